From an optimization exercise on the open Yosys and OpenROAD flow, aimed at small area; shortcuts taken in it are not production practice. At most, simulation tests tie the RTL to the original design; equivalence was not proved. The runs stand in the order in which they began. Some may have run side by side, so a run need not build on the results above it, and the first need not be the original design. The series may have gaps, and a smaller design here may also do less where the tests do not look. Only the layout flow was run in runs 2 to 6 and 9; the RTL was not checked for function there.

File: design/flow/run.sh
#!/bin/bash
# synth_recipe.tcl (not shown) runs the flow's synth.tcl, then flattens the netlist and writes it again
# the make line also repeats each setting of config.mk as NAME=value (left out here)
make -C /OpenROAD-flow-scripts/flow DESIGN_CONFIG=/design/flow/config.mk WORK_HOME=/design/flow/orfs CLKGATE_MAP_FILE= SYNTH_SCRIPT=/design/flow/synth_recipe.tcl finish
File: design/flow/config.mk
export PLATFORM = sky130hd
export DESIGN_NAME = router_top
export DESIGN_NICKNAME = router_top
export VERILOG_FILES = /design/flow/design.v
export SDC_FILE = /design/flow/constraint.sdc
export NUM_CORES = 4
export LEC_CHECK = 0
export CAP_MARGIN = 20
export CORE_MARGIN = 2
export CORE_UTILIZATION = 40
export SLEW_MARGIN = 20
File: design/flow/constraint.sdc
create_clock -name core_clock -period 5.0 [get_ports {clock}]
set_input_delay 1.0000 -clock core_clock [delete_from_list [all_inputs] [get_ports {clock}]]
set_output_delay 1.0000 -clock core_clock [all_outputs]
set_load 0.01 [all_outputs]
File: design/flow/design.v
module router_top (
    input clock,
    input resetn,
    input packet_valid,
    input [7:0] data_in,
    input read_enb_0, read_enb_1, read_enb_2,
    output [7:0] data_out_0, data_out_1, data_out_2,
    output vld_out_0, vld_out_1, vld_out_2,
    output err,
    output busy
);
    wire [7:0] dout;
    wire [2:0] write_enb;
    wire [2:0] soft_reset;
    wire write_enb_reg;
    wire [2:0] read_enb;
    wire [2:0] empty;
    wire [2:0] full;
    wire lfd_state;
    wire detect_add;
    wire ld_state;
    wire laf_state;
    wire full_state;
    wire fifo_full;
    wire rst_int_reg;
    wire parity_done;
    wire low_packet_valid;
    assign read_enb = {read_enb_2, read_enb_1, read_enb_0};
    router_fsm FSM (.clock(clock), .resetn(resetn), .packet_valid(packet_valid), .data_in(data_in), .parity_done(parity_done), .soft_reset_0(soft_reset[0]), .soft_reset_1(soft_reset[1]), .soft_reset_2(soft_reset[2]), .fifo_full(fifo_full), .low_packet_valid(low_packet_valid), .fifo_empty_0(empty[0]), .fifo_empty_1(empty[1]), .fifo_empty_2(empty[2]), .detect_add(detect_add), .ld_state(ld_state), .laf_state(laf_state), .lfd_state(lfd_state), .full_state(full_state), .write_enb_reg(write_enb_reg), .rst_int_reg(rst_int_reg), .busy(busy));
    router_register REG (.clock(clock), .resetn(resetn), .packet_valid(packet_valid), .data_in(data_in), .fifo_full(fifo_full), .detect_add(detect_add), .ld_state(ld_state), .laf_state(laf_state), .full_state(full_state), .lfd_state(lfd_state), .rst_int_reg(rst_int_reg), .err(err), .parity_done(parity_done), .low_packet_valid(low_packet_valid), .dout(dout));
    router_sync SYNC (.clock(clock), .resetn(resetn), .data_in(data_in), .detect_add(detect_add), .write_enb_reg(write_enb_reg), .read_enb_0(read_enb_0), .read_enb_1(read_enb_1), .read_enb_2(read_enb_2), .write_enb(write_enb), .fifo_full(fifo_full), .full_0(full[0]), .full_1(full[1]), .full_2(full[2]), .empty_0(empty[0]), .empty_1(empty[1]), .empty_2(empty[2]), .soft_reset_0(soft_reset[0]), .soft_reset_1(soft_reset[1]), .soft_reset_2(soft_reset[2]), .vld_out_0(vld_out_0), .vld_out_1(vld_out_1), .vld_out_2(vld_out_2));
    router_fifo FIFO0 (.clock(clock), .resetn(resetn), .soft_reset(soft_reset[0]), .write_enb(write_enb[0]), .read_enb(read_enb[0]), .data_in({lfd_state, dout}), .lfd_state(lfd_state), .full(full[0]), .empty(empty[0]), .data_out(data_out_0));
    router_fifo FIFO1 (.clock(clock), .resetn(resetn), .soft_reset(soft_reset[1]), .write_enb(write_enb[1]), .read_enb(read_enb[1]), .data_in({lfd_state, dout}), .lfd_state(lfd_state), .full(full[1]), .empty(empty[1]), .data_out(data_out_1));
    router_fifo FIFO2 (.clock(clock), .resetn(resetn), .soft_reset(soft_reset[2]), .write_enb(write_enb[2]), .read_enb(read_enb[2]), .data_in({lfd_state, dout}), .lfd_state(lfd_state), .full(full[2]), .empty(empty[2]), .data_out(data_out_2));
endmodule
module router_fsm (
    input clock, resetn,
    input packet_valid,
    input [7:0] data_in,
    input fifo_full, fifo_empty_0, fifo_empty_1, fifo_empty_2,
    input soft_reset_0, soft_reset_1, soft_reset_2,
    input parity_done, low_packet_valid,
    output reg detect_add, ld_state, laf_state, lfd_state, full_state,
    output reg write_enb_reg, rst_int_reg, busy
);
    parameter DECODE_ADDRESS = 3'b000,
              LOAD_FIRST_DATA = 3'b001,
              LOAD_DATA = 3'b010,
              LOAD_PARITY = 3'b011,
              FIFO_FULL_STATE = 3'b100,
              LOAD_AFTER_FULL = 3'b101,
              DECODE_ADDRESS_WAIT = 3'b110,
              CHECK_PARITY_ERROR = 3'b111;
    reg [2:0] state, next_state;
    reg [1:0] addr;
    always @(posedge clock) begin
        if (~resetn)
            state <= DECODE_ADDRESS;
        else if ((soft_reset_0 && addr == 2'b00) ||
                 (soft_reset_1 && addr == 2'b01) ||
                 (soft_reset_2 && addr == 2'b10))
            state <= DECODE_ADDRESS;
        else
            state <= next_state;
    end
    always @(posedge clock) begin
        if (~resetn)
            addr <= 2'b00;
        else if (detect_add)
            addr <= data_in[1:0];
    end
    always @(*) begin
        next_state = state;
        case (state)
            DECODE_ADDRESS: begin
                if ((packet_valid && (data_in[1:0] == 2'b00) && fifo_empty_0) ||
                    (packet_valid && (data_in[1:0] == 2'b01) && fifo_empty_1) ||
                    (packet_valid && (data_in[1:0] == 2'b10) && fifo_empty_2))
                    next_state = LOAD_FIRST_DATA;
                else if ((packet_valid && (data_in[1:0] == 2'b00) && ~fifo_empty_0) ||
                         (packet_valid && (data_in[1:0] == 2'b01) && ~fifo_empty_1) ||
                         (packet_valid && (data_in[1:0] == 2'b10) && ~fifo_empty_2))
                    next_state = DECODE_ADDRESS_WAIT;
            end
            DECODE_ADDRESS_WAIT: begin
                if ((addr == 2'b00 && fifo_empty_0) ||
                    (addr == 2'b01 && fifo_empty_1) ||
                    (addr == 2'b10 && fifo_empty_2))
                    next_state = LOAD_FIRST_DATA;
            end
            LOAD_FIRST_DATA: begin
                if (fifo_full)
                    next_state = FIFO_FULL_STATE;
                else
                    next_state = LOAD_DATA;
            end
            LOAD_DATA: begin
                if (fifo_full)
                    next_state = FIFO_FULL_STATE;
                else if (~packet_valid)
                    next_state = LOAD_PARITY;
            end
            LOAD_PARITY: begin
                next_state = CHECK_PARITY_ERROR;
            end
            FIFO_FULL_STATE: begin
                if (~fifo_full)
                    next_state = LOAD_AFTER_FULL;
            end
            LOAD_AFTER_FULL: begin
                if (~parity_done && low_packet_valid)
                    next_state = LOAD_PARITY;
                else if (~parity_done && ~low_packet_valid)
                    next_state = LOAD_DATA;
                else if (parity_done)
                    next_state = DECODE_ADDRESS;
            end
            CHECK_PARITY_ERROR: begin
                if (~fifo_full)
                    next_state = DECODE_ADDRESS;
                else
                    next_state = FIFO_FULL_STATE;
            end
        endcase
    end
    always @(*) begin
        detect_add = 0;
        ld_state = 0;
        laf_state = 0;
        lfd_state = 0;
        full_state = 0;
        write_enb_reg = 0;
        rst_int_reg = 0;
        busy = 0;
        case (state)
            DECODE_ADDRESS: begin
                detect_add = 1;
            end
            DECODE_ADDRESS_WAIT: begin
                detect_add = 1;
            end
            LOAD_FIRST_DATA: begin
                lfd_state = 1;
                busy = 1;
            end
            LOAD_DATA: begin
                ld_state = 1;
                write_enb_reg = 1;
                busy = 1;
            end
            LOAD_PARITY: begin
                busy = 1;
            end
            FIFO_FULL_STATE: begin
                full_state = 1;
                busy = 1;
            end
            LOAD_AFTER_FULL: begin
                laf_state = 1;
                busy = 1;
            end
            CHECK_PARITY_ERROR: begin
                rst_int_reg = 1;
                busy = 1;
            end
        endcase
    end
endmodule
module router_register (
    input clock, resetn, packet_valid,
    input [7:0] data_in,
    input fifo_full, detect_add, ld_state, laf_state, full_state, lfd_state, rst_int_reg,
    output reg err, parity_done, low_packet_valid,
    output reg [7:0] dout
);
    reg [7:0] hold_header_byte, fifo_full_header_byte, internal_parity, packet_parity_byte;
    reg [7:0] fifo_full_data_reg;  
    reg [5:0] count;  
    always @(posedge clock) begin
        if (~resetn)
            hold_header_byte <= 8'b0;
        else if (detect_add && packet_valid)
            hold_header_byte <= data_in;
    end
    always @(posedge clock) begin
        if (~resetn)
            fifo_full_header_byte <= 8'b0;
        else if (detect_add && packet_valid)
            fifo_full_header_byte <= data_in;
    end
    always @(posedge clock) begin
        if (~resetn)
            fifo_full_data_reg <= 8'b0;
        else if (ld_state && fifo_full)
            fifo_full_data_reg <= data_in;
    end
    always @(*) begin
        if (lfd_state)
            dout = hold_header_byte;
        else if (ld_state && ~fifo_full)
            dout = data_in;
        else if (ld_state && fifo_full)
            dout = fifo_full_data_reg;
        else if (laf_state)
            dout = fifo_full_header_byte;
        else
            dout = 8'b0;
    end
    always @(posedge clock) begin
        if (~resetn)
            internal_parity <= 8'b0;
        else if (detect_add)
            internal_parity <= 8'b0;
        else if (lfd_state && packet_valid)
            internal_parity <= internal_parity ^ hold_header_byte;
        else if (ld_state && packet_valid && ~full_state)
            internal_parity <= internal_parity ^ data_in;
    end
    always @(posedge clock) begin
        if (~resetn)
            packet_parity_byte <= 8'b0;
        else if (detect_add && packet_valid)
            packet_parity_byte <= 8'b0;
        else if ((ld_state && ~packet_valid) || (laf_state && ~packet_valid && ~parity_done))
            packet_parity_byte <= data_in;
    end
    always @(posedge clock) begin
        if (~resetn)
            count <= 6'b0;
        else if (detect_add)
            count <= data_in[7:2];  
        else if (ld_state && packet_valid)
            count <= count - 1;
    end
    always @(posedge clock) begin
        if (~resetn)
            low_packet_valid <= 0;
        else
            low_packet_valid <= ~packet_valid;
    end
    always @(posedge clock) begin
        if (~resetn)
            parity_done <= 0;
        else if (detect_add)
            parity_done <= 0;
        else if ((count == 0) && (ld_state || laf_state) && (~packet_valid))
            parity_done <= 1;
    end
    always @(posedge clock) begin
        if (~resetn)
            err <= 0;
        else if (rst_int_reg)
            err <= 0;
        else if (parity_done)
            err <= (internal_parity != packet_parity_byte);
    end
endmodule
module router_sync (
    input clock, resetn,
    input [7:0] data_in,
    input detect_add, write_enb_reg,
    input read_enb_0, read_enb_1, read_enb_2,
    input empty_0, empty_1, empty_2,
    input full_0, full_1, full_2,
    output reg [2:0] write_enb,
    output reg fifo_full,
    output reg vld_out_0, vld_out_1, vld_out_2,
    output reg soft_reset_0, soft_reset_1, soft_reset_2
);
    reg [1:0] internal_addr;
    reg [4:0] timer_0, timer_1, timer_2;  
    always @(posedge clock) begin
        if (~resetn)
            internal_addr <= 2'b0;
        else if (detect_add)
            internal_addr <= data_in[1:0];
    end
    always @(*) begin
        case (internal_addr)
            2'b00: write_enb = {2'b0, write_enb_reg};
            2'b01: write_enb = {1'b0, write_enb_reg, 1'b0};
            2'b10: write_enb = {write_enb_reg, 2'b0};
            default: write_enb = 3'b0;
        endcase
    end
    always @(*) begin
        case (internal_addr)
            2'b00: fifo_full = full_0;
            2'b01: fifo_full = full_1;
            2'b10: fifo_full = full_2;
            default: fifo_full = 0;
        endcase
    end
    always @(posedge clock) begin
        if (~resetn) begin
            vld_out_0 <= 0;
            timer_0 <= 0;
            soft_reset_0 <= 0;
        end else begin
            if (~empty_0)
                vld_out_0 <= 1;
            else
                vld_out_0 <= 0;
            if (vld_out_0 && ~read_enb_0)
                timer_0 <= timer_0 + 1;
            else
                timer_0 <= 0;
            if (timer_0 == 29) begin
                soft_reset_0 <= 1;
                vld_out_0 <= 0;
                timer_0 <= 0;
            end else
                soft_reset_0 <= 0;
        end
    end
    always @(posedge clock) begin
        if (~resetn) begin
            vld_out_1 <= 0;
            timer_1 <= 0;
            soft_reset_1 <= 0;
        end else begin
            if (~empty_1)
                vld_out_1 <= 1;
            else
                vld_out_1 <= 0;
            if (vld_out_1 && ~read_enb_1)
                timer_1 <= timer_1 + 1;
            else
                timer_1 <= 0;
            if (timer_1 == 29) begin
                soft_reset_1 <= 1;
                vld_out_1 <= 0;
                timer_1 <= 0;
            end else
                soft_reset_1 <= 0;
        end
    end
    always @(posedge clock) begin
        if (~resetn) begin
            vld_out_2 <= 0;
            timer_2 <= 0;
            soft_reset_2 <= 0;
        end else begin
            if (~empty_2)
                vld_out_2 <= 1;
            else
                vld_out_2 <= 0;
            if (vld_out_2 && ~read_enb_2)
                timer_2 <= timer_2 + 1;
            else
                timer_2 <= 0;
            if (timer_2 == 29) begin
                soft_reset_2 <= 1;
                vld_out_2 <= 0;
                timer_2 <= 0;
            end else
                soft_reset_2 <= 0;
        end
    end
endmodule
module router_fifo (
    input clock, resetn, soft_reset,
    input write_enb, read_enb, lfd_state,
    input [8:0] data_in,  
    output reg [7:0] data_out,  
    output reg full, empty
);
    reg [8:0] mem [15:0];  
    reg [3:0] wr_ptr, rd_ptr;  
    reg [4:0] count;  
    always @(posedge clock) begin
        if (~resetn || soft_reset)
            wr_ptr <= 0;
        else if (write_enb && ~full)
            wr_ptr <= wr_ptr + 1;
    end
    always @(posedge clock) begin
        if (~resetn || soft_reset)
            rd_ptr <= 0;
        else if (read_enb && ~empty)
            rd_ptr <= rd_ptr + 1;
    end
    always @(posedge clock) begin
        if (~resetn || soft_reset)
            count <= 0;
        else begin
            case ({write_enb & ~full, read_enb & ~empty})
                2'b10: count <= count + 1;
                2'b01: count <= count - 1;
                default: count <= count;
            endcase
        end
    end
    always @(*) begin
        full = (count == 16);
        empty = (count == 0);
    end
    always @(posedge clock) begin
        if (write_enb && ~full)
            mem[wr_ptr] <= data_in;
    end
    always @(posedge clock) begin
        if (~resetn)
            data_out <= 8'b0;
        else if (soft_reset)
            data_out <= 8'b0;
        else if (read_enb && ~empty)
            data_out <= mem[rd_ptr][7:0];
        else if (empty)
            data_out <= 8'b0;
    end
endmodule
==> results of run 1 <==
==> worst paths after layout <==
path / start / endpoint / slack, ps / depth (start not counted)
setup / recovery: FIFO1.count[0]$_SDFFE_PP0P_ / FIFO1.mem[0][7]$_DFFE_PP_ / 1520 / 6
setup reg to reg: FIFO1.count[0]$_SDFFE_PP0P_ / FIFO1.mem[0][7]$_DFFE_PP_ / 1520 / 6
hold reg to reg: FSM.rst_int_reg$_SDFF_PN0_ / REG.err$_SDFFE_PP0P_ / 440 / 1
hold / removal: FSM.rst_int_reg$_SDFF_PN0_ / REG.err$_SDFFE_PP0P_ / 440 / 1
==> cell families (layout without fill, tap and decap cells) <==
kind of cell,count (synthesis),in the layout,share of synthesized area (%)
DFF,533,533,68.2
AOI/OAI and AO/OA,91,91,2.77
buffers and inverters,95,206,1.82
muxes,169,169,15.0
and+or+nand+nor,337,337,7.52
adders and majority gates,37,37,2.28
xor gates and xnor gates,60,60,2.47
==> synth_stat cells, drive strengths merged (2+ instances only) <==
cell type / instances / area [um^2]
edfxtp: 384 / 11500
and3: 2 / 12.5
nand3b: 3 / 22.5
a31oi: 3 / 33.8
dfxtp: 149 / 2980
nor3: 16 / 80.1
xor2: 37 / 324
xnor2: 23 / 201
or3: 4 / 25.0
nand3: 27 / 135
nor2b: 6 / 37.5
a22oi: 8 / 60.1
clkbuf: 46 / 174
ha: 34 / 425
o311ai: 2 / 17.5
inv: 28 / 105
buf: 21 / 109
nand2b: 16 / 108
nor4: 9 / 90.1
or4: 3 / 26.3
and2: 2 / 12.5
a21oi: 47 / 235
nand4b: 3 / 26.3
nor2: 172 / 646
nand4: 11 / 68.8
fa: 3 / 60.1
a32oi: 2 / 17.5
mux4: 120 / 2700
or2: 2 / 12.5
mux2i: 49 / 490
a21o: 9 / 68.8
o21ai: 14 / 70.1
nand2: 54 / 203
and4: 2 / 20.0
nor4b: 2 / 47.6
==> through the flow <==
step | utilization (%) | hold WS [ps] | area (um^2) | instances | setup slack, ps
2_1_floorplan | - | 375 | 21300 | 1322 | 1000
3_3_place_gp | 43.1 | 437 | 22700 | 2020 | 1130
3_5_place_dp | 43.1 | 434 | 22700 | 2020 | 1090
4_1_cts | 46.4 | 439 | 24400 | 2121 | 1470
5_1_grt | 46.4 | 441 | 24400 | 2121 | 1210
6_report | 46.4 | 437 | 24400 | 2121 | 1520
==> layout make-up <==
| type | count | area (um^2) |
|---|---|---|
| sequential | 533 | 14500 |
| timing repair buffer | 77 | 683 |
| clock buffer | 78 | 1550 |
| fill | 4515 | 28200 |
| tap | 688 | 861 |
| clock inverter | 23 | 194 |
| inverter | 28 | 105 |
| multi-input combinational | 694 | 6480 |
==> routing by layer <==
metal | GRT usage [%] | share of wire (%) | vias up
li1 | - | - | 5158
met1 | 22.4 | 45 | 5695
met2 | 26.6 | 48 | 281
met3 | 3.22 | 5.1 | 74
met4 | 4.43 | 2.1 | 2
met5 | 0 | 0.029 | -
==> summary.txt, run 1 <==
Worst setup path
  – Family with the most delay on the worst path: simple AND/OR/NAND/NOR gates
  – Crit end category: flip-flop
  – CP bufs+invs: 1
  – Startpoint Class: flip-flop
  – Worst path required time: 5410 ps
  – CP arrival: ~3900 ps
  – CP max FO: 29
  – CP Cell Sequence: nor4_2 -> a32oi_1 -> nand2_1 -> mux2i_1 -> o21ai_4 -> buf_4
  – CP max stage delay: about 780 ps
  – Slowest stage cell, crit path: o21ai_4
  – Critical path class: reg -> reg

Die
  – Die footprint: around 55000 um^2
  – Io pins: 43
  – Starting Density: between 40 and 50%
  – Core Area: between 50000 and 60000 um^2
  – # rows: 84
  – Die X-Extent: between 200 and 250 um
  – Die H: about 230 um

Yosys
  – Number of synthesized flops with an enable pin: 384
  – Synth cell types: between 50 and 60
  – Share of the yosys chip area belonging to registers: between 60% and 70%
  – Syn Inst Count: around 1300
  – Async S/R FF share, synth: 0%
  – Synth Register Bits: between 500 and 600
  – Mapped Nets: around 1400
  – Top FF cell, synth: edfxtp_1
  – Synthesized cell area: 21300 um^2
  – Syn_area_per_cell: ~16 um^2
  – Yosys Warn Count: 4

Final layout
  – Most common cell after layout, fill and taps aside: edfxtp_1
  – Most frequent cells in the layout: edfxtp_1, nor2_1, dfxtp_1
  – Nets@finish: approximately 1400
  – Antenna cells: 0
  – Layout cells sized above 1: a little under a fifth
  – Area Growth Syn to Fin: 14.6%

Global route
  – Antenna violations before repair: 2
  – Largest net degree at the start of global routing: 34
  – Total GRT Usage: between 10% and 20%
  – GR Overflow Total: 0
  – Vias in the first global route: about 11000
  – First-pass GRT wire length: between 60000 and 70000 um

Clock tree
  – CTS hold repair buffers: 0
  – Clk pin slew, worst setup/hold paths: ~60 ps
  – CTS Buffer Depth: 3
  – TritonCTS buffer count: between 50 and 60
  – Root buffer cell: clkbuf_16
  – Post-CTS setup buffer count: 0
  – Skew-Pair Late Insertion Delay: just over 600 ps
  – CTS sink count: about 530
  – CTS tree: yes
  – Clock H-tree levels: 2
  – Post-cts resize count: 0

Drt
  – Post-DRT Antenna Nets: 0
  – Via count: between 10000 and 15000
  – DRC: 0
  – Vias per cell: between 5 and 6
  – Drt total wl: 44800 um
  – First DRT Iteration DRCs: around 930
  – Routed WL per cell: between 20 and 25 um
  – First-pass DRT Iterations: 5

STA
  – Max Clock Freq: ~290 MHz
  – Final Critical Period: approximately 3500 ps
  – RSZ-0062 raised after global routing: no
  – Period utilization: about 70%
  – Clock skew: 26.2 ps
  – Max-slew headroom: roughly 30%
  – Final setup viols: 0
  – Final hold violations: 0
  – Final TNS setup: 0 ps
  – Worst-margin pin slew: between 1000 and 1500 ps
  – Slew Viols, Final: 0

Run status
  – Status: timing/DRC/antenna clean

Worst hold path
  – Worst Hold Class: reg -> reg

Placed design
  – Post-DP HPWL: around 28000 um
  – Placer Congestion: about 0.79
  – IO buf count: between 40 and 50

Job
  – Max-cap violations: 0
Power of run 1 is not shown: the default activity estimate is doubtful for this run.
==> inputs of run 2 (changes only) <==
==> design/flow/design.v (replaced) <==
module router_top (
    input clock,
    input resetn,
    input packet_valid,
    input [7:0] data_in,
    input read_enb_0, read_enb_1, read_enb_2,
    output [7:0] data_out_0, data_out_1, data_out_2,
    output vld_out_0, vld_out_1, vld_out_2,
    output err,
    output busy
);
    localparam [2:0] DA  = 3'b000,    
                     DAW = 3'b001,    
                     LFD = 3'b100,    
                     LD  = 3'b101,    
                     LP  = 3'b110,    
                     FFS = 3'b011,    
                     LAF = 3'b111,    
                     CPE = 3'b010;    
    reg [2:0] state, next_state;
    reg [1:0] addr;
    wire [2:0] empty, full, soft_reset;
    wire st_da  = (state == DA);
    wire st_daw = (state == DAW);
    wire st_lfd = (state == LFD);
    wire st_ld  = (state == LD);
    wire st_laf = (state == LAF);
    wire st_cpe = (state == CPE);
    wire detect = st_da | st_daw;
    assign busy = ~detect;
    wire fifo_full = (addr == 2'd0) ? full[0] :
                     (addr == 2'd1) ? full[1] :
                     (addr == 2'd2) ? full[2] : 1'b0;
    wire din_empty  = (data_in[1:0] == 2'd0) ? empty[0] :
                      (data_in[1:0] == 2'd1) ? empty[1] :
                      (data_in[1:0] == 2'd2) ? empty[2] : 1'b0;
    wire addr_empty = (addr == 2'd0) ? empty[0] :
                      (addr == 2'd1) ? empty[1] :
                      (addr == 2'd2) ? empty[2] : 1'b0;
    wire soft_match = (addr == 2'd0) ? soft_reset[0] :
                      (addr == 2'd1) ? soft_reset[1] :
                      (addr == 2'd2) ? soft_reset[2] : 1'b0;
    reg parity_done, low_packet_valid;
    always @(*) begin
        next_state = state;
        case (state)
            DA:  if (packet_valid && data_in[1:0] != 2'd3)
                     next_state = din_empty ? LFD : DAW;
            DAW: if (addr_empty) next_state = LFD;
            LFD: next_state = fifo_full ? FFS : LD;
            LD:  if (fifo_full) next_state = FFS;
                 else if (~packet_valid) next_state = LP;
            LP:  next_state = CPE;
            FFS: if (~fifo_full) next_state = LAF;
            LAF: if (parity_done) next_state = DA;
                 else next_state = low_packet_valid ? LP : LD;
            CPE: next_state = fifo_full ? FFS : DA;
        endcase
    end
    always @(posedge clock) begin
        if (~resetn || soft_match)
            state <= DA;
        else
            state <= next_state;
    end
    always @(posedge clock)
        if (detect) addr <= data_in[1:0];
    reg [7:0] parity;
    reg [7:0] packet_parity;
    reg [5:0] count;
    reg       err_r;
    always @(posedge clock) begin
        if (detect) begin
            if (packet_valid) parity <= data_in;
        end else if (st_lfd) begin
            if (~packet_valid) parity <= 8'd0;
        end else if (st_ld && packet_valid)
            parity <= parity ^ data_in;
    end
    always @(posedge clock)
        if (~packet_valid && (st_ld || (st_laf && ~parity_done)))
            packet_parity <= data_in;
    always @(posedge clock) begin
        if (detect)
            count <= data_in[7:2];
        else if (st_ld && packet_valid)
            count <= count - 6'd1;
    end
    always @(posedge clock)
        low_packet_valid <= ~packet_valid;
    always @(posedge clock) begin
        if (~resetn || detect)
            parity_done <= 1'b0;
        else if (count == 6'd0 && (st_ld || st_laf) && ~packet_valid)
            parity_done <= 1'b1;
    end
    always @(posedge clock) begin
        if (~resetn || st_cpe)
            err_r <= 1'b0;
        else if (parity_done)
            err_r <= (parity != packet_parity);
    end
    assign err = err_r;
    wire [2:0] rd = {read_enb_2, read_enb_1, read_enb_0};
    wire [23:0] dout;
    wire [2:0] vld;
    genvar i;
    generate
        for (i = 0; i < 3; i = i + 1) begin : q
            router_queue Q (
                .clock(clock), .resetn(resetn),
                .write(st_ld && addr == i), .read(rd[i]),
                .data_in(data_in),
                .data_out(dout[8*i +: 8]), .vld_out(vld[i]),
                .full(full[i]), .empty(empty[i]), .soft_reset(soft_reset[i]));
        end
    endgenerate
    assign data_out_0 = dout[7:0];
    assign data_out_1 = dout[15:8];
    assign data_out_2 = dout[23:16];
    assign vld_out_0 = vld[0];
    assign vld_out_1 = vld[1];
    assign vld_out_2 = vld[2];
endmodule
module router_queue (
    input clock, resetn,
    input write, read,
    input [7:0] data_in,
    output reg [7:0] data_out,
    output reg vld_out,
    output full, empty, soft_reset
);
    reg [7:0] mem [0:15];
    reg [4:0] wr_ptr, rd_ptr;
    reg [4:0] timer;
    assign empty = (wr_ptr == rd_ptr);
    assign full = (wr_ptr[3:0] == rd_ptr[3:0]) && (wr_ptr[4] != rd_ptr[4]);
    assign soft_reset = (timer[4:1] == 4'b1111);
    wire timeout = (timer == 5'd29);
    wire do_write = write && ~full;
    wire do_read = read && ~empty;
    always @(posedge clock) begin
        if (~resetn || soft_reset)
            wr_ptr <= 5'd0;
        else if (do_write)
            wr_ptr <= wr_ptr + 5'd1;
    end
    always @(posedge clock) begin
        if (~resetn || soft_reset)
            rd_ptr <= 5'd0;
        else if (do_read)
            rd_ptr <= rd_ptr + 5'd1;
    end
    always @(posedge clock)
        if (do_write)
            mem[wr_ptr[3:0]] <= data_in;
    always @(posedge clock) begin
        if (~resetn || soft_reset || empty)
            data_out <= 8'd0;
        else if (read)
            data_out <= mem[rd_ptr[3:0]];
    end
    always @(posedge clock) begin
        if (~resetn)
            timer <= 5'd0;
        else if (timeout || (vld_out && ~read))
            timer <= timer + 5'd1;
        else
            timer <= 5'd0;
    end
    always @(posedge clock) begin
        if (~resetn || timeout)
            vld_out <= 1'b0;
        else
            vld_out <= ~empty;
    end
endmodule
==> summary.txt, run 2 <==
Yosys
  – Syn_area_per_cell: around 18 um^2
  – Synth top area cells: edfxtp_1, mux4_2, dfxtp_1
  – Syn Inst Count: ~1100
  – Top FF cell, synth: edfxtp_1
  – Synthesized cell area: 19600 um^2
  – Synth cell types: 57
  – Top-area cell type share of the netlist area: 62.6%
  – Yosys top cell by area: edfxtp_1
  – Most common cell in the synthesized netlist: edfxtp_1
  – Synth Register Bits: 486
  – Mapped Nets: 1130
  – Top cells by count, synth: edfxtp_1, mux4_2, nor2_1
  – Share of the yosys chip area belonging to registers: between 70% and 80%
  – Async S/R FF share, synth: 0%
  – Number of synthesized flops with an enable pin: ~410
  – Yosys Warn Count: 2

Clock tree
  – CTS sink count: between 400 and 500
  – Skew-Pair Late Insertion Delay: roughly 600 ps
  – CTS tree: yes
  – Post-CTS setup buffer count: 0
  – Clk pin slew, worst setup/hold paths: 60 ps
  – CTS hold repair buffers: 0
  – Clock H-tree levels: 2
  – Post-cts resize count: 0
  – TritonCTS buffer count: between 50 and 60
  – Root buffer cell: clkbuf_16
  – CTS Buffer Depth: 3

Die
  – Core Area: about 49000 um^2
  – # rows: around 80
  – Die H: about 230 um
  – Die footprint: 50700 um^2
  – Starting Density: 40.2%
  – Die X-Extent: ~230 um
  – Io pins: 43

Global route
  – GR Overflow Total: 0
  – Largest net degree at the start of global routing: 58
  – Total GRT Usage: 16.5%
  – First-pass GRT wire length: between 60000 and 70000 um
  – Antenna violations before repair: 1
  – Vias in the first global route: ~10000

Worst setup path
  – Worst path required time: 4000 ps
  – Crit end category: primary output
  – FF-to-FF path depth: 5
  – CP arrival: 2790 ps
  – Startpoint Class: flip-flop
  – Reg2reg end: q[1].Q.mem[8][7]$_DFFE_PP_
  – CP max FO: 20
  – Worst r2r src: state[2]$_SDFFE_PP0P_
  – R2R setup slack: 1840 ps
  – Critical path class: reg -> out

STA
  – Max-slew headroom: 37.6%
  – Final hold violations: 0
  – Period utilization: between 70% and 80%
  – Final TNS setup: 0 ps
  – Final Critical Period: 3790 ps
  – Final setup viols: 0
  – Clock skew: 30.0 ps
  – Worst-margin pin slew: between 900 and 1000 ps
  – Max Clock Freq: about 260 MHz
  – RSZ-0062 raised after global routing: no
  – Slew Viols, Final: 0

Drt
  – Via count: just under 10000
  – First-pass DRT Iterations: 5
  – Drt total wl: just over 40000 um
  – First DRT Iteration DRCs: 731
  – Routed WL per cell: 22.1 um
  – Post-DRT Antenna Nets: 0
  – DRC: 0
  – Vias per cell: approximately 5.4

Worst hold path
  – WHS Endpoint: q[0].Q.timer[0]$_SDFF_PN0_
  – Min-Delay Path Depth: 1
  – Worst Hold Class: reg -> reg
  – Hold Crit Start: q[0].Q.timer[0]$_SDFF_PN0_

Run status
  – Status: timing/DRC/antenna clean

Final layout
  – Area Growth Syn to Fin: 15.0%
  – Most frequent cells in the layout: edfxtp_1, mux4_2, nor2_1
  – Final Core Density: between 40% and 50%
  – Layout cells sized above 1: between 20% and 30%
  – Final Non-Filler Cells: around 1800
  – Antenna cells: 0
  – Nets@finish: 1200
  – Max reg flops: roughly 380
  – Most common cell after layout, fill and taps aside: edfxtp_1

Placed design
  – DP Cell Count: between 1500 and 2000
  – Post-DP HPWL: about 25000 um
  – IO buf count: 42
  – Placer Congestion: between 0.7 and 0.8

Job
  – Max-cap violations: 0
## run 2: changes by cell type in the layout (fill, tap and decap cells not counted), moves of 11 or more
cell | before | now
a21oi_1 | 47 | 17
edfxtp_1 | 384 | 408
ha_1 | 34 | 22
nor2_1 | 172 | 117
mux2i_1 | 49 | 26
dfxtp_1 | 146 | 75
inv_1 | 28 | 17
buf_4 | 35 | 21
nand3_1 | 27 | 14
## run 2: logic make-up (layout without fill, tap and decap cells)
group | after synthesis | count (layout) | synth area share, %
AOI/OAI and AO/OA | 68 | 68 | 2.53
muxes | 146 | 146 | 15.1
xor gates and xnor gates | 62 | 62 | 2.85
and+or+nand+nor | 246 | 246 | 5.96
buffers and inverters | 64 | 177 | 1.47
DFF | 486 | 486 | 70.6
adders and majority gates | 22 | 22 | 1.41
## run 2: layout make-up
cell class                 count  area [um^2]
fill                        4131        26200
sequential                   486        13800
multi-input combinational    544         5490
clock buffer                  70         1450
tap                          622          778
timing repair buffer          63          561
clock inverter                26          328
inverter                      18         67.6
## run 2: critical path, stage by stage, from the launching register on
cell,delay (ps)
dfxtp_1,550
nor2_1,760
clkinv_1,150
buf_4,240
clkdlybuf4s50_1,490
## run 2: stage by stage
| stage | worst slack [ps] | cell area, um^2 | hold WS [ps] |
|---|---|---|---|
| floorplan | 2510 | 19600 | 433 |
| global placement | 1780 | 20600 | 449 |
| detailed placement | 1630 | 20600 | 462 |
| CTS | 1140 | 22400 | 478 |
| global route | 1000 | 22500 | 483 |
| finish | 1210 | 22500 | 472 |
## run 2: how the worst max path moves through the flow
stage / end / startpoint / slack [ps] / depth (start not counted)
6_report: busy / state[1]$_SDFFE_PP0P_ / 1210 / 4
5_1_grt: busy / state[1]$_SDFFE_PP0P_ / 1000 / 4
4_1_cts: busy / state[1]$_SDFFE_PP0P_ / 1140 / 4
3_5_place_dp: q[1].Q.mem[0][5]$_DFFE_PP_ / state[2]$_SDFFE_PP0P_ / 1630 / 5
3_3_place_gp: q[2].Q.mem[1][2]$_DFFE_PP_ / q[2].Q.rd_ptr[1]$_SDFFE_PP0P_ / 1780 / 6
2_1_floorplan: q[1].Q.mem[3][0]$_DFFE_PP_ / state[0]$_SDFFE_PP0P_ / 2510 / 5
## run 2: per-layer routing
layer  share of wire, %  vias to the layer above  routed length [um]  GRT usage, %
li1                   -                     4448                   -             -
met1                 44                     5064               17900          22.6
met2                 49                      233               19900          27.2
met3                4.4                       56                1770          2.54
met4                2.1                        2                 839          5.15
met5              0.030                        -                  12             0
Power of run 2 is not shown: the default activity estimate is doubtful for this run.
==> inputs of run 3 (changes only) <==
--- a/design/flow/config.mk
+++ b/design/flow/config.mk
@@ -10,2 +10,3 @@
 export CORE_UTILIZATION = 40
+export CTS_BUF_LIST = sky130_fd_sc_hd__clkbuf_4
 export SLEW_MARGIN = 20
==> summary.txt, run 3 <==
Run status
  – Status: timing/DRC/antenna clean

Clock tree
  – Root buffer cell: clkbuf_4
  – Clk pin slew, worst setup/hold paths: about 70 ps
  – Clock H-tree levels: 3
  – CTS hold repair buffers: 0
  – CTS sink count: a little under 500
  – Post-CTS setup buffer count: 0
  – Post-cts resize count: 0
  – TritonCTS buffer count: roughly 120
  – CTS tree: yes
  – Skew-Pair Late Insertion Delay: roughly 850 ps
  – CTS Buffer Depth: 3

Worst hold path
  – Hold Crit Start: q[0].Q.timer[0]$_SDFF_PN0_
  – WHS Endpoint: q[0].Q.timer[0]$_SDFF_PN0_
  – Worst Hold Class: reg -> reg
  – Min-Delay Path Depth: 1

STA
  – Final Critical Period: about 4000 ps
  – Max Clock Freq: ~250 MHz
  – Period utilization: 79.8%
  – Slew Viols, Final: 0
  – Final hold violations: 0
  – Final setup viols: 0
  – Final TNS setup: 0 ps
  – Max-slew headroom: around two fifths
  – Clock skew: ~85 ps
  – Worst-margin pin slew: about 900 ps
  – RSZ-0062 raised after global routing: no

Final layout
  – Max reg flops: approximately 380
  – Area Growth Syn to Fin: 14.0%
  – Area of the multi-input gates: 5490 um^2
  – Nets@finish: approximately 1300
  – Layout cells sized above 1: between 20% and 30%
  – Most common cell after layout, fill and taps aside: edfxtp_1
  – Most frequent cells in the layout: edfxtp_1, clkbuf_4, mux4_2
  – Layout filler cell count: about 4300
  – Sequential Area: around 14000 um^2

Yosys
  – Syn_area_per_cell: between 15 and 20 um^2
  – Async S/R FF share, synth: 0%
  – Synthesized cell area: just under 20000 um^2
  – Yosys Warn Count: 2
  – Syn Inst Count: 1094
  – Top FF cell, synth: edfxtp_1
  – Synth top area cells: edfxtp_1, mux4_2, dfxtp_1
  – Share of the yosys chip area belonging to registers: 70.6%
  – Number of synthesized flops with an enable pin: 408
  – Yosys top cell by area: edfxtp_1
  – Top cells by count, synth: edfxtp_1, mux4_2, nor2_1
  – Synth Register Bits: just under 500
  – Most common cell in the synthesized netlist: edfxtp_1
  – Synth cell types: 57
  – Top-area cell type share of the netlist area: between 60% and 70%
  – Mapped Nets: 1130

Worst setup path
  – FF-to-FF path depth: 5
  – Crit end category: primary output
  – Startpoint Class: flip-flop
  – CP max FO: 20
  – Reg2reg end: q[1].Q.mem[8][0]$_DFFE_PP_
  – Worst path required time: around 4000 ps
  – CP arrival: ~3000 ps
  – Worst r2r src: state[2]$_SDFFE_PP0P_
  – Critical path class: reg -> out
  – R2R setup slack: 1800 ps

Job
  – Max-cap violations: 0

Drt
  – First DRT Iteration DRCs: slightly below 700
  – Drt total wl: 40900 um
  – DRC: 0
  – Routed met3 length: 2060 um
  – Max layer used: met5
  – Routed met1 length: 17900 um
  – Routed WL per cell: 20.9 um
  – Vias per cell: roughly 5.2
  – DR WL met2: 20300 um
  – Via count: 10200
  – First-pass DRT Iterations: 5
  – Post-DRT Antenna Nets: 0

Die
  – Io pins: 43
  – Die footprint: between 50000 and 60000 um^2
  – # rows: 81
  – Core Area: 48600 um^2
  – Starting Density: 40.2%
  – Die X-Extent: approximately 230 um
  – Die H: about 230 um

Placed design
  – Placer Congestion: between 0.7 and 0.8
  – IO buf count: 42
  – Post-DP HPWL: 24900 um

Global route
  – First-pass GRT wire length: roughly 63000 um
  – Largest net degree at the start of global routing: just under 60
  – Total GRT Usage: between 10% and 20%
  – Antenna violations before repair: 2
  – Vias in the first global route: roughly 11000
  – GR Overflow Total: 0
-- run 3: changes by cell type in the layout (fill, tap and decap cells not counted), moves of 2 or more --
cell        before  now
clkbuf_4         0  178
clkbuf_1        10    0
clkinv_4         0    2
clkbuf_16       52    0
clkinv_1         6   31
clkinv_2         8   10
clkbuf_8         8    0
clkinvlp_4       4    0
bufinv_16        6    2
-- run 3: metal layers --
layer,track usage [%],vias to the layer above
met4,5.92,2
met3,3.82,45
met5,0,-
li1,-,4698
met2,27.3,251
met1,22.1,5210
-- run 3: cell families after synthesis --
group | synth area share, %
AOI/OAI and AO/OA | 2.53
xor gates and xnor gates | 2.85
adders and majority gates | 1.41
buffers and inverters | 1.47
DFF | 70.6
muxes | 15.1
and+or+nand+nor | 5.96
-- run 3: final cells by class --
cell class	instances	share of cell area [%]
sequential	486	62.0
multi-input combinational	544	24.6
clock buffer	178	5.99
tap	622	3.49
timing repair buffer	63	2.51
clock inverter	45	1.12
inverter	18	0.303
antenna	1	0.0112
-- run 3: worst max path at each step --
| stage | from | endpoint | slack [ps] | depth (start not counted) |
|---|---|---|---|---|
| floorplan | state[0]$_SDFFE_PP0P_ | q[1].Q.mem[3][0]$_DFFE_PP_ | 2510 | 5 |
| global placement | q[2].Q.rd_ptr[1]$_SDFFE_PP0P_ | q[2].Q.mem[1][2]$_DFFE_PP_ | 1780 | 6 |
| detailed placement | state[2]$_SDFFE_PP0P_ | q[1].Q.mem[0][5]$_DFFE_PP_ | 1630 | 5 |
| CTS | state[1]$_SDFFE_PP0P_ | busy | 890 | 4 |
| global route | state[1]$_SDFFE_PP0P_ | busy | 750 | 4 |
| finish | state[1]$_SDFFE_PP0P_ | busy | 1010 | 4 |
-- run 3: per-stage QoR --
| stage | worst slack, ps | area (um^2) | hold WS (ps) | cells | utilization [%] |
|---|---|---|---|---|---|
| after floorplan | 2510 | 19600 | 433 | 1094 | - |
| after global placement | 1780 | 20600 | 449 | 1731 | 42.4 |
| after detailed placement | 1630 | 20600 | 462 | 1731 | 42.4 |
| after CTS | 888 | 22200 | 479 | 1954 | 45.7 |
| after global routing | 750 | 22300 | 485 | 1957 | 45.8 |
| final | 1010 | 22300 | 473 | 1957 | 45.8 |
-- run 3: worst max-delay path: stages (launching register included) --
cell             delay, ps
dfxtp_1                550
nor2_1                 760
clkinv_1               150
buf_4                  240
clkdlybuf4s50_1        490
Power of run 3 is not shown: the default activity estimate is doubtful for this run.
==> inputs of run 4 (changes only) <==
--- a/design/flow/config.mk
+++ b/design/flow/config.mk
@@ -9,4 +9,4 @@
 export CORE_MARGIN = 2
-export CORE_UTILIZATION = 40
-export CTS_BUF_LIST = sky130_fd_sc_hd__clkbuf_4
+export CORE_UTILIZATION = 60
+export CTS_BUF_LIST = sky130_fd_sc_hd__clkbuf_8
 export SLEW_MARGIN = 20
==> summary.txt, run 4 <==
STA
  – Final TNS setup: 0 ps
  – Max Clock Freq: 239 MHz
  – Max-slew headroom: between 20% and 30%
  – Worst-margin pin slew: 1090 ps
  – Final setup viols: 0
  – RSZ-0062 raised after global routing: no
  – Clock skew: 32.4 ps
  – Final hold violations: 0
  – Slew Viols, Final: 0
  – Final Critical Period: ~4200 ps
  – Period utilization: roughly 84%

Die
  – # rows: between 60 and 70
  – Die H: ~180 um
  – Starting Density: about three fifths
  – Die footprint: approximately 34000 um^2
  – Io pins: between 40 and 50
  – Core Area: about 32000 um^2
  – Die X-Extent: approximately 180 um

Placed design
  – IO buf count: between 40 and 50
  – Placer Congestion: between 0.8 and 0.9
  – Post-DP HPWL: 24100 um

Yosys
  – Top-area cell type share of the netlist area: 62.6%
  – Syn Inst Count: about 1100
  – Syn_area_per_cell: 17.9 um^2
  – Async S/R FF share, synth: 0%
  – Synth top area cells: edfxtp_1, mux4_2, dfxtp_1
  – Share of the yosys chip area belonging to registers: between 70% and 80%
  – Synth Register Bits: between 400 and 500
  – Number of synthesized flops with an enable pin: a little over 400
  – Top cells by count, synth: edfxtp_1, mux4_2, nor2_1
  – Most common cell in the synthesized netlist: edfxtp_1
  – Yosys Warn Count: 2
  – Yosys top cell by area: edfxtp_1
  – Synthesized cell area: a little under 20000 um^2
  – Mapped Nets: about 1100
  – Top FF cell, synth: edfxtp_1
  – Synth cell types: 57

Final layout
  – Most frequent cells in the layout: edfxtp_1, mux4_2, nor2_1
  – Nets@finish: between 1000 and 1500
  – Most common cell after layout, fill and taps aside: edfxtp_1
  – Layout cells sized above 1: between 20% and 30%
  – Layout filler cell count: 2164
  – Area Growth Syn to Fin: 12.4%
  – Antenna cells: 0
  – Final Core Density: between 60% and 70%
  – Max reg flops: 384

Clock tree
  – Clock H-tree levels: 3
  – CTS hold repair buffers: 0
  – Skew-Pair Late Insertion Delay: 630 ps
  – Clk pin slew, worst setup/hold paths: roughly 60 ps
  – CTS Buffer Depth: 3
  – Post-cts resize count: 0
  – CTS tree: yes
  – Root buffer cell: clkbuf_8
  – TritonCTS buffer count: 79
  – Post-CTS setup buffer count: 0
  – CTS sink count: just under 500

Worst setup path
  – Startpoint Class: flip-flop
  – CP max FO: 20
  – CP arrival: approximately 3200 ps
  – Critical path class: reg -> out
  – Crit end category: primary output
  – Worst path required time: ~4000 ps

Global route
  – Vias in the first global route: 10000
  – Antenna violations before repair: 0
  – Total GRT Usage: about a quarter
  – GR Overflow Total: 0
  – Largest net degree at the start of global routing: 54
  – First-pass GRT wire length: 59300 um

Drt
  – Routed WL per cell: ~23 um
  – DRC: 0
  – Vias per cell: roughly 5.8
  – First DRT Iteration DRCs: 759
  – Drt total wl: approximately 39000 um
  – Via count: between 9000 and 10000
  – Post-DRT Antenna Nets: 0
  – First-pass DRT Iterations: 5

Worst hold path
  – Worst Hold Class: reg -> reg

Job
  – Max-cap violations: 0

Run status
  – Status: timing/DRC/antenna clean
run 4: logic make-up after synthesis:
logic type | share of synthesized area [%]
and+or+nand+nor | 5.96
buffers and inverters | 1.47
adders and majority gates | 1.41
DFF | 70.6
muxes | 15.1
AOI/OAI and AO/OA | 2.53
xor gates and xnor gates | 2.85
run 4: worst max-delay path, cell delays in order, from the launching register on:
cell,delay (ps)
dfxtp_1,530
nor2_1,680
clkinv_1,690
clkdlybuf4s50_1,650
run 4: final cells by class:
type	instances	area, um^2	area share (%)
clock inverter	59	285	1.30
timing repair buffer	64	556	2.53
clock buffer	89	1220	5.57
sequential	486	13800	62.9
multi-input combinational	544	5470	24.9
inverter	18	67.6	0.307
tap	442	553	2.52
run 4: worst paths after layout:
path	from	endpoint	slack (ps)	depth (start not counted)
max	state[1]$_SDFFE_PP0P_	busy	820	3
min	q[2].Q.timer[0]$_SDFF_PN0_	q[2].Q.timer[0]$_SDFF_PN0_	470	1
max reg2reg	q[2].Q.rd_ptr[2]$_SDFFE_PP0P_	q[2].Q.mem[2][5]$_DFFE_PP_	1690	6
min reg2reg	q[2].Q.timer[0]$_SDFF_PN0_	q[2].Q.timer[0]$_SDFF_PN0_	470	1
run 4: per-layer routing:
metal	GRT usage, %	part of all wire [%]	up-vias
met3	4.92	6.1	30
met2	38.3	49	264
met4	6.37	1.1	0
met5	0	0	-
li1	-	-	4522
met1	34.0	44	5071
run 4: through the flow:
stage	cell area [um^2]	hold WS, ps	worst slack [ps]	instances
finish	22000	467	824	1702
global route	22000	492	509	1702
CTS	21900	471	782	1700
detailed placement	20400	458	1450	1552
global placement	20400	451	1570	1551
floorplan	19600	433	2510	1094
Power of run 4 is not shown: the default activity estimate is doubtful for this run.
==> inputs of run 5 (changes only) <==
--- a/design/flow/design.v
+++ b/design/flow/design.v
@@ -134,7 +134,9 @@
     reg [4:0] wr_ptr, rd_ptr;
+    localparam [4:0] TIMEOUT = 5'b11000, FLUSH = 5'b10000;
     reg [4:0] timer;
+    wire [4:0] timer_step = {timer[3:0], ~(timer[4] ^ timer[2])};
     assign empty = (wr_ptr == rd_ptr);
     assign full = (wr_ptr[3:0] == rd_ptr[3:0]) && (wr_ptr[4] != rd_ptr[4]);
-    assign soft_reset = (timer[4:1] == 4'b1111);
-    wire timeout = (timer == 5'd29);
+    assign soft_reset = (timer == FLUSH);
+    wire timeout = (timer == TIMEOUT);
     wire do_write = write && ~full;
@@ -166,3 +168,3 @@
         else if (timeout || (vld_out && ~read))
-            timer <= timer + 5'd1;
+            timer <= timer_step;
         else
--- a/design/flow/config.mk
+++ b/design/flow/config.mk
@@ -11,2 +11,4 @@
 export CTS_BUF_LIST = sky130_fd_sc_hd__clkbuf_8
+export CTS_CLUSTER_DIAMETER = 60
+export CTS_CLUSTER_SIZE = 14
 export SLEW_MARGIN = 20
==> summary.txt, run 5 <==
Worst setup path
  – Setup crit end: busy
  – R2R setup slack: between 1500 and 2000 ps
  – Critical path class: reg -> out
  – Crit end category: primary output
  – Critical Path Source: state[2]$_SDFFE_PP0P_
  – Worst path required time: 4000 ps
  – CP arrival: approximately 2700 ps
  – Slowest stage cell, crit path: nor2_1
  – Reg2reg end: q[0].Q.mem[11][1]$_DFFE_PP_
  – CP Cell Sequence: nor2_1 -> clkinv_1 -> buf_4 -> clkdlybuf4s50_1
  – Worst r2r src: state[2]$_SDFFE_PP0P_
  – FF-to-FF path depth: 5
  – Startpoint Class: flip-flop
  – CP max FO: 20
  – CP max stage delay: between 700 and 800 ps

Final layout
  – Nets@finish: about 1200
  – Most frequent cells in the layout: edfxtp_1, mux4_2, nor2_1
  – Area Growth Syn to Fin: 8.19%
  – Most common cell after layout, fill and taps aside: edfxtp_1
  – Antenna cells: 0
  – Design area: 21100 um^2
  – Max reg flops: 384
  – Layout cells sized above 1: 18.8%

Die
  – Starting Density: between 60% and 70%
  – Core Area: around 32000 um^2
  – Die H: ~180 um
  – # rows: 66
  – Die X-Extent: approximately 180 um
  – Die footprint: 34000 um^2
  – Io pins: 43

STA
  – Period utilization: 73.9%
  – Final Critical Period: around 3700 ps
  – Worst-margin pin slew: roughly 1000 ps
  – RSZ-0062 raised after global routing: no
  – Final Hold Slack: around 460 ps
  – Final critical-path setup slack: between 1000 and 1500 ps
  – Max-slew headroom: 32.2%
  – Final TNS setup: 0 ps
  – Slew Viols, Final: 0
  – Final setup viols: 0
  – Max Clock Freq: 271 MHz
  – Final hold violations: 0
  – Clock skew: 34.5 ps

Drt
  – Vias per cell: approximately 6
  – First DRT Iteration DRCs: 719
  – Routed WL per cell: about 24 um
  – First-pass DRT Iterations: 5
  – Drt total wl: slightly below 40000 um
  – Via count: about 9600
  – DRC: 0
  – Post-DRT Antenna Nets: 0

Yosys
  – Synth Register Bits: 486
  – Top FF cell, synth: edfxtp_1
  – Share of the yosys chip area belonging to registers: about 70%
  – Top-area cell type share of the netlist area: around 63%
  – Number of synthesized flops with an enable pin: 408
  – Yosys top cell by area: edfxtp_1
  – Syn Inst Count: roughly 1100
  – Synth top area cells: edfxtp_1, mux4_2, dfxtp_1
  – Most common cell in the synthesized netlist: edfxtp_1
  – Syn_area_per_cell: roughly 18 um^2
  – Top cells by count, synth: edfxtp_1, mux4_2, nor2_1
  – Async S/R FF share, synth: 0%
  – Synth cell types: 56
  – Yosys Warn Count: 2
  – Mapped Nets: between 1000 and 1500
  – Synthesized cell area: a little under 20000 um^2

Clock tree
  – Post-cts resize count: 0
  – CTS tree: yes
  – TritonCTS buffer count: 42
  – Clk pin slew, worst setup/hold paths: about 90 ps
  – Skew-Pair Late Insertion Delay: about 580 ps
  – CTS sink count: 486
  – CTS hold repair buffers: 0
  – CTS Buffer Depth: 3
  – Root buffer cell: clkbuf_8
  – Post-CTS setup buffer count: 0
  – Clock H-tree levels: 2

Global route
  – Total GRT Usage: a little under a quarter
  – Antenna violations before repair: 1
  – Vias in the first global route: between 9000 and 10000
  – Largest net degree at the start of global routing: 57
  – First-pass GRT wire length: around 60000 um
  – GR Overflow Total: 0

Worst hold path
  – Worst Hold Class: reg -> reg

Placed design
  – Placer Congestion: between 0.8 and 0.9
  – Worst slack, placed: between 1500 and 2000 ps
  – IO buf count: between 40 and 50
  – Area after DPL: a little over 20000 um^2
  – Post-DP HPWL: 24500 um

Job
  – Max-cap violations: 0

Run status
  – Status: timing/DRC/antenna clean
run 5: cell count changes after synthesis, moves of 6 or more:
cell	change
buf_2	-7
a21oi_1	+9
o21a_1	+8
ha_1	-6
nand2b_1	+8
a311oi_1	-6
nor2_1	-15
buf_4	+7
nand2_1	+9
nand3_1	-10
and2_1	+17
run 5: critical path: cells and delay by family, from the launching register on:
kind / cells / cell delay (ps)
buffers and inverters: 3 / 870
flip-flops: 1 / 540
AND/OR/NAND/NOR: 1 / 720
run 5: worst min-delay path by stage:
stage / slack (ps) / startpoint / cells past startpoint / to
global route: 480 / q[2].Q.timer[0]$_SDFF_PN0_ / 1 / q[2].Q.timer[1]$_SDFF_PN0_
finish: 460 / q[1].Q.timer[0]$_SDFF_PN0_ / 1 / q[1].Q.timer[1]$_SDFF_PN0_
global placement: 440 / q[2].Q.timer[0]$_SDFF_PN0_ / 1 / q[2].Q.timer[1]$_SDFF_PN0_
floorplan: 430 / q[0].Q.timer[1]$_SDFF_PN0_ / 1 / q[0].Q.timer[2]$_SDFF_PN0_
CTS: 460 / q[2].Q.timer[0]$_SDFF_PN0_ / 1 / q[2].Q.timer[1]$_SDFF_PN0_
detailed placement: 450 / q[2].Q.timer[0]$_SDFF_PN0_ / 1 / q[2].Q.timer[1]$_SDFF_PN0_
run 5: area by class of cell:
cell class                      count  area, um^2
Fill cell                        2245       11200
Timing Repair Buffer               60         518
Clock inverter                     32         134
Clock buffer                       45         619
Multi-Input combinational cell    541        5440
Sequential cell                   486       13800
Tap cell                          442         553
Inverter                           14        52.6
run 5: kinds of logic after synthesis:
family	count (synthesis)	synth area share, %
fa+ha+maj	16	1.02
xor+xnor	58	2.72
simple gates	254	6.38
flops	486	70.7
buf+inv	65	1.62
compound gates	66	2.32
mux	147	15.2
run 5: per-layer routing:
metal	up-vias	share of wire, %	GRT usage (%)
met5	-	0	0
met3	58	5.2	3.14
met1	4952	44	35.8
met4	0	2.0	5.82
li1	4342	-	-
met2	279	48	37.1
run 5: metrics by stage:
stage,utilization [%],std cells
after detailed placement,63.0,1543
after CTS,65.3,1620
after floorplan,-,1092
after global routing,65.4,1620
after global placement,63.0,1543
final,65.4,1620
Power of run 5 is not shown: the default activity estimate is doubtful for this run.
==> inputs of run 6 (changes only) <==
--- a/design/flow/config.mk
+++ b/design/flow/config.mk
@@ -10,5 +10,5 @@
 export CORE_UTILIZATION = 60
-export CTS_BUF_LIST = sky130_fd_sc_hd__clkbuf_8
-export CTS_CLUSTER_DIAMETER = 60
-export CTS_CLUSTER_SIZE = 14
+export CTS_BUF_LIST = sky130_fd_sc_hd__clkbuf_16
+export CTS_CLUSTER_DIAMETER = 80
+export CTS_CLUSTER_SIZE = 24
 export SLEW_MARGIN = 20
==> summary.txt, run 6 <==
Run status
  – Status: timing/DRC/antenna clean

Final layout
  – Layout cells sized above 1: between 10% and 20%
  – Area of the multi-input gates: ~5400 um^2
  – Antenna cells: 0
  – Most frequent cells in the layout: edfxtp_1, mux4_2, nor2_1
  – Most common cell after layout, fill and taps aside: edfxtp_1
  – Sequential Area: between 10000 and 15000 um^2
  – Layout filler cell count: between 2000 and 2500
  – Area Growth Syn to Fin: 8.22%
  – Max reg flops: between 300 and 400
  – Nets@finish: 1158
  – Final Core Density: 65.5%

Die
  – Die footprint: 34000 um^2
  – Starting Density: around three fifths
  – Die H: 184 um
  – Core Area: ~32000 um^2
  – Io pins: 43
  – # rows: 66
  – Die X-Extent: approximately 180 um

Clock tree
  – CTS Buffer Depth: 3
  – Post-cts resize count: 0
  – CTS tree: yes
  – CTS sink count: between 400 and 500
  – Clock H-tree levels: 1
  – Post-CTS setup buffer count: 0
  – Skew-Pair Late Insertion Delay: around 560 ps
  – CTS hold repair buffers: 0
  – Clk pin slew, worst setup/hold paths: about 100 ps
  – Root buffer cell: clkbuf_16
  – TritonCTS buffer count: 25

STA
  – Final setup viols: 0
  – Worst-margin pin slew: 1020 ps
  – Clock skew: roughly 27 ps
  – RSZ-0062 raised after global routing: no
  – Final TNS setup: 0 ps
  – Period utilization: 74.1%
  – Max-slew headroom: 31.2%
  – Final Critical Period: between 3000 and 4000 ps
  – Final Hold Slack: between 400 and 500 ps
  – Final hold violations: 0
  – Max Clock Freq: between 200 and 300 MHz
  – Slew Viols, Final: 0

Global route
  – Largest net degree at the start of global routing: 57
  – GR Overflow Total: 0
  – Total GRT Usage: about a quarter
  – Grt met3 use: under 10%
  – Busiest layer in global routing: met2
  – Antenna violations before repair: 1
  – First-pass GRT wire length: a little under 60000 um
  – Vias in the first global route: between 9000 and 10000
  – M2 GR Usage: approximately 37%
  – Global routing usage on met1: a little over a third

Yosys
  – Async S/R FF share, synth: 0%
  – Synthesized cell area: 19500 um^2
  – Syn Inst Count: between 1000 and 1500
  – Synth Register Bits: slightly below 500
  – Top-area cell type share of the netlist area: between 60% and 70%
  – Yosys Warn Count: 2
  – Top FF cell, synth: edfxtp_1
  – Top cells by count, synth: edfxtp_1, mux4_2, nor2_1
  – Syn_area_per_cell: 17.9 um^2
  – Yosys top cell by area: edfxtp_1
  – Synth top area cells: edfxtp_1, mux4_2, dfxtp_1
  – Share of the yosys chip area belonging to registers: 70.7%
  – Synth cell types: 56
  – Mapped Nets: 1122
  – Number of synthesized flops with an enable pin: between 400 and 500
  – Most common cell in the synthesized netlist: edfxtp_1

Worst setup path
  – CP arrival: around 2700 ps
  – Crit end category: primary output
  – Critical path class: reg -> out
  – CP max FO: 20
  – Startpoint Class: flip-flop
  – Worst path required time: 4000 ps

Drt
  – First-pass DRT Iterations: 5
  – Drt total wl: 38600 um
  – Via count: around 9500
  – Routed WL per cell: roughly 24 um
  – First DRT Iteration DRCs: 757
  – DRC: 0
  – Vias per cell: between 5 and 6
  – Post-DRT Antenna Nets: 0

Placed design
  – Post-DP HPWL: between 20000 and 25000 um
  – IO buf count: 42
  – Placer Congestion: 0.809

Job
  – Max-cap violations: 0

Worst hold path
  – Worst Hold Class: reg -> reg
[run 6: cell types whose count changed in the layout (fill, tap and decap cells not counted), sizes merged]
cell / change
clkbuf: -19
inv: -9
clkinv: -3
[run 6: through the flow]
step	std cells	area, um^2	setup slack [ps]
3_3_place_gp	1543	20300	1620
3_5_place_dp	1543	20300	1520
2_1_floorplan	1092	19500	2520
4_1_cts	1589	21100	1290
5_1_grt	1589	21100	1080
6_report	1589	21100	1290
[run 6: worst max-delay path, cell delays in order (launching register included)]
cell,delay [ps]
dfxtp_1,540
nor2_1,730
clkinv_1,150
buf_4,230
clkdlybuf4s50_1,490
[run 6: final timing paths]
kind | start | endpoint | slack, ps | cells past startpoint
setup / recovery | state[2]$_SDFFE_PP0P_ | busy | 1290 | 4
hold / removal | q[0].Q.timer[1]$_SDFF_PN0_ | q[0].Q.timer[2]$_SDFF_PN0_ | 460 | 1
setup reg to reg | q[2].Q.rd_ptr[2]$_SDFFE_PP0P_ | q[2].Q.mem[0][2]$_DFFE_PP_ | 1740 | 5
hold reg to reg | q[0].Q.timer[1]$_SDFF_PN0_ | q[0].Q.timer[2]$_SDFF_PN0_ | 460 | 1
[run 6: layer usage]
layer / wire [um] / vias to the layer above
li1: - / 4305
met1: 17500 / 4961
met2: 18700 / 217
met3: 1610 / 47
met4: 736 / 0
met5: 0 / -
[run 6: layout make-up]
class | count | area share, %
clock buffer | 26 | 3.08
clock inverter | 20 | 0.515
inverter | 14 | 0.249
multi-input combinational | 541 | 25.7
sequential | 486 | 65.4
tap | 442 | 2.62
timing repair buffer | 60 | 2.45
[run 6: kinds of logic (layout without fill, tap and decap cells)]
logic type | count (synthesis) | after routing | share of synthesized area [%]
DFF | 486 | 486 | 70.7
xor gates and xnor gates | 58 | 58 | 2.72
AOI/OAI and AO/OA | 66 | 66 | 2.32
and+or+nand+nor | 254 | 254 | 6.38
muxes | 147 | 147 | 15.2
adders and majority gates | 16 | 16 | 1.02
buffers and inverters | 65 | 120 | 1.62
Power of run 6 is not shown: the default activity estimate is doubtful for this run.
==> inputs of run 7 (changes only) <==
--- a/design/flow/design.v
+++ b/design/flow/design.v
@@ -68,3 +68,3 @@
     reg [7:0] parity;
-    reg [7:0] packet_parity;
+    reg       mismatch;
     reg [5:0] count;
@@ -79,5 +79,6 @@
     end
+    wire parity_set = count == 6'd0 && (st_ld || st_laf) && ~packet_valid;
     always @(posedge clock)
-        if (~packet_valid && (st_ld || (st_laf && ~parity_done)))
-            packet_parity <= data_in;
+        if (parity_set && ~parity_done)
+            mismatch <= (parity != data_in);
     always @(posedge clock) begin
@@ -93,3 +94,3 @@
             parity_done <= 1'b0;
-        else if (count == 6'd0 && (st_ld || st_laf) && ~packet_valid)
+        else if (parity_set)
             parity_done <= 1'b1;
@@ -100,3 +101,3 @@
         else if (parity_done)
-            err_r <= (parity != packet_parity);
+            err_r <= mismatch;
     end
--- a/design/flow/config.mk
+++ b/design/flow/config.mk
@@ -9,6 +9,6 @@
 export CORE_MARGIN = 2
-export CORE_UTILIZATION = 60
-export CTS_BUF_LIST = sky130_fd_sc_hd__clkbuf_16
-export CTS_CLUSTER_DIAMETER = 80
-export CTS_CLUSTER_SIZE = 24
+export CORE_UTILIZATION = 70
+export CTS_BUF_LIST = sky130_fd_sc_hd__clkbuf_8
+export CTS_CLUSTER_DIAMETER = 70
+export CTS_CLUSTER_SIZE = 18
 export SLEW_MARGIN = 20
==> summary.txt, run 7 <==
Yosys
  – Top-area cell type share of the netlist area: 62.6%
  – Yosys Warn Count: 2
  – Synth top area cells: edfxtp_1, mux4_2, dfxtp_1
  – Most common cell in the synthesized netlist: edfxtp_1
  – Synth Register Bits: 479
  – Top FF cell, synth: edfxtp_1
  – Share of the yosys chip area belonging to registers: 70.7%
  – Synth cell types: 50
  – Mapped Nets: around 1100
  – Yosys top cell by area: edfxtp_1
  – Async S/R FF share, synth: 0%
  – Number of synthesized flops with an enable pin: roughly 400
  – Syn_area_per_cell: ~18 um^2
  – Top cells by count, synth: edfxtp_1, mux4_2, nor2_1
  – Syn Inst Count: 1069
  – Synthesized cell area: slightly below 20000 um^2

Placed design
  – Placer Congestion: between 0.7 and 0.8
  – IO buf count: 42
  – Area after DPL: 19900 um^2
  – Post-DP HPWL: between 20000 and 25000 um

STA
  – Max-slew headroom: 33.5%
  – RSZ-0062 raised after global routing: no
  – Period utilization: 79.2%
  – Max Clock Freq: roughly 250 MHz
  – Final hold violations: 0
  – Final TNS setup: 0 ps
  – Clock skew: roughly 28 ps
  – Final setup viols: 0
  – Final Critical Period: 3960 ps
  – Slew Viols, Final: 0
  – Worst-margin pin slew: between 900 and 1000 ps

Global route
  – First-pass GRT wire length: around 57000 um
  – Total GRT Usage: 26.9%
  – GR Overflow Total: 0
  – Antenna violations before repair: 0
  – Vias in the first global route: roughly 9000
  – Largest net degree at the start of global routing: between 50 and 60

Die
  – Starting Density: between 70% and 80%
  – Core Area: roughly 27000 um^2
  – Die footprint: about 29000 um^2
  – # rows: 60
  – Io pins: 43
  – Die H: 170 um
  – Die X-Extent: between 150 and 200 um

Clock tree
  – Skew-Pair Late Insertion Delay: 630 ps
  – TritonCTS buffer count: 31
  – Post-cts resize count: 0
  – CTS sink count: 479
  – CTS tree: yes
  – CTS Buffer Depth: 3
  – Clk pin slew, worst setup/hold paths: between 100 and 150 ps
  – Root buffer cell: clkbuf_8
  – Clock H-tree levels: 1
  – CTS hold repair buffers: 0
  – Post-CTS setup buffer count: 0

Drt
  – Post-DRT Antenna Nets: 0
  – Vias per cell: 6.46
  – DRC: 0
  – Via count: 9493
  – First DRT Iteration DRCs: ~1100
  – Routed WL per cell: between 20 and 30 um
  – Drt total wl: roughly 37000 um
  – First-pass DRT Iterations: 5

Final layout
  – Most frequent cells in the layout: edfxtp_1, mux4_2, nor2_1
  – Nets@finish: 1134
  – Design area: 20500 um^2
  – Area of the multi-input gates: roughly 5300 um^2
  – Most common cell after layout, fill and taps aside: edfxtp_1
  – Sequential Area: roughly 14000 um^2
  – Area Growth Syn to Fin: 6.60%
  – Layout filler cell count: 1547
  – Layout cells sized above 1: approximately 18%
  – Antenna cells: 0
  – Max reg flops: about 380

Worst setup path
  – Worst path required time: 4000 ps
  – CP max stage delay: a little over 800 ps
  – Startpoint Class: flip-flop
  – CP arrival: between 2000 and 3000 ps
  – Crit end category: primary output
  – FF-to-FF path depth: 7
  – Critical path class: reg -> out
  – CP max FO: 18
  – CP Cell Sequence: nor2_1 -> inv_1 -> clkdlybuf4s50_1
  – Slowest stage cell, crit path: dfxtp_1

Job
  – Max-cap violations: 0

Run status
  – Status: timing/DRC/antenna clean

Worst hold path
  – Min-Delay Path Depth: 1
  – Worst Hold Class: reg -> reg
-- run 7: cell count changes after synthesis, sizes merged, moves of 4 or more --
cell,before,now
nand2,58,35
and2,18,28
clkbuf,21,31
a21oi,28,19
a211oi,3,11
edfxtp,408,401
nor2,102,109
xnor2,21,14
buf,30,25
o22ai,0,5
a31oi,4,0
xor2,37,33
-- run 7: worst paths after layout --
kind                                                    start                          to  slack (ps)
worst max-delay path                    state[1]$_SDFFE_PP0P_                        busy        1040
worst min-delay path               q[2].Q.timer[0]$_SDFF_PN0_  q[2].Q.timer[1]$_SDFF_PN0_         480
worst max register to register  q[1].Q.rd_ptr[1]$_SDFFE_PP0P_  q[1].Q.mem[3][2]$_DFFE_PP_        1750
worst min register to register     q[2].Q.timer[0]$_SDFF_PN0_  q[2].Q.timer[1]$_SDFF_PN0_         480
-- run 7: layout make-up --
class | count | area share (%)
repair buffers | 58 | 2.42
multi-input cells | 520 | 26.1
flip-flops and latches | 479 | 66.4
well taps | 341 | 2.08
clock inverters | 26 | 0.683
inverters | 14 | 0.256
clock buffers | 32 | 2.15
-- run 7: logic make-up (layout without fill, tap and decap cells) --
kind of cell               after synthesis  count (layout)  share of synthesized area, %
DFF                                    479             479                          70.7
and+or+nand+nor                        239             239                          6.13
muxes                                  149             149                          15.6
buffers and inverters                   70             130                          1.71
AOI/OAI and AO/OA                       69              69                          2.52
xor gates and xnor gates                47              47                          2.30
adders and majority gates               16              16                          1.04
-- run 7: stage by stage --
stage / worst slack [ps] / hold WS, ps / std cells / util, %
global route: 835 / 497 / 1470 / 76.1
finish: 1040 / 476 / 1470 / 76.1
detailed placement: 1550 / 448 / 1411 / 73.8
CTS: 1060 / 478 / 1469 / 75.9
floorplan: 2420 / 431 / 1069 / -
global placement: 1730 / 438 / 1410 / 73.7
-- run 7: metal layers --
metal  global-route usage, %  routed length (um)  part of all wire, %  up-vias
met5                       0                   0                    0        -
met4                    4.31                 525                  1.4        0
met3                    3.73                2280                  6.1       35
met2                    43.2               18100                   48      340
met1                    41.6               16500                   44     4899
li1                        -                   -                    -     4219
-- run 7: critical path, delay by kind of cell, from the launching register on --
family	cells	cell delay [ps]
flops	1	820
simple gates	1	370
buf+inv	2	1130
Power of run 7 is not shown: the default activity estimate is doubtful for this run.
==> inputs of run 8 (changes only) <==
--- a/design/flow/config.mk
+++ b/design/flow/config.mk
@@ -10,5 +10,5 @@
 export CORE_UTILIZATION = 70
-export CTS_BUF_LIST = sky130_fd_sc_hd__clkbuf_8
-export CTS_CLUSTER_DIAMETER = 70
-export CTS_CLUSTER_SIZE = 18
+export CTS_BUF_LIST = sky130_fd_sc_hd__clkbuf_16
+export CTS_CLUSTER_DIAMETER = 90
+export CTS_CLUSTER_SIZE = 30
 export SLEW_MARGIN = 20
==> summary.txt, run 8 <==
Global route
  – Vias in the first global route: about 9100
  – First-pass GRT wire length: roughly 56000 um
  – Total GRT Usage: 26.8%
  – Largest net degree at the start of global routing: 53
  – Antenna violations before repair: 0
  – GR Overflow Total: 0

Job
  – Max-cap violations: 0

STA
  – Slew Viols, Final: 0
  – Worst-margin pin slew: between 900 and 1000 ps
  – Final hold violations: 0
  – Final Critical Period: ~3800 ps
  – Period utilization: 76.7%
  – Clock skew: between 10 and 15 ps
  – Max Clock Freq: approximately 260 MHz
  – RSZ-0062 raised after global routing: no
  – Final setup viols: 0
  – Max-slew headroom: between 30% and 40%
  – Final TNS setup: 0 ps

Final layout
  – Area Growth Syn to Fin: 6.32%
  – Most frequent cells in the layout: edfxtp_1, mux4_2, nor2_1
  – Layout cells sized above 1: between 10% and 20%
  – Antenna cells: 0
  – Design area: just over 20000 um^2
  – Final Non-Filler Cells: 1443
  – Nets@finish: approximately 1100
  – Most common cell after layout, fill and taps aside: edfxtp_1
  – Max reg flops: 384
  – Final Core Density: 75.9%

Yosys
  – Largest family of logic cells by synthesized area: multiplexers
  – Synth Area in Simple Gates: 6.13%
  – Top-area cell type share of the netlist area: between 60 and 70%
  – Most common cell in the synthesized netlist: edfxtp_1
  – Synth Register Bits: between 400 and 500
  – Share of the yosys chip area belonging to registers: 70.7%
  – Synthesized cell area: slightly below 20000 um^2
  – Synth top area cells: edfxtp_1, mux4_2, dfxtp_1
  – Mapped Nets: 1099
  – Synthesized-area fraction occupied by adder cells: 1.04%
  – Top FF cell, synth: edfxtp_1
  – Post-synthesis mux area share: around 16%
  – Post-Synth XOR/XNOR Area: between 2 and 2.5%
  – Yosys top cell by area: edfxtp_1
  – Compound-Gate Fraction of Synth Area: under 10%
  – Number of synthesized flops with an enable pin: 401
  – Yosys Warn Count: 2
  – Synth cell types: 50
  – Top cells by count, synth: edfxtp_1, mux4_2, nor2_1
  – Syn_area_per_cell: approximately 18 um^2
  – Syn Inst Count: 1069
  – Async S/R FF share, synth: 0%

Placed design
  – IO buf count: 42
  – DP Cell Count: between 1000 and 1500
  – Post-DP HPWL: approximately 24000 um
  – Placer Congestion: 0.784
  – Area after DPL: 19900 um^2

Drt
  – DRC: 0
  – Post-DRT Antenna Nets: 0
  – First-pass DRT Iterations: 5
  – Drt total wl: between 30000 and 40000 um
  – First DRT Iteration DRCs: 1001
  – Routed WL per cell: between 20 and 30 um
  – Via count: approximately 9400
  – Vias per cell: roughly 6.5

Worst setup path
  – Worst path required time: about 4000 ps
  – Crit end category: primary output
  – CP max FO: 18
  – Reg2reg end: q[1].Q.mem[3][3]$_DFFE_PP_
  – R2R setup slack: approximately 1800 ps
  – Startpoint Class: flip-flop
  – FF-to-FF path depth: 6
  – Critical path class: reg -> out
  – CP arrival: approximately 2800 ps
  – Worst r2r src: q[1].Q.rd_ptr[2]$_SDFFE_PP0P_

Worst hold path
  – WHS Endpoint: q[2].Q.timer[1]$_SDFF_PN0_
  – Min-Delay Path Depth: 1
  – Worst Hold Class: reg -> reg
  – Hold Crit Start: q[2].Q.timer[0]$_SDFF_PN0_

Clock tree
  – CTS tree: yes
  – Root buffer cell: clkbuf_16
  – Post-cts resize count: 0
  – CTS Buffer Depth: 3
  – CTS hold repair buffers: 0
  – Clock H-tree levels: 1
  – Skew-Pair Late Insertion Delay: 530 ps
  – Clk pin slew, worst setup/hold paths: 110 ps
  – CTS sink count: between 400 and 500
  – Post-CTS setup buffer count: 0
  – TritonCTS buffer count: 19

Die
  – Io pins: 43
  – Core Area: about 27000 um^2
  – # rows: 60
  – Die footprint: 28800 um^2
  – Die H: 170 um
  – Die X-Extent: approximately 170 um
  – Starting Density: 71.4%

Run status
  – Status: timing/DRC/antenna clean
==> run 8: logic make-up after synthesis <==
kind of cell	after synthesis
buffers and inverters	70
multiplexers	149
AND/OR/NAND/NOR	239
flip-flops	479
adder cells (fa/ha/maj)	16
AO/OA/AOI/OAI	69
XOR/XNOR	47
==> run 8: stage by stage <==
stage / setup slack, ps / hold slack [ps]
6_report: 1170 / 476
5_1_grt: 945 / 500
4_1_cts: 1160 / 480
3_5_place_dp: 1550 / 448
3_3_place_gp: 1730 / 438
2_1_floorplan: 2420 / 431
==> run 8: critical path, cell delays in order (launching register included) <==
cell and delay (ps):
dfxtp_1 810, nor2_1 370, inv_1 480, clkdlybuf4s50_1 630
==> run 8: cell type report <==
class | instances | area [um^2]
clock inverter | 12 | 45.0
tap | 341 | 427
sequential | 479 | 13600
fill | 1550 | 6500
inverter | 14 | 52.6
multi-input combinational | 520 | 5350
timing repair buffer | 58 | 495
clock buffer | 19 | 475
==> run 8: how the worst max path moves through the flow <==
stage	start	to	slack, ps	cells past startpoint
6_report	state[1]$_SDFFE_PP0P_	busy	1170	3
5_1_grt	state[1]$_SDFFE_PP0P_	busy	950	3
4_1_cts	state[1]$_SDFFE_PP0P_	busy	1160	3
3_5_place_dp	q[0].Q.rd_ptr[2]$_SDFFE_PP0P_	q[0].Q.mem[0][2]$_DFFE_PP_	1550	6
3_3_place_gp	q[2].Q.rd_ptr[2]$_SDFFE_PP0P_	q[2].Q.mem[1][1]$_DFFE_PP_	1730	5
2_1_floorplan	q[0].Q.rd_ptr[0]$_SDFFE_PP0P_	q[0].Q.mem[3][0]$_DFFE_PP_	2420	8
==> run 8: layer usage <==
metal | track usage (%) | wire length, um | vias to the layer above
met4 | 4.46 | 549 | 0
met1 | 40.7 | 16000 | 4845
met5 | 0 | 0 | -
li1 | - | - | 4191
met3 | 3.87 | 2670 | 36
met2 | 43.4 | 18200 | 358
Power of run 8 is not shown: the default activity estimate is doubtful for this run.
==> inputs of run 9 (changes only) <==
--- a/design/flow/design.v
+++ b/design/flow/design.v
@@ -134,3 +134,3 @@
     reg [7:0] mem [0:15];
-    reg [4:0] wr_ptr, rd_ptr;
+    reg [4:0] count;
     localparam [4:0] TIMEOUT = 5'b11000, FLUSH = 5'b10000;
@@ -138,4 +138,4 @@
     wire [4:0] timer_step = {timer[3:0], ~(timer[4] ^ timer[2])};
-    assign empty = (wr_ptr == rd_ptr);
-    assign full = (wr_ptr[3:0] == rd_ptr[3:0]) && (wr_ptr[4] != rd_ptr[4]);
+    assign empty = (count == 5'd0);
+    assign full = count[4];
     assign soft_reset = (timer == FLUSH);
@@ -146,15 +146,32 @@
         if (~resetn || soft_reset)
-            wr_ptr <= 5'd0;
-        else if (do_write)
-            wr_ptr <= wr_ptr + 5'd1;
+            count <= 5'd0;
+        else if (do_write && ~do_read)
+            count <= count + 5'd1;
+        else if (do_read && ~do_write)
+            count <= count - 5'd1;
     end
-    always @(posedge clock) begin
-        if (~resetn || soft_reset)
-            rd_ptr <= 5'd0;
-        else if (do_read)
-            rd_ptr <= rd_ptr + 5'd1;
-    end
+    integer k;
     always @(posedge clock)
-        if (do_write)
-            mem[wr_ptr[3:0]] <= data_in;
+        if (do_write) begin
+            mem[0] <= data_in;
+            for (k = 1; k < 16; k = k + 1)
+                mem[k] <= mem[k-1];
+        end
+    wire [3:0] c = count[3:0];
+    wire [7:0] l1 [0:7];
+    wire [7:0] l2 [0:3];
+    wire [7:0] l3 [0:1];
+    genvar j;
+    generate
+        for (j = 0; j < 8; j = j + 1) begin : m1
+            assign l1[j] = c[0] ? mem[(2*j + 16) % 16] : mem[(2*j + 15) % 16];
+        end
+        for (j = 0; j < 4; j = j + 1) begin : m2
+            assign l2[j] = c[1] ? l1[2*j+1] : l1[2*j];
+        end
+        for (j = 0; j < 2; j = j + 1) begin : m3
+            assign l3[j] = c[2] ? l2[2*j+1] : l2[2*j];
+        end
+    endgenerate
+    wire [7:0] head_data = c[3] ? l3[1] : l3[0];
     always @(posedge clock) begin
@@ -163,3 +180,3 @@
         else if (read)
-            data_out <= mem[rd_ptr[3:0]];
+            data_out <= head_data;
     end
==> summary.txt, run 9 <==
Run status
  – Status: timing/DRC/antenna clean

Placed design
  – Placer Congestion: slightly below 0.8
  – IO buf count: 42
  – Post-DP HPWL: ~18000 um

Yosys
  – Synthesized cell area: approximately 19000 um^2
  – Number of synthesized flops with an enable pin: approximately 400
  – Synth Register Bits: ~460
  – Mapped Nets: ~1000
  – Share of the yosys chip area belonging to registers: roughly 71%
  – Top cells by count, synth: edfxtp_1, mux4_2, dfxtp_1
  – Yosys Warn Count: 3
  – Synth cell types: 59
  – Top FF cell, synth: edfxtp_1
  – Async S/R FF share, synth: 0%
  – Most common cell in the synthesized netlist: edfxtp_1
  – Syn Inst Count: ~1000
  – Top-area cell type share of the netlist area: around two thirds
  – Synth top area cells: edfxtp_1, mux4_2, dfxtp_1
  – Yosys top cell by area: edfxtp_1
  – Syn_area_per_cell: approximately 18 um^2

Final layout
  – Layout cells sized above 1: 15.6%
  – Layout filler cell count: approximately 1500
  – Most common cell after layout, fill and taps aside: edfxtp_1
  – Nets@finish: 1067
  – Sequential Area: between 10000 and 15000 um^2
  – Area of the multi-input gates: between 5000 and 6000 um^2
  – Most frequent cells in the layout: edfxtp_1, mux4_2, dfxtp_1
  – Area Growth Syn to Fin: 6.79%
  – Max reg flops: ~380
  – Antenna cells: 0

STA
  – Final TNS setup: 0 ps
  – RSZ-0062 raised after global routing: no
  – Max Clock Freq: slightly below 300 MHz
  – Max-slew headroom: a little over a third
  – Final hold violations: 0
  – Final setup viols: 0
  – Clock skew: between 20 and 30 ps
  – Slew Viols, Final: 0
  – Worst-margin pin slew: ~950 ps
  – Period utilization: roughly 69%
  – Final Critical Period: 3460 ps

Worst setup path
  – Slowest stage cell, crit path: dfxtp_1
  – Critical Path Source: state[1]$_SDFFE_PP0P_
  – CP arrival: approximately 2500 ps
  – Critical path class: reg -> out
  – Reg2reg end: q[2].Q.count[4]$_SDFFE_PP0P_
  – Setup crit end: busy
  – CP max stage delay: between 800 and 900 ps
  – R2R setup slack: 1800 ps
  – FF-to-FF path depth: 11
  – Worst path required time: around 4000 ps
  – CP max FO: 19
  – Startpoint Class: flip-flop
  – CP Cell Sequence: or2_2 -> clkdlybuf4s50_1
  – Worst r2r src: q[2].Q.count[2]$_SDFFE_PP0P_
  – Crit end category: primary output

Job
  – Max-cap violations: 0

Global route
  – Largest net degree at the start of global routing: just over 80
  – Grt met3 use: between 2 and 3%
  – Total GRT Usage: between 20 and 25%
  – Busiest layer in global routing: met1
  – First-pass GRT wire length: 49500 um
  – M2 GR Usage: 35.0%
  – Antenna violations before repair: 0
  – Vias in the first global route: a little under 9000
  – Global routing usage on met1: 35.9%
  – GR Overflow Total: 0

Clock tree
  – CTS tree: yes
  – Clock H-tree levels: 1
  – Post-CTS setup buffer count: 0
  – CTS sink count: roughly 460
  – Clk pin slew, worst setup/hold paths: approximately 110 ps
  – Post-cts resize count: 0
  – CTS hold repair buffers: 0
  – Skew-Pair Late Insertion Delay: between 500 and 600 ps
  – TritonCTS buffer count: 19
  – CTS Buffer Depth: 3
  – Root buffer cell: clkbuf_16

Worst hold path
  – Worst Hold Class: reg -> reg

Die
  – Die X-Extent: between 150 and 200 um
  – Die footprint: approximately 28000 um^2
  – # rows: 59
  – Starting Density: 71.5%
  – Core Area: 26100 um^2
  – Io pins: 43
  – Die H: around 170 um

Drt
  – Via count: between 8000 and 9000
  – Routed WL per cell: 22.0 um
  – Post-DRT Antenna Nets: 0
  – Vias per cell: between 6 and 7
  – First-pass DRT Iterations: 5
  – Drt total wl: just over 30000 um
  – First DRT Iteration DRCs: between 900 and 1000
  – DRC: 0
[run 9: changes by cell type after synthesis, moves of 13 or more]
cell | before | now
nor2_1 | 109 | 46
nand2b_1 | 19 | 6
dfxtp_1 | 78 | 63
a211oi_1 | 10 | 29
a22o_1 | 0 | 24
nand2_1 | 35 | 20
mux4_2 | 120 | 86
a21oi_1 | 19 | 49
xor2_1 | 29 | 6
clkbuf_1 | 31 | 14
nor2b_1 | 2 | 30
[run 9: worst min path at each step]
stage	cells past startpoint	end	start	slack, ps
after detailed placement	0	q[2].Q.mem[2][5]$_DFFE_PP_	q[2].Q.mem[1][5]$_DFFE_PP_	430
after floorplan	0	q[1].Q.mem[1][0]$_DFFE_PP_	q[1].Q.mem[0][0]$_DFFE_PP_	420
final	0	q[1].Q.mem[1][3]$_DFFE_PP_	q[1].Q.mem[0][3]$_DFFE_PP_	430
after CTS	0	q[1].Q.mem[1][3]$_DFFE_PP_	q[1].Q.mem[0][3]$_DFFE_PP_	430
after global placement	0	q[1].Q.mem[3][3]$_DFFE_PP_	q[1].Q.mem[2][3]$_DFFE_PP_	420
after global routing	0	q[1].Q.mem[1][3]$_DFFE_PP_	q[1].Q.mem[0][3]$_DFFE_PP_	440
[run 9: per-stage QoR]
stage               worst slack (ps)  util, %  std cells  instance area (um^2)  hold slack (ps)
finish                          1540     76.3       1384                 19900              427
global route                    1430     76.3       1384                 19900              441
CTS                             1560     76.3       1384                 19900              426
detailed placement              1600     74.2       1350                 19300              427
global placement                1630     74.2       1350                 19300              423
floorplan                      -1920        -       1009                 18700              417
[run 9: cells by family after synthesis]
group                    after synthesis  synth area share (%)
AND/OR/NAND/NOR                      162                  4.85
flip-flops                           464                  71.4
buffers and inverters                 65                  2.10
AO/OA/AOI/OAI                        152                  5.79
adder cells (fa/ha/maj)               17                  1.26
multiplexers                         130                  13.7
XOR/XNOR                              19                 0.894
[run 9: worst max-delay path: cells and delay by family (launching register included)]
family	cells	cell delay [ps]
buffers and inverters	1	640
flip-flops	1	810
AND/OR/NAND/NOR	1	480
[run 9: layer usage]
layer  up-vias  wire (um)
met3        28       1460
met1      4599      14400
met5         -          0
met4         0        387
li1       4079          -
met2       189      14300
[run 9: cell type report]
cell class | count | share of cell area, %
clock inverter | 15 | 0.378
sequential | 464 | 66.9
clock buffer | 19 | 2.39
inverter | 14 | 0.264
tap | 335 | 2.11
timing repair buffer | 57 | 2.68
multi-input combinational | 480 | 25.3
Power of run 9 is not shown: the default activity estimate is doubtful for this run.
==> inputs of run 10 (changes only) <==
--- a/design/flow/design.v
+++ b/design/flow/design.v
@@ -68,3 +68,3 @@
     reg [7:0] parity;
-    reg       mismatch;
+    reg [7:0] packet_parity;
     reg [5:0] count;
@@ -81,4 +81,4 @@
     always @(posedge clock)
-        if (parity_set && ~parity_done)
-            mismatch <= (parity != data_in);
+        if (~packet_valid && (st_ld || (st_laf && ~parity_done)))
+            packet_parity <= data_in;
     always @(posedge clock) begin
@@ -101,3 +101,3 @@
         else if (parity_done)
-            err_r <= mismatch;
+            err_r <= (parity != packet_parity);
     end
@@ -135,3 +135,3 @@
     reg [4:0] count;
-    localparam [4:0] TIMEOUT = 5'b11000, FLUSH = 5'b10000;
+    localparam [4:0] IDLE = 5'b11101, TIMEOUT = 5'b01111, FLUSH = 5'b11110;
     reg [4:0] timer;
@@ -140,4 +140,4 @@
     assign full = count[4];
-    assign soft_reset = (timer == FLUSH);
-    wire timeout = (timer == TIMEOUT);
+    assign soft_reset = (timer[4:1] == FLUSH[4:1]);
+    wire timeout = (timer[3:0] == TIMEOUT[3:0]);
     wire do_write = write && ~full;
@@ -147,6 +147,4 @@
             count <= 5'd0;
-        else if (do_write && ~do_read)
-            count <= count + 5'd1;
-        else if (do_read && ~do_write)
-            count <= count - 5'd1;
+        else if (do_write != do_read)
+            count <= count + {{4{do_read}}, 1'b1};
     end
@@ -184,3 +182,3 @@
         if (~resetn)
-            timer <= 5'd0;
+            timer <= IDLE;
         else if (timeout || (vld_out && ~read))
@@ -188,3 +186,3 @@
         else
-            timer <= 5'd0;
+            timer <= IDLE;
     end
==> summary.txt, run 10 <==
Run status
  – Status: timing/DRC/antenna clean

Die
  – Io pins: 43
  – Die footprint: 27700 um^2
  – Die X-Extent: around 170 um
  – Starting Density: a little under three quarters
  – Core Area: 26000 um^2
  – Die H: 166 um
  – # rows: 59

Clock tree
  – Clock H-tree levels: 1
  – Skew-Pair Late Insertion Delay: around 530 ps
  – Post-cts resize count: 0
  – Post-CTS setup buffer count: 0
  – CTS Buffer Depth: 3
  – Clk pin slew, worst setup/hold paths: between 100 and 150 ps
  – CTS hold repair buffers: 0
  – Root buffer cell: clkbuf_16
  – CTS sink count: 471
  – TritonCTS buffer count: 19
  – CTS tree: yes

Global route
  – Vias in the first global route: 9184
  – First-pass GRT wire length: between 50000 and 60000 um
  – Antenna violations before repair: 0
  – Total GRT Usage: 23.5%
  – GR Overflow Total: 0
  – Largest net degree at the start of global routing: 135

Yosys
  – Synthesized cell area: approximately 18000 um^2
  – Most common cell in the synthesized netlist: edfxtp_1
  – Yosys Warn Count: 3
  – Synth Register Bits: about 470
  – Yosys top cell by area: edfxtp_1
  – Mapped Nets: ~1000
  – Number of synthesized flops with an enable pin: roughly 410
  – Synth cell types: 56
  – Syn Inst Count: 1026
  – Async S/R FF share, synth: 0%
  – Top cells by count, synth: edfxtp_1, mux4_2, dfxtp_1
  – Syn_area_per_cell: about 18 um^2
  – Share of the yosys chip area belonging to registers: 73.1%
  – Synth top area cells: edfxtp_1, mux4_2, dfxtp_1
  – Top-area cell type share of the netlist area: between 60% and 70%
  – Top FF cell, synth: edfxtp_1

Final layout
  – Nets@finish: about 1100
  – Layout filler cell count: about 1500
  – Max reg flops: 384
  – Layout cells sized above 1: between 10% and 20%
  – Antenna cells: 0
  – Area Growth Syn to Fin: 7.05%
  – Final Core Density: roughly 76%
  – Most frequent cells in the layout: edfxtp_1, mux4_2, dfxtp_1
  – Most common cell after layout, fill and taps aside: edfxtp_1

Placed design
  – Post-DP HPWL: ~19000 um
  – IO buf count: 42
  – Placer Congestion: 0.796

STA
  – RSZ-0062 raised after global routing: no
  – Max-slew headroom: between 20% and 30%
  – Final hold violations: 0
  – Final setup viols: 0
  – Final TNS setup: 0 ps
  – Max Clock Freq: 275 MHz
  – Worst-margin pin slew: about 1100 ps
  – Slew Viols, Final: 0
  – Clock skew: between 10 and 15 ps
  – Period utilization: 72.7%
  – Final Critical Period: 3630 ps

Drt
  – Routed WL per cell: roughly 23 um
  – First DRT Iteration DRCs: approximately 1100
  – Drt total wl: ~32000 um
  – Post-DRT Antenna Nets: 0
  – First-pass DRT Iterations: 7
  – Via count: between 9000 and 10000
  – Vias per cell: 6.73
  – DRC: 0

Worst setup path
  – Worst r2r src: q[0].Q.count[1]$_SDFFE_PP0P_
  – Startpoint Class: flip-flop
  – CP max FO: 24
  – Critical Path Source: state[1]$_SDFFE_PP0P_
  – CP arrival: ~2600 ps
  – Crit end category: primary output
  – Worst path required time: around 4000 ps
  – Critical path class: reg -> out

Worst hold path
  – Worst Hold Class: reg -> reg
  – Hold Crit Start: q[1].Q.mem[7][6]$_DFFE_PP_

Job
  – Max-cap violations: 0
-- run 10: changes by cell type after synthesis, sizes merged, moves of 12 or more --
cell    before  now
a22oi        1   33
nand2       20   54
clkbuf      15   31
o21ai       12   24
and2        23    4
nor2b       30   18
mux2i       32   10
nor2        46   29
a211oi      35   12
-- run 10: cell families (layout without fill, tap and decap cells) --
logic type	Yosys count	after routing	share of synthesized area [%]
flip-flops	471	471	73.1
AND/OR/NAND/NOR	178	178	4.99
AO/OA/AOI/OAI	175	175	6.73
multiplexers	106	106	12.2
buffers and inverters	68	99	1.51
XOR/XNOR	24	24	1.14
adder cells (fa/ha/maj)	4	4	0.271
-- run 10: stage by stage --
step                setup WS [ps]  hold WS (ps)  instance area (um^2)  instances
finish                       1370           448                 19800       1392
global route                 1170           460                 19800       1392
CTS                          1370           452                 19800       1392
detailed placement           1560           428                 19300       1360
global placement             1630           423                 19200       1360
floorplan                     275           421                 18500       1026
-- run 10: area by class of cell --
class | count | area (um^2) | area share (%)
Sequential cell | 471 | 13500 | 68.3
Clock inverter | 13 | 56.3 | 0.285
Inverter | 12 | 45.0 | 0.228
Timing Repair Buffer | 55 | 556 | 2.81
Tap cell | 335 | 419 | 2.12
Multi-Input combinational cell | 487 | 4710 | 23.8
Clock buffer | 19 | 475 | 2.40
-- run 10: metal layers --
metal	GRT usage (%)	share of wire, %	vias up
met1	36.5	45	4822
met5	0	0	-
met2	37.6	48	327
met3	3.04	6.0	33
li1	-	-	4183
met4	4.01	1.3	0
-- run 10: path summary, 6_finish.rpt --
path	endpoint	slack, ps	cells past startpoint
max	busy	1370	4
min	q[1].Q.mem[8][6]$_DFFE_PP_	450	0
max reg2reg	q[0].Q.count[4]$_SDFFE_PP0P_	1810	8
min reg2reg	q[1].Q.mem[8][6]$_DFFE_PP_	450	0
-- run 10: critical path: stages, from the launching register on --
cell and delay, ps:
dfxtp_1 830, nor2_1 360, inv_1 120, buf_4 220
clkdlybuf4s50_1 570
Power of run 10 is not shown: the default activity estimate is doubtful for this run.
==> inputs of run 11 (changes only) <==
--- a/design/flow/design.v
+++ b/design/flow/design.v
@@ -107,2 +107,9 @@
     wire [2:0] vld;
+    wire [23:0] tail;
+    reg [7:0] shared;
+    wire any_write = st_ld && ~fifo_full && addr != 2'd3;
+    always @(posedge clock)
+        if (any_write)
+            shared <= (addr == 2'd0) ? tail[7:0] :
+                      (addr == 2'd1) ? tail[15:8] : tail[23:16];
     genvar i;
@@ -113,3 +120,3 @@
                 .write(st_ld && addr == i), .read(rd[i]),
-                .data_in(data_in),
+                .data_in(data_in), .shared(shared), .tail(tail[8*i +: 8]),
                 .data_out(dout[8*i +: 8]), .vld_out(vld[i]),
@@ -129,2 +136,4 @@
     input [7:0] data_in,
+    input [7:0] shared,
+    output [7:0] tail,
     output reg [7:0] data_out,
@@ -133,3 +142,4 @@
 );
-    reg [7:0] mem [0:15];
+    reg [7:0] mem [0:14];
+    assign tail = mem[14];
     reg [4:0] count;
@@ -154,3 +164,3 @@
             mem[0] <= data_in;
-            for (k = 1; k < 16; k = k + 1)
+            for (k = 1; k < 15; k = k + 1)
                 mem[k] <= mem[k-1];
@@ -163,4 +173,5 @@
     generate
-        for (j = 0; j < 8; j = j + 1) begin : m1
-            assign l1[j] = c[0] ? mem[(2*j + 16) % 16] : mem[(2*j + 15) % 16];
+        assign l1[0] = c[0] ? mem[0] : shared;
+        for (j = 1; j < 8; j = j + 1) begin : m1
+            assign l1[j] = c[0] ? mem[2*j] : mem[2*j - 1];
         end
==> summary.txt, run 11 <==
Run status
  – Status: timing/DRC/antenna clean

Global route
  – First-pass GRT wire length: about 53000 um
  – GR Overflow Total: 0
  – Antenna violations before repair: 1
  – Total GRT Usage: 25.9%
  – Largest net degree at the start of global routing: ~110
  – Vias in the first global route: 9170

Drt
  – Post-DRT Antenna Nets: 0
  – Drt total wl: approximately 35000 um
  – Routed WL per cell: 24.3 um
  – DRC: 0
  – First DRT Iteration DRCs: approximately 1100
  – First-pass DRT Iterations: 5
  – Vias per cell: 6.70
  – Via count: roughly 9500

Placed design
  – IO buf count: 42
  – Post-DP HPWL: between 20000 and 25000 um
  – Placer Congestion: 0.841

Clock tree
  – Post-cts resize count: 0
  – CTS sink count: 455
  – Root buffer cell: clkbuf_16
  – Post-CTS setup buffer count: 0
  – Skew-Pair Late Insertion Delay: roughly 540 ps
  – TritonCTS buffer count: 19
  – Clock H-tree levels: 1
  – CTS tree: yes
  – CTS Buffer Depth: 3
  – CTS hold repair buffers: 0
  – Clk pin slew, worst setup/hold paths: 110 ps

STA
  – Final TNS setup: 0 ps
  – Period utilization: between 70 and 80%
  – Max-slew headroom: between 20% and 30%
  – Max Clock Freq: around 280 MHz
  – RSZ-0062 raised after global routing: no
  – Final hold violations: 0
  – Final Critical Period: ~3600 ps
  – Final setup viols: 0
  – Worst-margin pin slew: 1040 ps
  – Slew Viols, Final: 0
  – Clock skew: ~19 ps

Yosys
  – Top FF cell, synth: edfxtp_1
  – Share of the yosys chip area belonging to registers: a little under three quarters
  – Number of synthesized flops with an enable pin: 392
  – Syn_area_per_cell: 17.3 um^2
  – Synth top area cells: edfxtp_1, mux4_2, dfxtp_1
  – Synth Register Bits: around 460
  – Synthesized cell area: ~18000 um^2
  – Async S/R FF share, synth: 0%
  – Most common cell in the synthesized netlist: edfxtp_1
  – Top-area cell type share of the netlist area: around 65%
  – Top cells by count, synth: edfxtp_1, mux4_2, nand2_1
  – Yosys top cell by area: edfxtp_1
  – Synth cell types: just over 60
  – Mapped Nets: approximately 1100
  – Yosys Warn Count: 3
  – Syn Inst Count: about 1100

Final layout
  – Max reg flops: 360
  – Area Growth Syn to Fin: 6.97%
  – Layout cells sized above 1: between 10% and 20%
  – Most frequent cells in the layout: edfxtp_1, mux4_2, nand2_1
  – Antenna cells: 0
  – Nets@finish: ~1100
  – Most common cell after layout, fill and taps aside: edfxtp_1

Worst setup path
  – CP max FO: 19
  – Critical path class: reg -> out
  – CP arrival: approximately 2600 ps
  – Crit end category: primary output
  – Worst path required time: 4000 ps
  – Startpoint Class: flip-flop

Job
  – Max-cap violations: 0

Die
  – # rows: between 50 and 60
  – Core Area: 25800 um^2
  – Die H: 165 um
  – Die footprint: between 20000 and 30000 um^2
  – Io pins: 43
  – Die X-Extent: 165 um
  – Starting Density: a little over two thirds

Worst hold path
  – Worst Hold Class: reg -> reg
-- run 11: worst paths after layout --
path                           startpoint                      endpoint  slack [ps]  depth (start not counted)
max                 state[2]$_SDFFE_PP0P_                          busy        1390                          3
min            q[2].Q.mem[1][2]$_DFFE_PP_    q[2].Q.mem[2][2]$_DFFE_PP_         450                          0
max reg2reg  q[2].Q.count[1]$_SDFFE_PP0P_  q[2].Q.count[4]$_SDFFE_PP0P_        2000                         10
min reg2reg    q[2].Q.mem[1][2]$_DFFE_PP_    q[2].Q.mem[2][2]$_DFFE_PP_         450                          0
-- run 11: per-stage QoR --
| step | hold WS (ps) | std cells | setup slack, ps | cell area [um^2] | util (%) |
|---|---|---|---|---|---|
| 6_report | 449 | 1419 | 1390 | 19500 | 75.5 |
| 5_1_grt | 453 | 1419 | 1240 | 19500 | 75.5 |
| 4_1_cts | 454 | 1419 | 1380 | 19500 | 75.5 |
| 3_5_place_dp | 427 | 1386 | 1570 | 19000 | 73.4 |
| 3_3_place_gp | 424 | 1386 | 1630 | 19000 | 73.4 |
| 2_1_floorplan | 421 | 1052 | 267 | 18300 | - |
-- run 11: per-layer routing --
metal / vias up / GRT usage (%) / wire, um
li1: 4249 / - / -
met1: 4882 / 39.9 / 15100
met2: 342 / 41.2 / 16700
met3: 35 / 3.55 / 2220
met4: 0 / 4.31 / 515
met5: - / 0 / 0
-- run 11: critical path: stages (launching register included) --
cell and delay (ps):
dfxtp_1 740, nor2_1 350, inv_2 370, clkdlybuf4s50_1 610
-- run 11: cell type report --
type                       instances  area [um^2]
sequential                       455        13000
fill                            1537         6320
clock inverter                    14         73.8
timing repair buffer              58          553
clock buffer                      19          475
tap                              335          419
multi-input combinational        525         4910
inverter                          13         48.8
-- run 11: logic make-up (layout without fill, tap and decap cells) --
group | count (synthesis) | after routing | share of synthesized area, %
AND/OR/NAND/NOR | 195 | 195 | 5.38
XOR/XNOR | 25 | 25 | 1.20
buffers and inverters | 72 | 104 | 1.74
multiplexers | 117 | 117 | 13.0
AO/OA/AOI/OAI | 184 | 184 | 6.96
flip-flops | 455 | 455 | 71.4
adder cells (fa/ha/maj) | 4 | 4 | 0.274
Power of run 11 is not shown: the default activity estimate is doubtful for this run.
==> inputs of run 12 (changes only) <==
--- a/design/flow/design.v
+++ b/design/flow/design.v
@@ -114,2 +114,12 @@
                       (addr == 2'd1) ? tail[15:8] : tail[23:16];
+    reg full16;
+    wire [2:0] grow, shrink;
+    always @(posedge clock) begin
+        if (~resetn || soft_match)
+            full16 <= 1'b0;
+        else if (|grow)
+            full16 <= 1'b1;
+        else if (|shrink)
+            full16 <= 1'b0;
+    end
     genvar i;
@@ -122,3 +132,5 @@
                 .data_out(dout[8*i +: 8]), .vld_out(vld[i]),
-                .full(full[i]), .empty(empty[i]), .soft_reset(soft_reset[i]));
+                .full(full[i]), .grow(grow[i]), .shrink(shrink[i]),
+                .empty(empty[i]), .soft_reset(soft_reset[i]));
+            assign full[i] = full16 && addr == i;
         end
@@ -140,3 +152,5 @@
     output reg vld_out,
-    output full, empty, soft_reset
+    input full,
+    output grow, shrink,
+    output empty, soft_reset
 );
@@ -144,3 +158,3 @@
     assign tail = mem[14];
-    reg [4:0] count;
+    reg [3:0] count;
     localparam [4:0] IDLE = 5'b11101, TIMEOUT = 5'b01111, FLUSH = 5'b11110;
@@ -148,4 +162,3 @@
     wire [4:0] timer_step = {timer[3:0], ~(timer[4] ^ timer[2])};
-    assign empty = (count == 5'd0);
-    assign full = count[4];
+    assign empty = (count == 4'd0) && ~full;
     assign soft_reset = (timer[4:1] == FLUSH[4:1]);
@@ -154,7 +167,9 @@
     wire do_read = read && ~empty;
+    assign grow = do_write && ~do_read && count == 4'd15;
+    assign shrink = do_read && ~do_write && full;
     always @(posedge clock) begin
         if (~resetn || soft_reset)
-            count <= 5'd0;
+            count <= 4'd0;
         else if (do_write != do_read)
-            count <= count + {{4{do_read}}, 1'b1};
+            count <= count + {{3{do_read}}, 1'b1};
     end
==> summary.txt, run 12 <==
STA
  – Final setup viols: 0
  – RSZ-0062 raised after global routing: no
  – Worst-margin pin slew: about 1000 ps
  – Max Clock Freq: ~270 MHz
  – Period utilization: between 70% and 80%
  – Clock skew: roughly 38 ps
  – Max-slew headroom: around a third
  – Final hold violations: 0
  – Slew Viols, Final: 0
  – Final Critical Period: ~3700 ps

Worst hold path
  – Min-Delay Path Depth: 0
  – Hold Crit Start: q[2].Q.mem[1][1]$_DFFE_PP_
  – Worst Hold Class: reg -> reg
  – WHS Endpoint: q[2].Q.mem[2][1]$_DFFE_PP_

Global route
  – Vias in the first global route: 9308
  – GR Overflow Total: 0
  – Grt met3 use: 2.76%
  – Largest net degree at the start of global routing: between 100 and 150
  – Antenna violations before repair: 0
  – Global routing usage on met1: 41.3%
  – M2 GR Usage: about 43%
  – Busiest layer in global routing: met2
  – First-pass GRT wire length: 55000 um
  – Total GRT Usage: between 20% and 30%

Clock tree
  – CTS hold repair buffers: 0
  – CTS Buffer Depth: 3
  – CTS tree: yes
  – Clk pin slew, worst setup/hold paths: approximately 110 ps
  – Clock H-tree levels: 1
  – Post-cts resize count: 0
  – Root buffer cell: clkbuf_16
  – CTS sink count: ~450
  – Skew-Pair Late Insertion Delay: roughly 540 ps
  – TritonCTS buffer count: 19
  – Post-CTS setup buffer count: 0

Die
  – Core Area: around 25000 um^2
  – Die X-Extent: between 150 and 200 um
  – # rows: 58
  – Die H: approximately 160 um
  – Starting Density: about 72%
  – Die footprint: 27200 um^2
  – Io pins: 43

Final layout
  – Nets@finish: around 1100
  – Most common cell after layout, fill and taps aside: edfxtp_1
  – Most frequent cells in the layout: edfxtp_1, mux4_2, dfxtp_1
  – Final Core Density: about three quarters
  – Layout cells sized above 1: about 15%
  – Area Growth Syn to Fin: 7.12%
  – Max reg flops: 360
  – Layout filler cell count: 1397
  – Antenna cells: 0

Yosys
  – Yosys top cell by area: edfxtp_1
  – Top FF cell, synth: edfxtp_1
  – Synth top area cells: edfxtp_1, mux4_2, dfxtp_1
  – Yosys Warn Count: 3
  – Synth Register Bits: between 400 and 500
  – Syn Inst Count: around 1000
  – Synth cell types: 54
  – Top cells by count, synth: edfxtp_1, mux4_2, dfxtp_1
  – Async S/R FF share, synth: 0%
  – Share of the yosys chip area belonging to registers: between 70% and 80%
  – Synthesized cell area: 18100 um^2
  – Mapped Nets: about 1000
  – Top-area cell type share of the netlist area: 64.9%
  – Syn_area_per_cell: around 18 um^2
  – Number of synthesized flops with an enable pin: a little under 400
  – Most common cell in the synthesized netlist: edfxtp_1

Worst setup path
  – CP arrival: 2700 ps
  – Worst path required time: around 4000 ps
  – Critical path class: reg -> out
  – Worst r2r src: addr[1]$_DFFE_PN_
  – CP Cell Sequence: nor2_1 -> inv_1 -> clkdlybuf4s50_1
  – R2R setup slack: 1500 ps
  – Startpoint Class: flip-flop
  – CP max stage delay: about 660 ps
  – CP max FO: 14
  – FF-to-FF path depth: 8
  – Crit end category: primary output
  – Slowest stage cell, crit path: nor2_1
  – Reg2reg end: q[2].Q.count[3]$_SDFFE_PP0P_

Job
  – Max-cap violations: 0

Drt
  – Via count: between 9000 and 10000
  – Post-DRT Antenna Nets: 0
  – First DRT Iteration DRCs: 1331
  – First-pass DRT Iterations: 5
  – Drt total wl: about 35000 um
  – DRC: 0
  – Routed WL per cell: 25.4 um
  – Vias per cell: ~7

Run status
  – Status: timing/DRC/antenna clean

Placed design
  – IO buf count: between 40 and 50
  – Post-DP HPWL: roughly 23000 um
  – Placer Congestion: a little over 0.8
## run 12: worst max path at each step
stage	slack (ps)	cells past startpoint	endpoint	start
CTS	1340	3	busy	state[1]$_SDFFE_PP0P_
global placement	1720	4	q[0].Q.data_out[1]$_SDFFE_PP0P_	resetn
detailed placement	1530	8	q[2].Q.count[3]$_SDFFE_PP0P_	addr[1]$_DFFE_PN_
global route	1130	3	busy	state[1]$_SDFFE_PP0P_
floorplan	-210	8	q[1].Q.count[2]$_SDFFE_PP0P_	state[2]$_SDFFE_PP0P_
finish	1300	3	busy	state[1]$_SDFFE_PP0P_
## run 12: layer usage
layer  share of wire, %  vias up
li1                   -     4084
met1                 42     4888
met2                 49      407
met3                6.8       52
met4                1.8        0
met5                  0        -
## run 12: worst max-delay path: cells and delay by family (launching register included)
kind / cells / cell delay [ps]
buf+inv: 2 / 1010
flops: 1 / 480
simple gates: 1 / 660
## run 12: cell type report
type	count	area, um^2	area share, %
inverter	10	37.5	0.193
clock buffer	19	475	2.45
clock inverter	12	71.3	0.367
sequential	453	13000	66.9
timing repair buffer	56	538	2.77
multi-input combinational	493	4880	25.2
tap	330	413	2.13
## run 12: kinds of logic (layout without fill, tap and decap cells)
| kind of cell | after synthesis | after routing | synth area share [%] |
|---|---|---|---|
| compound gates | 154 | 154 | 5.74 |
| xor+xnor | 23 | 23 | 1.11 |
| fa+ha+maj | 8 | 8 | 0.552 |
| buf+inv | 64 | 97 | 1.64 |
| flops | 453 | 453 | 71.7 |
| mux | 139 | 139 | 14.4 |
| simple gates | 169 | 169 | 4.94 |
## run 12: per-stage QoR
stage	instance area (um^2)	setup slack, ps	instances	TNS, ps	hold WS, ps
6_report	19400	1300	1373	0	450
2_1_floorplan	18200	-215	1010	-239	417
3_5_place_dp	18900	1530	1342	0	428
4_1_cts	19400	1340	1373	0	455
5_1_grt	19400	1130	1373	0	465
3_3_place_gp	18900	1720	1342	0	422
Power of run 12 is not shown: the default activity estimate is doubtful for this run.
==> inputs of run 13 (changes only) <==
--- a/design/flow/design.v
+++ b/design/flow/design.v
@@ -68,4 +68,4 @@
     reg [7:0] parity;
-    reg [7:0] packet_parity;
-    reg [5:0] count;
+    reg [7:0] count_parity;
+    wire [5:0] count = count_parity[5:0];
     reg       err_r;
@@ -80,10 +80,9 @@
     wire parity_set = count == 6'd0 && (st_ld || st_laf) && ~packet_valid;
-    always @(posedge clock)
-        if (~packet_valid && (st_ld || (st_laf && ~parity_done)))
-            packet_parity <= data_in;
     always @(posedge clock) begin
         if (detect)
-            count <= data_in[7:2];
-        else if (st_ld && packet_valid)
-            count <= count - 6'd1;
+            count_parity[5:0] <= data_in[7:2];
+        else if (parity_done ? (st_ld && ~packet_valid) : parity_set)
+            count_parity <= data_in;
+        else if (st_ld && packet_valid && ~parity_done)
+            count_parity[5:0] <= count - 6'd1;
     end
@@ -101,3 +100,3 @@
         else if (parity_done)
-            err_r <= (parity != packet_parity);
+            err_r <= (parity != count_parity);
     end
==> summary.txt, run 13 <==
Worst setup path
  – Crit end category: primary output
  – Startpoint Class: flip-flop
  – Critical path class: reg -> out
  – R2R setup slack: around 1800 ps
  – Worst path required time: roughly 4000 ps
  – CP max FO: 20
  – Reg2reg end: q[1].Q.count[2]$_SDFFE_PP0P_
  – Critical Path Source: state[1]$_SDFFE_PP0P_
  – CP max stage delay: roughly 700 ps
  – CP Cell Sequence: nor2_1 -> clkinv_1 -> clkdlybuf4s50_1
  – FF-to-FF path depth: 8
  – CP arrival: 2860 ps
  – Worst r2r src: state[1]$_SDFFE_PP0P_
  – Slowest stage cell, crit path: nor2_1

STA
  – Worst-margin pin slew: about 1100 ps
  – Max-slew headroom: 28.9%
  – Period utilization: between 70% and 80%
  – Final critical-path setup slack: roughly 1100 ps
  – Max Clock Freq: 259 MHz
  – Final Critical Period: about 3900 ps
  – Slew Viols, Final: 0
  – Final setup viols: 0
  – Clock skew: between 20 and 30 ps
  – Final hold violations: 0
  – RSZ-0062 raised after global routing: no

Yosys
  – Yosys Warn Count: 3
  – Synth top area cells: edfxtp_1, mux4_2, dfxtp_1
  – Number of synthesized flops with an enable pin: between 300 and 400
  – Yosys top cell by area: edfxtp_1
  – Synthesized cell area: 18000 um^2
  – Mapped Nets: slightly above 1000
  – Top-area cell type share of the netlist area: between 60% and 70%
  – Async S/R FF share, synth: 0%
  – Syn Inst Count: between 1000 and 1500
  – Syn_area_per_cell: 17.8 um^2
  – Most common cell in the synthesized netlist: edfxtp_1
  – Synth Register Bits: 447
  – Synth cell types: 56
  – Top cells by count, synth: edfxtp_1, mux4_2, dfxtp_1
  – Share of the yosys chip area belonging to registers: between 70 and 80%
  – Top FF cell, synth: edfxtp_1

Global route
  – Vias in the first global route: 9320
  – Total GRT Usage: between 20% and 30%
  – First-pass GRT wire length: roughly 55000 um
  – Largest net degree at the start of global routing: between 80 and 90
  – GR Overflow Total: 0
  – Antenna violations before repair: 0

Final layout
  – Most common cell after layout, fill and taps aside: edfxtp_1
  – Final Non-Filler Cells: between 1000 and 1500
  – Most frequent cells in the layout: edfxtp_1, mux4_2, dfxtp_1
  – Design area: a little under 20000 um^2
  – Max reg flops: 360
  – Nets@finish: 1054
  – Layout cells sized above 1: roughly 15%
  – Area Growth Syn to Fin: 6.97%

Die
  – Io pins: between 40 and 50
  – Starting Density: between 70 and 80%
  – Die X-Extent: about 160 um
  – Core Area: ~25000 um^2
  – Die footprint: between 20000 and 30000 um^2
  – # rows: slightly below 60
  – Die H: 164 um

Clock tree
  – Clock H-tree levels: 1
  – Post-CTS setup buffer count: 0
  – Clk pin slew, worst setup/hold paths: approximately 110 ps
  – Post-cts resize count: 0
  – CTS sink count: 447
  – CTS hold repair buffers: 0
  – CTS Buffer Depth: 3
  – Skew-Pair Late Insertion Delay: between 500 and 600 ps
  – TritonCTS buffer count: 18
  – Root buffer cell: clkbuf_16
  – CTS tree: yes

Drt
  – DRC: 0
  – Routed met3 length: around 2100 um
  – DR WL met2: roughly 18000 um
  – First-pass DRT Iterations: 5
  – First DRT Iteration DRCs: about 1100
  – Routed met1 length: 14600 um
  – Vias per cell: between 6 and 7
  – Max layer used: met4
  – Via count: 9531
  – Drt total wl: between 30000 and 40000 um
  – Routed WL per cell: around 25 um
  – Post-DRT Antenna Nets: 0

Placed design
  – IO buf count: 42
  – Area after DPL: 18700 um^2
  – DP Cell Count: between 1000 and 1500
  – Placer Congestion: roughly 0.85
  – Post-DP HPWL: about 23000 um
  – Worst slack, placed: between 1500 and 2000 ps

Worst hold path
  – WHS Endpoint: q[2].Q.mem[7][7]$_DFFE_PP_
  – Worst Hold Class: reg -> reg
  – Hold Crit Start: q[2].Q.mem[6][7]$_DFFE_PP_
  – Min-Delay Path Depth: 0

Run status
  – Status: timing/DRC/antenna clean

Job
  – Max-cap violations: 0
run 13: kinds of logic (layout without fill, tap and decap cells):
family	after synthesis	in the layout	synth area share [%]
XOR/XNOR	22	22	1.07
other	0	1	0
multiplexers	136	136	14.3
AND/OR/NAND/NOR	171	171	4.99
adder cells (fa/ha/maj)	8	8	0.557
AO/OA/AOI/OAI	161	161	6.26
buffers and inverters	63	99	1.59
flip-flops	447	447	71.3
run 13: critical path: cells and delay by family, from the launching register on:
kind | cells | cell delay (ps)
and+or+nand+nor | 1 | 690
DFF | 1 | 540
buffers and inverters | 2 | 1090
run 13: worst max-delay path by stage:
stage | to | cells past startpoint
after floorplan | q[0].Q.count[2]$_SDFFE_PP0P_ | 7
after global placement | q[2].Q.data_out[4]$_SDFFE_PP0P_ | 4
after detailed placement | q[0].Q.data_out[5]$_SDFFE_PP0P_ | 4
after CTS | busy | 3
after global routing | busy | 3
final | busy | 3
run 13: cell type report:
class / instances / area [um^2]
fillers: 1358 / 5950
repair buffers: 57 / 533
clock buffers: 18 / 450
clock inverters: 14 / 66.3
flip-flops and latches: 447 / 12800
multi-input cells: 498 / 4910
well taps: 330 / 413
diodes: 1 / 2.50
inverters: 10 / 37.5
run 13: per-layer routing:
metal  GRT usage [%]  vias to the layer above
met5               0                        -
met4            5.46                        0
met3            2.68                       38
met2            43.6                      369
met1            40.2                     5009
li1                -                     4115
run 13: per-stage QoR:
step | TNS (ps) | hold slack (ps) | utilization, %
6_report | 0 | 444 | 76.4
5_1_grt | 0 | 461 | 76.3
4_1_cts | 0 | 450 | 76.3
3_5_place_dp | 0 | 427 | 74.3
3_3_place_gp | 0 | 426 | 74.3
2_1_floorplan | -1920 | 421 | -
Power of run 13 is not shown: the default activity estimate is doubtful for this run.

port drivers added, routing unchanged:
In the flow no input, the clock included, has a driving cell. The finished layouts below were timed again as built, in two steps. Step 1 sets driving cells, clkbuf_16 on the clock port and buf_2 on the other inputs (assumed; they add their load-dependent delay and slew). Step 2, shift: input delay + t, output delay - t, t = (earliest + latest rising clock arrival at the registers) / 2. This alone moves slack from input paths to output paths. Slacks: no drivers / after step 1 / after step 2; pairs: no drivers / after step 1.
run | shift t [ns] | setup slack, ns | worst hold slack (ns) | slew at the worst register clock pin (ns)
run 1 | 0.653 | 1.520 / 1.520 / 1.083 | 0.437 / 0.437 / 0.437 | 0.06 / 0.06
run 2 | 0.650 | 1.208 / 1.149 / 1.799 | 0.472 / 0.472 / 0.472 | 0.06 / 0.06
run 3 | 0.867 | 1.008 / 0.950 / 1.799 | 0.473 / 0.473 / 0.473 | 0.08 / 0.08
run 4 | 0.662 | 0.824 / 0.776 / 1.438 | 0.467 / 0.467 / 0.467 | 0.06 / 0.06
run 5 | 0.611 | 1.305 / 1.256 / 1.749 | 0.461 / 0.461 / 0.461 | 0.09 / 0.09
run 6 | 0.601 | 1.294 / 1.242 / 1.742 | 0.461 / 0.461 / 0.461 | 0.10 / 0.10
run 7 | 0.663 | 1.042 / 0.995 / 1.659 | 0.476 / 0.476 / 0.476 | 0.11 / 0.11
run 8 | 0.577 | 1.167 / 1.119 / 1.696 | 0.476 / 0.476 / 0.476 | 0.11 / 0.11
run 9 | 0.578 | 1.544 / 1.493 / 1.575 | 0.427 / 0.427 / 0.427 | 0.11 / 0.11
run 10 | 0.579 | 1.366 / 1.314 / 1.475 | 0.448 / 0.448 / 0.448 | 0.11 / 0.11
run 11 | 0.578 | 1.391 / 1.342 / 1.533 | 0.449 / 0.449 / 0.449 | 0.11 / 0.11
run 12 | 0.571 | 1.303 / 1.250 / 1.470 | 0.450 / 0.450 / 0.450 | 0.12 / 0.12
run 13 | 0.583 | 1.140 / 1.089 / 1.628 | 0.444 / 0.444 / 0.444 | 0.11 / 0.11
After both steps setup and hold are still met in every run listed. For run 1, which loses most, drivers alone change the setup slack by 0.000 ns; drivers and shift together by -0.437 ns.
